From an optimization exercise on the open Yosys and OpenROAD flow, aimed at small area; shortcuts taken in it are not production practice. RTL that was checked went through simulation tests only; none was proved equivalent to the original. The runs stand in the order in which they began. Some may have run side by side, so a run need not build on the results above it, and the first need not be the original design. Some runs may be left out. An edit can pass the tests and still lose a function that they never use. For runs 3 and 4, only the layout was checked, not whether the RTL still works. In runs 6 to 12 the design's own scripts or RTL, not TritonCTS, make the clock network. The clock input has no modelled driver; a real chip could not lean on it and would need a root buffer or a full tree.

<file path="flow/config.mk">
export PLATFORM = sky130hd
export DESIGN_NAME = main
export DESIGN_NICKNAME = main
export VERILOG_FILES = /design/flow/design.v
export SDC_FILE = /design/flow/constraint.sdc
export NUM_CORES = 4
export LEC_CHECK = 0
export CAP_MARGIN = 20
export CORE_MARGIN = 2
export CORE_UTILIZATION = 40
export SLEW_MARGIN = 20
</file>
<file path="flow/constraint.sdc">
create_clock -name core_clock -period 12.0 [get_ports {clk}]
set_input_delay 2.4000 -clock core_clock [delete_from_list [all_inputs] [get_ports {clk}]]
set_output_delay 2.4000 -clock core_clock [all_outputs]
set_load 0.01 [all_outputs]
</file>
<file path="flow/design.v">
module clk_div_1000(input wire fast_clk, input wire rst, output wire tick);
    reg [9:0] cntr;
    reg divided_clk;
    assign tick = (cntr >= 500) && !divided_clk;
    always @(posedge fast_clk) begin
        if (rst) begin
            cntr <= 0;
            divided_clk <= 0;
        end else begin
            cntr <= (cntr == 999) ? 0 : cntr + 1;
            divided_clk <= (cntr >= 500);
        end
    end
endmodule
module blink(input wire clk, input wire rst, output wire led);
    reg [16:0] cntr;
    assign led = cntr > 50000 ? 1 : 0;
    always @(posedge clk) begin
        if (rst)
            cntr <= 0;
        else
            cntr <= (cntr == 100000) ? 0 : cntr + 1;
    end
endmodule
module LowLevel3_7Seg(
	input wire clk,
	input wire rst,
	input wire seg_sw_en,
	input wire [7:0] Dig1,
	input wire [7:0] Dig2,
	input wire [7:0] Dig3,
	output wire[7:0] Seg,
	output wire[2:0] Dig
);
	reg [1:0] curr_dig;
	assign Seg = (curr_dig == 0) ?  ~Dig1 : (curr_dig == 1) ? ~Dig2 : (curr_dig == 2) ? ~Dig3 : 8'b00000000;
	assign Dig = (curr_dig == 0) ?  1 : (curr_dig == 1) ? 2 : (curr_dig == 2) ? 4 : 3'b000;
	always @(posedge clk) begin
		if (rst)
			curr_dig <= 0;
		else if (seg_sw_en)
			curr_dig <= (curr_dig == 2) ? 0 : curr_dig + 1;
	end
endmodule
module DigToSegs(input wire[3:0] DigVal, output wire [7:0] Seg);
	assign Seg = 
	(DigVal == 0) ? 8'b00111111 :
	(DigVal == 1) ? 8'b00000110 :
	(DigVal == 2) ? 8'b01011011 :
	(DigVal == 3) ? 8'b01001111 :
	(DigVal == 4) ? 8'b01100110 :
	(DigVal == 5) ? 8'b01101101 :
	(DigVal == 6) ? 8'b01111101 :
	(DigVal == 7) ? 8'b00000111 :
	(DigVal == 8) ? 8'b01111111 :
	(DigVal == 9) ? 8'b01101111 :
	(DigVal == 10) ? 8'b01110111 :
	(DigVal == 11) ? 8'b01111100 :
	(DigVal == 12) ? 8'b00111001 :
	(DigVal == 13) ? 8'b01011110 :
	(DigVal == 14) ? 8'b01111001 :
	(DigVal == 15) ? 8'b01110001 : 0;	
endmodule
module NumberOn3_7Seg(
	input wire clk,
	input wire rst,
	input wire seg_sw_en,
	input wire[9:0] Num,
	output wire[7:0] Seg,
	output wire[2:0] Dig
);
	wire[3:0] Dig1Val = Num / 100;
	wire[3:0] Dig2Val = (Num / 10) % 10;
	wire[3:0] Dig3Val = Num % 10;
	wire[7:0] Dig1;
	wire[7:0] Dig2;
	wire[7:0] Dig3;
	DigToSegs GetDig1(.DigVal(Dig1Val), .Seg(Dig1));
	DigToSegs GetDig2(.DigVal(Dig2Val), .Seg(Dig2));
	DigToSegs GetDig3(.DigVal(Dig3Val), .Seg(Dig3));
	LowLevel3_7Seg indicator(
		.clk(clk),
		.rst(rst),
		.seg_sw_en(seg_sw_en),
		.Dig1(Dig1),
		.Dig2(Dig2),
		.Dig3(Dig3),
		.Seg(Seg),
		.Dig(Dig)
	);	
endmodule
module count1000(input wire clk, input wire rst, output wire [9:0] value);
    reg [10:0] div_cntr;
    reg [9:0] out_cntr;
    reg divided_clk;
    wire tick = (div_cntr >= 1000) && !divided_clk;
    always @(posedge clk) begin
        if (rst) begin
            div_cntr <= 0;
            divided_clk <= 0;
            out_cntr <= 0;
        end else begin
            div_cntr <= (div_cntr == 1999) ? 0 : div_cntr + 1;
            divided_clk <= (div_cntr >= 1000);
            if (tick)
                out_cntr <= (out_cntr == 999) ? 0 : out_cntr + 1;
        end
    end
	 assign value = out_cntr;
endmodule
module main(
	input wire clk,
	input wire rst,
	output wire led5,
	output wire led6,
    output wire [7:0] disp_7seg_segments,
    output wire [2:0] disp_7seg_dig
);
    wire [9:0] displayed_val;
    wire disp7seg_tick;
    count1000 count1000_inst1(.clk(clk), .rst(rst), .value(displayed_val));
    clk_div_1000 clk_div_1000_inst1(.fast_clk(clk), .rst(rst), .tick(disp7seg_tick));
    NumberOn3_7Seg NumberOn3_7Seg_inst1(
        .clk(clk),
        .rst(rst),
        .seg_sw_en(disp7seg_tick),
        .Num(displayed_val),
        .Seg(disp_7seg_segments),
        .Dig(disp_7seg_dig)
    );
	blink blink_inst1(.clk(clk), .rst(rst), .led(led5));
	blink blink_inst2(.clk(clk), .rst(rst), .led(led6));
endmodule
</file>
<file path="flow/run.sh">
#!/bin/bash
# synth_recipe.tcl (not shown) runs the flow's synth.tcl, then flattens the netlist and writes it again
# the make line also repeats each setting of config.mk as NAME=value (left out here)
make -C /OpenROAD-flow-scripts/flow DESIGN_CONFIG=/design/flow/config.mk WORK_HOME=/design/flow/orfs CLKGATE_MAP_FILE= SYNTH_SCRIPT=/design/flow/synth_recipe.tcl finish
</file>
==> results of run 1 <==
==> sequential cells by signal (all words and copies together), names as in the netlist <==
register,count
count1000_inst1.divided_clk,1
blink_inst2.cntr,17
count1000_inst1.out_cntr,10
clk_div_1000_inst1.cntr,10
clk_div_1000_inst1.divided_clk,1
blink_inst1.cntr,17
count1000_inst1.div_cntr,11
NumberOn3_7Seg_inst1.indicator.curr_dig,2
==> placed cells by master (no fill, tap or decap), types with 4 or more instances in the layout <==
cell type	synthesis	routed
xnor2_1	41	39
nor4_1	5	5
a211oi_1	8	8
and3_1	13	13
and2_1	10	10
nand2_1	76	76
nand2b_1	7	7
o221ai_1	6	6
xor2_1	32	32
and4_1	4	4
clkdlybuf4s50_1	0	14
inv_1	43	43
clkbuf_16	0	9
a21o_1	15	15
ha_1	20	20
or3_1	10	10
or2_2	5	5
mux2i_1	9	9
dfxtp_1	69	69
o21ai_1	7	6
o211ai_1	15	15
nor3_1	25	24
nor2_1	140	140
o22ai_1	9	9
nor2b_1	4	4
a31oi_1	12	12
a21oi_1	52	52
nand4_1	15	15
o21ai_0	42	42
o21a_1	6	6
o31ai_1	8	8
buf_4	2	6
a41o_1	5	5
nand3_1	49	49
==> cells by family after synthesis <==
kind of cell               count (synthesis)  synth area share
adders and majority gates                 22            0.0404
AOI/OAI and AO/OA                        252             0.278
muxes                                     13            0.0224
and+or+nand+nor                          396             0.297
buffers and inverters                     94            0.0604
xor gates and xnor gates                  73            0.0955
DFF                                       69             0.206
==> cells in the mapped netlist (9+ instances only) <==
master,count,share of area
clkbuf_1,28,0.016
and2_1,10,0.0093
nor3_1,25,0.019
nand4_1,15,0.014
o211ai_1,15,0.017
nor2_1,140,0.079
dfxtp_1,69,0.21
xnor2_1,41,0.054
inv_1,43,0.024
mux2i_1,9,0.013
a31oi_1,12,0.011
or3_1,10,0.0093
o21ai_0,42,0.031
and3_1,13,0.012
a21oi_1,52,0.039
ha_1,20,0.037
o22ai_1,9,0.0084
a21o_1,15,0.017
nand2_1,76,0.043
xor2_1,32,0.042
nand3_1,49,0.037
==> metal layers <==
metal / share of wire / track usage
met2: 0.44 / 0.290
met5: 0 / 0
met4: 0.018 / 0.0556
met3: 0.038 / 0.0232
met1: 0.51 / 0.277
==> worst paths after layout <==
path	cells after the start	slack (ns)	end
min reg2reg	1	0.47	clk_div_1000_inst1.cntr[0]$_SDFF_PP0_
min	1	0.47	clk_div_1000_inst1.cntr[0]$_SDFF_PP0_
max reg2reg	7	9.47	count1000_inst1.out_cntr[9]$_SDFFE_PP0P_
max	30	0.76	disp_7seg_segments[3]
==> through the flow <==
step	util	cells	setup WS, ns	hold WS (ns)	instance area, sq um
floorplan	-	919	2.18	0.430	6690
global placement	0.421	1114	1.09	0.443	6940
detailed placement	0.422	1114	0.849	0.457	6940
CTS	0.440	1130	0.456	0.472	7250
global route	0.442	1130	0.0110	0.503	7270
finish	0.442	1130	0.758	0.471	7270
==> final cells by class <==
cell class,count,area [sq um]
repair buffers,20,185
well taps,220,275
fillers,1754,9200
multi-input cells,756,4940
inverters,49,189
flip-flops and latches,69,1380
clock inverters,5,60.1
clock buffers,11,243
==> repair_timing <==
action	4_1_cts	5_1_grt
endpoints found under the setup margin	0	7
resized for setup	0	4
setup buffers	0	0
endpoints found under the hold margin	0	0
==> qor.yml, run 1 <==
clock_network:
  cts_root_buf: "clkbuf_16"
  clock_latency_ns: 0.33
  cts_hold_buffers: 0
  cts_made_buffers: 9
  clk_pin_slew_ns: 0.06
  cts_sinks: 69
  htree_levels: 3
  cts_tree: "built"
  cts_buffer_depth: 2
floorplan:
  die_h_microns: 133
  fp.coreArea_sq_mm: 0.0165
  die_x_microns: 133
  num_rows: 47
  floorplan.die_area_sq_mm: 0.0178
  io_pins: 15
  start_util: 0.406
sta:
  tightestPinTransition_ns: 0.884
  fmax_ghz: 0.0890
  final_hold_viol_count: 0
  fin_crit_ns: 11.24
  post-route-period-util: 0.937
  clock_skew_ns: 0.00817
  tns_ns: 0
  rsz0062_at_grt: "false"
  setup_viol: 0
  drv_slew: 0
  max_slew_margin: 0.410
placed_design:
  io_buffer_count: 14
  dp_hpwl_microns: 12300
  place.gp.congestion: 0.888
cells_and_area:
  area_growth_pct: 8.66
  drive_gt1_frac: 0.0868
  n_antenna_cell: 0
  fin_nets: 927
drt:
  routedWlPerCell_microns: 15.1
  drt-pass1-iter-count: 5
  drc: 0
  routed_wl_microns: 17100
  drt_iter0_markers: 447
  drtAntennaViolNets: 0
  vias: 6593
  viasPerCell: 5.83
grt:
  antenna_found_initial: 0
  grt_max_degree: 27
  grt_usage: 0.189
  overflow: 0
  grt_pass1_wl_microns: 28600
  grt_pass1_vias: 5891
min_path:
  min_from: "clk_div_1000_inst1.cntr[0]$_SDFF_PP0_"
  holdCritPathClass: "reg2reg"
synth:
  yosys_most_used_dff: "dfxtp_1"
  syn_area_per_cell_sq_um: 7.28
  synth_cells: 919
  synth_nets: 941
  synth-seq-cells: 69
  synth_area_sq_mm: 0.00669
  synth_edf_count: 0
  yosysWarnings: 4
  ys_seq_area_frac: 0.206
  ys_async_sr_fraction: 0
  synth_cell_types: 106
setup_path:
  critical_path_required_ns: 9.60
  crit_family: "compound AO/OA/AOI/OAI gates"
  crit_path_start: "count1000_inst1.out_cntr[7]$_SDFFE_PP0P_"
  crit_type: "reg2out"
  rr_startpoint: "count1000_inst1.out_cntr[4]$_SDFFE_PP0P_"
  cp-start-kind: "flop"
  max_stage_delay_ns: 0.59
  slowest_stage: "or4b_4"
  critPathCaptureType: "primary output"
  path_max_fanout: 18
  crit_top_cell: "ha_1"
  cp.arrival_ns: 8.84
  critPathBufInv: 4
run_status:
  outcome: "timing/DRC/antenna clean"
job:
  drv_cap: 0
Power of run 1 is not shown: the default activity estimate is doubtful for this run.
==> run 2, diff against run 1 <==
==> flow/design.v (replaced) <==
module main(
	input wire clk,
	input wire rst,
	output wire led5,
	output wire led6,
    output wire [7:0] disp_7seg_segments,
    output wire [2:0] disp_7seg_dig
);
    localparam [8:0] PS_Z = 9'b010101010;
    localparam [8:0] PS_X = 9'b000101101;
    reg  [8:0] ps;
    wire ps_wrap = (ps == PS_X);
    wire ps_ld = rst | ps_wrap;
    reg  [1:0] q;
    always @(posedge clk) begin
        ps[8:1] <= ps_ld ? PS_Z[8:1] : ~ps[7:0];
        ps[0]   <= rst ? PS_Z[0] : ps_wrap ? ~PS_Z[0] : (ps[3] ^ ps[8]);
        q       <= rst ? 2'd0 : q + {1'b0, ps_wrap};
    end
    wire scan_tick = ps_wrap & ~q[0];
    wire num_tick  = ps_wrap & (q == 2'd1);
    reg [1:0] p;
    always @(posedge clk) begin
        if (rst)
            p <= 2'd0;
        else if (scan_tick)
            p <= {p[0], ~(p[0] | p[1])};
    end
    assign disp_7seg_dig = {p[1], p[0], ~(p[0] | p[1])};
    reg [3:0] d_u, d_t, d_h;
    wire u9 = (d_u == 4'd9);
    wire t9 = (d_t == 4'd9);
    wire h9 = (d_h == 4'd9);
    always @(posedge clk) begin
        if (rst) begin
            d_u <= 4'd0; d_t <= 4'd0; d_h <= 4'd0;
        end else if (num_tick) begin
            d_u <= u9 ? 4'd0 : d_u + 4'd1;
            if (u9) begin
                d_t <= t9 ? 4'd0 : d_t + 4'd1;
                if (t9)
                    d_h <= h9 ? 4'd0 : d_h + 4'd1;
            end
        end
    end
    wire [3:0] dv = p[0] ? d_t : p[1] ? d_u : d_h;
    reg  [6:0] pat;
    always @(*) begin
        case (dv)
            4'd0: pat = 7'h3f;
            4'd1: pat = 7'h06;
            4'd2: pat = 7'h5b;
            4'd3: pat = 7'h4f;
            4'd4: pat = 7'h66;
            4'd5: pat = 7'h6d;
            4'd6: pat = 7'h7d;
            4'd7: pat = 7'h07;
            4'd8: pat = 7'h7f;
            4'd9: pat = 7'h6f;
            default: pat = 7'bxxxxxxx;
        endcase
    end
    assign disp_7seg_segments = {1'b1, ~pat};
    localparam [15:0] BL_Z = 16'b1010101010101010;
    localparam [15:0] BL_X = 16'b0110110110111101;
    localparam [15:0] BL_M = 16'b1111001111111111;    
    reg [15:0] bl;
    reg led;
    wire bl_wrap = ((bl & BL_M) == (BL_X & BL_M));
    wire bl_ld = rst | bl_wrap;
    always @(posedge clk) begin
        bl[15:1] <= bl_ld ? BL_Z[15:1] : ~bl[14:0];
        bl[0]    <= rst ? BL_Z[0] : bl_wrap ? (led ? BL_Z[0] : ~BL_Z[0]) : (bl[12] ^ bl[15]);
        led      <= ~rst & (led ^ bl_wrap);
    end
    assign led5 = led;
    assign led6 = led;
endmodule
==> run 2 against run 1 <==
Critical path depth decreased by 23. Via count decreased by 79%. Maximum frequency increased by 120%. First-iteration DRC count decreased by 88%. Register-to-register slack improved by 0.33 ns. Clock-buffer cell count decreased by 6. Die area decreased by 71%. Still clean on timing, DRC and antenna. Setup slack improved by 6.1 ns. Cell count decreased by 76%.
==> qor.yml, run 2 <==
setup_path:
  path_max_fanout: 8  # -10
  critPathCaptureType: "primary output"
  cp-start-kind: "flop"
  crit_type: "reg2out"
  crit_chain: "mux2i_1, o21ai_0, inv_1, ha_1, or2_2, a21oi_1, clkdlybuf4s50_1"
  slowest_stage: "clkdlybuf4s50_1"
  crit_family: "buffers and inverters"
  max_stage_delay_ns: 0.55  # -0.04 ns
  critical_path_required_ns: 9.60  # about the same
  critPathBufInv: 2  # -2
  cp.arrival_ns: 2.73  # -6.11 ns
placed_design:
  io_buffer_count: 13  # -1
  dp_hpwl_microns: 2300  # -81%
  place.gp.congestion: 0.776  # -13%
synth:
  ys_seq_area_frac: 0.458  # +0.252
  synth_top_family_by_area: "simple AND/OR/NAND/NOR gates"
  synth_edf_count: 0  # unchanged
  synth_compound_area_frac: 0.118  # -0.160
  yosysWarnings: 1  # -3
  yosys.area.top_type: "dfxtp_1"
  synthXorXnorAreaFrac: 0.0191  # -0.0765
  synth_cell_types: 40  # -62%
  synth-seq-cells: 42  # -39%
  yosys_most_used_dff: "dfxtp_1"
  synth_cells: 204  # -78%
  synth_adder_area_share: 0.0477  # +0.00733
  synth-simple-area-share: 0.275  # -0.0217
  ys_async_sr_fraction: 0  # unchanged
  synth_nets: 213  # -77%
  synth_top_area_share: 0.458  # +0.252
  synthTopCellsByArea: "dfxtp_1 (46%), ha_1 (4.8%), a21oi_1 (4.4%)"
  yosysMostFrequentCell: "dfxtp_1"
  syn_area_per_cell_sq_um: 9.00  # +24%
  synth_area_sq_mm: 0.00184  # -73%
  muxShareOfSynthArea: 0.0389  # +0.0164
  synth.top_cells.by_count: "dfxtp_1 (42), nor2_1 (21), nand2_1 (17), a21oi_1 (16), nand2b_1 (10)"
cells_and_area:
  drive_gt1_frac: 0.0645  # -0.0223
  n_antenna_cell: 0  # unchanged
  reg.largest.list: "bl: 16 flops, ps: 9 flops"
  final_common_cell: "dfxtp_1"
  fin_nets: 225  # -76%
  area_growth_pct: 15.0
  largest-register: "bl"
  largest_register_ffs: 16
  mostFrequentLayoutCells: "dfxtp_1 (42), nor2_1 (21), nand2_1 (17)"
sta:
  clock_skew_ns: 0.00876  # +0.000587 ns
  drv_slew: 0  # unchanged
  fin_crit_ns: 5.13  # -6.11 ns
  setup_viol: 0  # unchanged
  tightestPinTransition_ns: 0.881  # -0.00314 ns
  rsz0062_at_grt: "false"
  max_slew_margin: 0.407  # -0.00251
  fmax_ghz: 0.195  # +120%
  post-route-period-util: 0.427  # -0.509
  final_hold_viol_count: 0  # unchanged
  tns_ns: 0  # unchanged
floorplan:
  fp.coreArea_sq_mm: 0.00438  # -73%
  num_rows: 24  # -49%
  die_x_microns: 71.7  # -46%
  floorplan.die_area_sq_mm: 0.00515  # -71%
  io_pins: 15  # unchanged
  start_util: 0.419  # +0.0123
  die_h_microns: 71.7  # -46%
grt:
  grt_max_degree: 35  # +30%
  grt_pass1_wl_microns: 5610  # -80%
  grt_pass1_vias: 1250  # -79%
  overflow: 0  # unchanged
  grt_usage: 0.135  # -0.0540
  antenna_found_initial: 0  # unchanged
clock_network:
  htree_levels: 2  # -1
  post_cts_buffers: 0  # unchanged
  cts_sinks: 42  # -39%
  cts_root_buf: "clkbuf_8"
  cts_tree: "built"
  cts_hold_buffers: 0  # unchanged
  cts_buffer_depth: 2  # unchanged
  clk_pin_slew_ns: 0.09  # +0.03 ns
  clock_latency_ns: 0.29  # -0.04 ns
  cts_resized: 0  # unchanged
  cts_made_buffers: 5  # -4
drt:
  drtAntennaViolNets: 0  # unchanged
  drt_iter0_markers: 55  # -88%
  routedWlPerCell_microns: 11.9  # -22%
  routed_wl_microns: 3190  # -81%
  viasPerCell: 5.12  # -12%
  drt-pass1-iter-count: 4  # -1
  vias: 1376  # -79%
  drc: 0  # unchanged
run_status:
  outcome: "timing/DRC/antenna clean"
min_path:
  holdCritPathClass: "reg2reg"
job:
  drv_cap: 0  # unchanged
## run 2: path summary, 6_finish.rpt
path / from / slack, ns / cells after the start / endpoint
max: p[1]$_SDFFE_PP0P_ / 6.87 / 7 / disp_7seg_segments[3]
min: bl[10]$_SDFF_PP0_ / 0.36 / 1 / bl[11]$_SDFF_PP1_
min reg2reg: bl[10]$_SDFF_PP0_ / 0.36 / 1 / bl[11]$_SDFF_PP1_
max reg2reg: ps[7]$_SDFF_PP1_ / 9.80 / 4 / d_t[3]$_SDFFE_PP0P_
## run 2: layout make-up
| class | count | area (sq um) |
|---|---|---|
| fillers | 428 | 2270 |
| clock inverters | 3 | 45.0 |
| repair buffers | 14 | 138 |
| flip-flops and latches | 42 | 841 |
| multi-input cells | 144 | 920 |
| well taps | 52 | 65.1 |
| inverters | 9 | 33.8 |
| clock buffers | 5 | 68.8 |
## run 2: cell families (layout without fill, tap and decap cells)
| group | Yosys count | count (layout) |
|---|---|---|
| compound gates | 36 | 36 |
| xor+xnor | 4 | 4 |
| fa+ha+maj | 7 | 7 |
| buf+inv | 18 | 31 |
| flops | 42 | 42 |
| mux | 7 | 7 |
| other cells | 1 | 1 |
| simple gates | 89 | 89 |
## run 2: per-layer routing
layer,share of wire,up-vias,track usage
met5,0,-,0
li1,-,738,-
met2,0.43,11,0.201
met4,0.012,0,0.0440
met1,0.53,623,0.192
met3,0.023,4,0.0338
## run 2: metrics by stage
stage          area (sq um)  std cells  setup slack [ns]  hold slack [ns]   util
6_report               2110        269              6.87            0.360  0.481
5_1_grt                2110        269              6.68            0.392  0.481
4_1_cts                2110        269              6.85            0.369  0.481
3_5_place_dp           2000        261              7.17            0.356  0.455
3_3_place_gp           2000        261              7.22            0.345  0.455
2_1_floorplan          1840        204              7.62            0.343      -
Power of run 2 is not shown: the default activity estimate is doubtful for this run.
==> run 3, diff against run 2 <==
--- a/flow/design.v
+++ b/flow/design.v
@@ -17,3 +17,4 @@
         ps[0]   <= rst ? PS_Z[0] : ps_wrap ? ~PS_Z[0] : (ps[3] ^ ps[8]);
-        q       <= rst ? 2'd0 : q + {1'b0, ps_wrap};
+        q[0]    <= ~rst & (q[0] ^ ps_wrap);
+        q[1]    <= ~rst & (q[1] ^ (q[0] & ps_wrap));
     end
@@ -30,16 +31,25 @@
     reg [3:0] d_u, d_t, d_h;
-    wire u9 = (d_u == 4'd9);
-    wire t9 = (d_t == 4'd9);
-    wire h9 = (d_h == 4'd9);
+    function [3:0] inc10(input [3:0] d);
+        case (d)
+            4'd0: inc10 = 4'd1;
+            4'd1: inc10 = 4'd2;
+            4'd2: inc10 = 4'd3;
+            4'd3: inc10 = 4'd4;
+            4'd4: inc10 = 4'd5;
+            4'd5: inc10 = 4'd6;
+            4'd6: inc10 = 4'd7;
+            4'd7: inc10 = 4'd8;
+            4'd8: inc10 = 4'd9;
+            4'd9: inc10 = 4'd0;
+            default: inc10 = 4'bxxxx;
+        endcase
+    endfunction
+    wire u9 = d_u[3] & d_u[0];
+    wire t9 = d_t[3] & d_t[0];
+    wire en_t = num_tick & u9;
+    wire en_h = en_t & t9;
     always @(posedge clk) begin
-        if (rst) begin
-            d_u <= 4'd0; d_t <= 4'd0; d_h <= 4'd0;
-        end else if (num_tick) begin
-            d_u <= u9 ? 4'd0 : d_u + 4'd1;
-            if (u9) begin
-                d_t <= t9 ? 4'd0 : d_t + 4'd1;
-                if (t9)
-                    d_h <= h9 ? 4'd0 : d_h + 4'd1;
-            end
-        end
+        d_u <= rst ? 4'd0 : num_tick ? inc10(d_u) : d_u;
+        d_t <= rst ? 4'd0 : en_t ? inc10(d_t) : d_t;
+        d_h <= rst ? 4'd0 : en_h ? inc10(d_h) : d_h;
     end
==> flow/flow/run.sh (new file) <==
#!/bin/bash
# Own layout flow: the standard synthesis, then an area re-mapping of its
# combinational logic (registers kept as they are, same instances and names),
# then the standard ORFS steps with smaller port buffers and a lighter clock tree.
set -euo pipefail
HERE=$(pwd)
R=$HERE/orfs/results/sky130hd/main/base
LIB=$FLOW_HOME/platforms/sky130hd/lib/sky130_fd_sc_hd__tt_025C_1v80.lib

bash standard.sh synth > log_synth.txt 2>&1
cp $R/1_2_yosys.v $HERE/synth_standard.v

cat > $HERE/reopt.ys <<EOT
read_liberty -ignore_miss_func $LIB
setattr -mod -set keep_hierarchy 1 sky130_fd_sc_hd__dfxtp_1
read_verilog $HERE/synth_standard.v
hierarchy -top $FLOW_TOP
flatten
delete t:\$scopeinfo
opt_clean -purge
abc -liberty $LIB -dont_use *lpflow* -dont_use *probe* -script $HERE/flow/area.abc
opt_clean -purge
hilomap -singleton -hicell sky130_fd_sc_hd__conb_1 HI -locell sky130_fd_sc_hd__conb_1 LO
rename -hide w:*.*
select -module $FLOW_TOP
tee -o $HERE/reopt_stat.txt stat -liberty $LIB
write_verilog -noattr -selected $HERE/synth_reopt.v
EOT
yosys -s $HERE/reopt.ys > log_reopt.txt 2>&1
cp $HERE/synth_reopt.v $R/1_2_yosys.v
rm -f $R/1_synth.odb

bash standard.sh \
  BUFFER_PORTS_ARGS="-buffer_cell sky130_fd_sc_hd__buf_1" \
  CTS_ARGS="-sink_clustering_enable -repair_clock_nets -buf_list sky130_fd_sc_hd__clkbuf_8 -sink_clustering_size 50 -sink_clustering_max_diameter 300 -dont_use_dummy_load" \
  finish > log_finish.txt 2>&1
==> flow/flow/area.abc (new file) <==
&get -n
&deepsyn -T 30
&put
dch -f
&get -n
&nf -R 1000
&put
==> flow/standard.sh (new file) <==
#!/bin/bash
# synth_recipe.tcl (not shown) runs the flow's synth.tcl, then flattens the netlist and writes it again
# the make line also repeats each setting of config.mk as NAME=value (left out here)
make -C /OpenROAD-flow-scripts/flow DESIGN_CONFIG=/design/flow/config.mk WORK_HOME=/design/flow/orfs CLKGATE_MAP_FILE= SYNTH_SCRIPT=/design/flow/synth_recipe.tcl "${@:-finish}"
removed: flow/run.sh
==> run 3 against run 2 <==
Maximum frequency increased by 4.3%. Clock skew increased by 0.013 ns. Critical path depth increased by 1. Non-clock buffer count unchanged. Die area decreased by 18%. Clock-buffer cell count unchanged. Area after synthesis decreased by 19%. Global-route usage increased by 1.1 points. Core utilization decreased by 1.9 points. Sequential share of layout area increased by 11 points. Highest routed layer unchanged.
==> qor.yml, run 3 <==
run_status:
  outcome: "timing/DRC/antenna clean"
sta:
  final_hold_viol_count: 0  # unchanged
  tns_ns: 0  # unchanged
  clock_skew_ns: 0.0217  # +0.0129 ns
  drv_slew: 0  # unchanged
  max_slew_margin: 0.572  # +0.165
  tightestPinTransition_ns: 0.636  # -0.245 ns
  fmax_ghz: 0.203  # +4.3%
  rsz0062_at_grt: "false"
  fin_crit_ns: 4.92  # -0.210 ns
  post-route-period-util: 0.410  # -0.0175
  setup_viol: 0  # unchanged
setup_path:
  crit_chain: "nor2b_1, a222oi_1, nand3_1, nand2_1, nor2_1, or3_1, nand3_1, buf_1"
  crit_top_cell: "nand3_1"
  path_max_fanout: 11  # +3
  cp-start-kind: "flop"
  crit_type: "reg2out"
  cp.arrival_ns: 2.52  # -0.21 ns
  critPathCaptureType: "primary output"
  max_stage_delay_ns: 0.56  # about the same
  critical_path_required_ns: 9.60  # about the same
  slowest_stage: "a222oi_1"
  crit_path_start: "p[0]$_SDFFE_PP0P_"
  rr_startpoint: "ps[4]$_SDFF_PP0_"
cells_and_area:
  mostFrequentLayoutCells: "dfxtp_1 (42), nor2_1 (21), nand2_1 (20)"
  fillers: 359  # -16%
  reg.largest.list: "bl: 16 flops, ps: 9 flops"
  drive_gt1_frac: 0.0331  # -0.0314
  n_antenna_cell: 0  # unchanged
  regArea_sq_um: 841  # unchanged
  final_common_cell: "dfxtp_1"
  fin_nets: 185  # -18%
  largest_register_ffs: 16  # unchanged
  largest-register: "bl"
  area_growth_pct: 12.5
  multi_input_area_sq_um: 634  # -31%
placed_design:
  dp_hpwl_microns: 1950  # -15%
  place.gp.congestion: 0.778  # +0.21%
  io_buffer_count: 13  # unchanged
synth:
  yosysWarnings: 1  # unchanged
  syn_area_per_cell_sq_um: 9.15  # +1.7%
  synth_area_sq_mm: 0.00148  # -19%
  synth_nets: 164  # -23%
  synth_cells: 162  # -21%
floorplan:
  num_rows: 22  # -8.3%
  start_util: 0.411  # -0.00749
  die_x_microns: 64.9  # -9.6%
  io_pins: 15  # unchanged
  die_h_microns: 64.9  # -9.6%
  fp.coreArea_sq_mm: 0.00361  # -18%
  floorplan.die_area_sq_mm: 0.00421  # -18%
clock_network:
  cts_root_buf: "clkbuf_8"
  clock_latency_ns: 0.29  # about the same
  cts_tree: "built"
  cts_sinks: 42  # unchanged
  cts_resized: 0  # unchanged
  clk_pin_slew_ns: 0.08  # about the same
  htree_levels: 2  # unchanged
  cts_made_buffers: 5  # unchanged
  cts_hold_buffers: 0  # unchanged
  post_cts_buffers: 0  # unchanged
  cts_buffer_depth: 2  # unchanged
drt:
  viasPerCell: 5.23  # +2.3%
  drtAntennaViolNets: 0  # unchanged
  drt_iter0_markers: 75  # +36%
  vias: 1198  # -13%
  drt-pass1-iter-count: 4  # unchanged
  routedWlPerCell_microns: 11.8  # -0.33%
  drc: 0  # unchanged
  routed_wl_microns: 2710  # -15%
grt:
  antenna_found_initial: 0  # unchanged
  grt_pass1_vias: 1098  # -12%
  grt_pass1_wl_microns: 4760  # -15%
  grt_usage: 0.146  # +0.0106
  grt_max_degree: 33  # -5.7%
  overflow: 0  # unchanged
job:
  drv_cap: 0  # unchanged
min_path:
  min_from: "bl[10]$_SDFF_PP0_"
  holdCritPathClass: "reg2reg"
run 3: routing by layer:
metal | up-vias | wire [microns] | track usage | part of all wire
met5 | - | 0 | 0 | 0
met2 | 25 | 1180 | 0.226 | 0.43
met3 | 6 | 140 | 0.0486 | 0.052
li1 | 618 | - | - | -
met1 | 549 | 1330 | 0.178 | 0.49
met4 | 0 | 58 | 0.0798 | 0.021
run 3: layout make-up:
cell class / count / share of cell area
clock buffers: 5 / 0.0413
inverters: 2 / 0.00450
multi-input cells: 118 / 0.380
flip-flops and latches: 42 / 0.504
well taps: 48 / 0.0360
repair buffers: 14 / 0.0338
run 3: metrics by stage:
step	utilization	instance area [sq um]	std cells	hold slack, ns	worst slack (ns)
2_1_floorplan	-	1480	162	0.343	7.66
3_3_place_gp	0.443	1600	224	0.347	7.55
3_5_place_dp	0.443	1600	224	0.347	7.40
4_1_cts	0.463	1670	229	0.368	7.09
5_1_grt	0.463	1670	229	0.383	6.82
6_report	0.463	1670	229	0.366	7.08
run 3: worst max-delay path, delay by kind of cell (launching register included):
family,cells,cell delay [ns]
AOI/OAI and AO/OA,1,0.56
buffers and inverters,1,0.15
DFF,1,0.52
and+or+nand+nor,6,1.03
run 3: path summary, 6_finish.rpt:
check | end | slack, ns | cells after the start
setup / recovery | disp_7seg_segments[4] | 7.08 | 8
setup reg to reg | d_h[3]$_SDFFE_PP0P_ | 8.97 | 9
hold / removal | bl[11]$_SDFF_PP1_ | 0.37 | 1
hold reg to reg | bl[11]$_SDFF_PP1_ | 0.37 | 1
Power of run 3 is not shown: the default activity estimate is doubtful for this run.
==> run 4, diff against run 3 <==
--- a/flow/flow/run.sh
+++ b/flow/flow/run.sh
@@ -1,9 +1,12 @@
 #!/bin/bash
-# Own layout flow: the standard synthesis, then an area re-mapping of its
-# combinational logic (registers kept as they are, same instances and names),
-# then the standard ORFS steps with smaller port buffers and a lighter clock tree.
+# Own layout flow:
+#  1. the standard synthesis, then an area re-mapping of its combinational
+#     logic (registers kept as they are: same instances, names and cells);
+#  2. the standard ORFS floorplan and placement, with buf_1 port buffers;
+#  4. the standard ORFS routing and finishing.
 set -euo pipefail
-HERE=$(pwd)
+export HERE=$(pwd)
 R=$HERE/orfs/results/sky130hd/main/base
 LIB=$FLOW_HOME/platforms/sky130hd/lib/sky130_fd_sc_hd__tt_025C_1v80.lib
+P=$FLOW_HOME/platforms/sky130hd
 
@@ -32,5 +35,27 @@
 
-bash standard.sh \
-  BUFFER_PORTS_ARGS="-buffer_cell sky130_fd_sc_hd__buf_1" \
-  CTS_ARGS="-sink_clustering_enable -repair_clock_nets -buf_list sky130_fd_sc_hd__clkbuf_8 -sink_clustering_size 50 -sink_clustering_max_diameter 300 -dont_use_dummy_load" \
-  finish > log_finish.txt 2>&1
+export BUFFER_PORTS_ARGS="-buffer_cell sky130_fd_sc_hd__buf_1"
+bash standard.sh place > log_place.txt 2>&1
+
+best=""
+for cfg in "2 clkbuf_4" "3 clkbuf_4" "2 clkbuf_8" "4 clkbuf_4" "3 clkbuf_8" "4 clkbuf_8" "2 clkbuf_16" "3 clkbuf_16" "4 clkbuf_16"; do
+  set -- $cfg
+  export CLK_K=$1 CLK_BUF=$2 OUT_DB=$HERE/cts_$1_$2.odb OUT_SDC=$HERE/cts_$1_$2.sdc
+  cat > $HERE/cts_$1_$2.tcl <<EOT
+read_lef $P/lef/sky130_fd_sc_hd.tlef
+read_lef $P/lef/sky130_fd_sc_hd_merged.lef
+read_liberty $LIB
+read_db $R/3_place.odb
+read_sdc $R/3_place.sdc
+source $HERE/flow/clk_try.tcl
+EOT
+  openroad -no_init -exit $HERE/cts_$1_$2.tcl > log_cts_$1_$2.txt 2>&1 || continue
+  s=$(awk '/^MAXSLEW/{print $2}' log_cts_$1_$2.txt)
+  echo "$cfg $s" >> log_cts_choice.txt
+  if awk -v s="$s" 'BEGIN{exit !(s != "" && s < 0.110)}'; then best="$1_$2"; break; fi
+done
+[ -n "$best" ] || { echo "no clock network candidate met the slew target" >> log_cts_choice.txt; exit 1; }
+echo "chosen $best" >> log_cts_choice.txt
+cp $HERE/cts_$best.sdc $R/4_cts.sdc
+cp $HERE/cts_$best.odb $R/4_1_cts.odb
+
+bash standard.sh finish > log_finish.txt 2>&1
==> flow/flow/clk_split.tcl (new file) <==
# split the flip-flops into K groups (by k-means on location) and drive
# each group's clock pins from its own buffer of type BUF placed at the group's centre
proc clk_split {K BUF} {
  set block [ord::get_db_block]
  set pts {}
  foreach inst [$block getInsts] {
    set m [$inst getMaster]
    if {![$m isSequential]} continue
    set bb [$inst getBBox]
    lappend pts [list [$inst getName] [expr {([$bb xMin]+[$bb xMax])/2.0}] [expr {([$bb yMin]+[$bb yMax])/2.0}]]
  }
  set pts [lsort -real -index 1 $pts]
  set n [llength $pts]
  set cs {}
  for {set k 0} {$k < $K} {incr k} {
    set p [lindex $pts [expr {int(($k+0.5)*$n/$K)}]]
    lappend cs [list [lindex $p 1] [lindex $p 2]]
  }
  for {set it 0} {$it < 50} {incr it} {
    set groups {}
    for {set k 0} {$k < $K} {incr k} { lappend groups {} }
    foreach p $pts {
      set best -1; set bd 1e30
      for {set k 0} {$k < $K} {incr k} {
        set c [lindex $cs $k]
        set d [expr {pow([lindex $p 1]-[lindex $c 0],2)+pow([lindex $p 2]-[lindex $c 1],2)}]
        if {$d < $bd} {set bd $d; set best $k}
      }
      lset groups $best [concat [lindex $groups $best] [list $p]]
    }
    set cs {}
    foreach g $groups {
      set sx 0; set sy 0
      foreach p $g { set sx [expr {$sx+[lindex $p 1]}]; set sy [expr {$sy+[lindex $p 2]}] }
      set m [llength $g]; if {$m == 0} {set m 1}
      lappend cs [list [expr {$sx/$m}] [expr {$sy/$m}]]
    }
  }
  set dbu [$block getDbUnitsPerMicron]
  set k 0
  foreach g $groups c $cs {
    if {[llength $g] == 0} continue
    set pins {}
    foreach p $g { lappend pins [get_pins "[lindex $p 0]/CLK"] }
    insert_buffer -buffer_cell $BUF -load_pins $pins -location [list [expr {[lindex $c 0]/$dbu}] [expr {[lindex $c 1]/$dbu}]] -buffer_name clkbuf_leaf_$k -net_name clk_leaf_$k
    incr k
  }
}
==> flow/flow/clk_try.tcl (new file) <==
source $::env(FLOW_HOME)/platforms/sky130hd/setRC.tcl
source $::env(HERE)/flow/clk_split.tcl
clk_split $::env(CLK_K) sky130_fd_sc_hd__$::env(CLK_BUF)
detailed_placement
set_propagated_clock [all_clocks]
estimate_parasitics -placement
set mx 0
foreach p [all_registers -edge_triggered -clock_pins] {
  foreach t {rise fall} { set s [get_property $p slew_max_$t] ; if {$s > $mx} {set mx $s} }
}
puts "MAXSLEW $mx"
report_clock_skew
report_checks -path_delay min
report_checks -path_delay max
write_db $::env(OUT_DB)
write_sdc $::env(OUT_SDC)
--- a/flow/config.mk
+++ b/flow/config.mk
@@ -9,3 +9,4 @@
 export CORE_MARGIN = 2
-export CORE_UTILIZATION = 40
+export CORE_UTILIZATION = 70
+export PLACE_DENSITY = 0.8
 export SLEW_MARGIN = 20
==> run 4 against run 3 <==
Global-route usage rose by 9.5 points. Synthesized cell count did not move. Critical endpoint unchanged. Core utilization rose by 35 points. Clock skew rose by 0.0069 ns. Still clean on timing, DRC and antenna. Die area fell by 41%. Non-clock buffer count did not move. Critical path depth did not move. Worst hold slack improved by 0.0048 ns. Cell count fell by 10%. Via count rose by 0.67%.
==> qor.yml, run 4 <==
placed_design:
  io_buffer_count: 13  # unchanged
  dp_hpwl_microns: 2000  # +2.8%
  dp.cells: 203  # -9.4%
  place_area_sq_mm: 0.00157  # -1.6%
  place.gp.congestion: 0.789  # +1.4%
  place_ws_ns: 7.41  # +0.0102 ns
setup_path:
  slowest_stage: "a222oi_1"
  critPathCaptureType: "primary output"
  cp.arrival_ns: 2.39  # -0.13 ns
  path_max_fanout: 11  # unchanged
  crit_top_cell: "nand3_1"
  cp-start-kind: "flop"
  reg2reg_depth: 9  # unchanged
  max_stage_delay_ns: 0.55  # about the same
  crit_type: "reg2out"
  critical_path_required_ns: 9.60  # about the same
  crit_chain: "nor2b_1, a222oi_1, nand3_1, nand2_1, nor2_1, or3_1, nand3_1, buf_1"
cells_and_area:
  final_cells: 206  # -10%
  mostFrequentLayoutCells: "dfxtp_1 (42), nor2_1 (21), nand2_1 (20)"
  largest-register: "bl"
  area_growth_pct: 8.86
  finalInstanceArea_sq_mm: 0.00161  # -3.2%
  n_antenna_cell: 0  # unchanged
  drive_gt1_frac: 0.0223  # -0.0108
  final_common_cell: "dfxtp_1"
  fin_nets: 183  # -1.1%
  reg.largest.list: "bl: 16 flops, ps: 9 flops"
  largest_register_ffs: 16  # unchanged
floorplan:
  start_util: 0.748  # +0.337
  floorplan.die_area_sq_mm: 0.00250  # -41%
  io_pins: 15  # unchanged
  die_h_microns: 50.0  # -23%
  die_x_microns: 50.0  # -23%
  num_rows: 16  # -27%
  fp.coreArea_sq_mm: 0.00198  # -45%
clock_network:
  clock_latency_ns: 0.16  # -0.13 ns
  clk_pin_slew_ns: 0.10  # +0.02 ns
sta:
  setup_viol: 0  # unchanged
  tns_ns: 0  # unchanged
  rsz0062_at_grt: "false"
  drv_slew: 0  # unchanged
  worst_slack_ns: 7.21  # +0.125 ns
  post-route-period-util: 0.400  # -0.0104
  tightestPinTransition_ns: 0.691  # +0.0554 ns
  fmax_ghz: 0.209  # +2.6%
  clock_skew_ns: 0.0286  # +0.00689 ns
  fin_crit_ns: 4.79  # -0.125 ns
  max_slew_margin: 0.535  # -0.0373
  final_hold_viol_count: 0  # unchanged
synth:
  syn_area_per_cell_sq_um: 9.15  # unchanged
  synth_nets: 164  # unchanged
  synth_cells: 162  # unchanged
  synth_area_sq_mm: 0.00148  # unchanged
  yosysWarnings: 1  # unchanged
grt:
  grt_pass1_wl_microns: 4850  # +1.9%
  grt_pass1_vias: 1147  # +4.5%
  grt_usage: 0.240  # +0.0946
  antenna_found_initial: 0  # unchanged
  overflow: 0  # unchanged
  grt_max_degree: 33  # unchanged
drt:
  drc: 0  # unchanged
  vias: 1206  # +0.67%
  drt_iter0_markers: 29  # -61%
  routedWlPerCell_microns: 13.4  # +14%
  drtAntennaViolNets: 0  # unchanged
  routed_wl_microns: 2760  # +2.1%
  viasPerCell: 5.85  # +12%
  drt-pass1-iter-count: 4  # unchanged
job:
  drv_cap: 0  # unchanged
min_path:
  hold_depth: 1  # unchanged
  holdCritPathClass: "reg2reg"
run_status:
  outcome: "timing/DRC/antenna clean"
==> run 4: per-stage QoR <==
stage	util	hold WS, ns
floorplan	-	0.343
global placement	0.794	0.347
detailed placement	0.794	0.353
global route	0.814	0.399
finish	0.814	0.371
==> run 4: critical path: cells and delay by family, from the launching register on <==
family / cells / cell delay [ns]
buf+inv: 1 / 0.15
compound gates: 1 / 0.55
simple gates: 6 / 1.03
flops: 1 / 0.53
==> run 4: final timing paths <==
check,slack [ns],startpoint,to
min reg2reg,0.37,bl[8]$_SDFF_PP0_,bl[9]$_SDFF_PP1_
min,0.37,bl[8]$_SDFF_PP0_,bl[9]$_SDFF_PP1_
max reg2reg,9.01,ps[4]$_SDFF_PP0_,d_h[3]$_SDFFE_PP0P_
max,7.21,p[0]$_SDFFE_PP0P_,disp_7seg_segments[4]
==> run 4: layer usage <==
metal	share of wire	track usage	up-vias
li1	-	-	609
met2	0.48	0.445	33
met4	0.020	0.0556	0
met1	0.46	0.299	557
met5	0	0	-
met3	0.038	0.0182	7
==> run 4: cell type report <==
cell class              count  area (sq um)
inverters                   2          7.51
multi-input cells         118           634
clock buffers               3          41.3
well taps                  27          33.8
repair buffers             14          56.3
fillers                   132           368
flip-flops and latches     42           841
Power of run 4 is not shown: the default activity estimate is doubtful for this run.
==> run 5, diff against run 4 <==
--- a/flow/design.v
+++ b/flow/design.v
@@ -29,18 +29,7 @@
     end
-    assign disp_7seg_dig = {p[1], p[0], ~(p[0] | p[1])};
+    wire s0 = ~(p[0] | p[1]);
+    assign disp_7seg_dig = {p[1], p[0], s0};
     reg [3:0] d_u, d_t, d_h;
-    function [3:0] inc10(input [3:0] d);
-        case (d)
-            4'd0: inc10 = 4'd1;
-            4'd1: inc10 = 4'd2;
-            4'd2: inc10 = 4'd3;
-            4'd3: inc10 = 4'd4;
-            4'd4: inc10 = 4'd5;
-            4'd5: inc10 = 4'd6;
-            4'd6: inc10 = 4'd7;
-            4'd7: inc10 = 4'd8;
-            4'd8: inc10 = 4'd9;
-            4'd9: inc10 = 4'd0;
-            default: inc10 = 4'bxxxx;
-        endcase
+    function [3:0] tog(input [3:0] d);
+        tog = {(d[2] & d[1] & d[0]) | (d[3] & d[0]), d[1] & d[0], d[0] & ~d[3], 1'b1};
     endfunction
@@ -51,7 +40,7 @@
     always @(posedge clk) begin
-        d_u <= rst ? 4'd0 : num_tick ? inc10(d_u) : d_u;
-        d_t <= rst ? 4'd0 : en_t ? inc10(d_t) : d_t;
-        d_h <= rst ? 4'd0 : en_h ? inc10(d_h) : d_h;
+        d_u <= {4{~rst}} & (d_u ^ ({4{num_tick}} & tog(d_u)));
+        d_t <= {4{~rst}} & (d_t ^ ({4{en_t}} & tog(d_t)));
+        d_h <= {4{~rst}} & (d_h ^ ({4{en_h}} & tog(d_h)));
     end
-    wire [3:0] dv = p[0] ? d_t : p[1] ? d_u : d_h;
+    wire [3:0] dv = ({4{s0}} & d_h) | ({4{p[0]}} & d_t) | ({4{p[1]}} & d_u);
     reg  [6:0] pat;
--- a/flow/flow/run.sh
+++ b/flow/flow/run.sh
@@ -3,3 +3,4 @@
 #  1. the standard synthesis, then an area re-mapping of its combinational
-#     logic (registers kept as they are: same instances, names and cells);
+#     logic (registers kept as they are: same instances, names and cells),
+#     the smallest of several ABC runs (flow/reopt.sh);
 #  2. the standard ORFS floorplan and placement, with buf_1 port buffers;
@@ -15,19 +16,4 @@
 
-cat > $HERE/reopt.ys <<EOT
-read_liberty -ignore_miss_func $LIB
-setattr -mod -set keep_hierarchy 1 sky130_fd_sc_hd__dfxtp_1
-read_verilog $HERE/synth_standard.v
-hierarchy -top $FLOW_TOP
-flatten
-delete t:\$scopeinfo
-opt_clean -purge
-abc -liberty $LIB -dont_use *lpflow* -dont_use *probe* -script $HERE/flow/area.abc
-opt_clean -purge
-hilomap -singleton -hicell sky130_fd_sc_hd__conb_1 HI -locell sky130_fd_sc_hd__conb_1 LO
-rename -hide w:*.*
-select -module $FLOW_TOP
-tee -o $HERE/reopt_stat.txt stat -liberty $LIB
-write_verilog -noattr -selected $HERE/synth_reopt.v
-EOT
-yosys -s $HERE/reopt.ys > log_reopt.txt 2>&1
+bash $HERE/flow/reopt.sh $HERE/synth_standard.v $HERE/synth_reopt.v $HERE/reopt $FLOW_TOP $LIB > log_reopt.txt 2>&1
+cp $HERE/reopt/summary.txt $HERE/reopt_summary.txt
 cp $HERE/synth_reopt.v $R/1_2_yosys.v
==> flow/flow/reopt.sh (new file) <==
#!/bin/bash
# reopt.sh IN.v OUT.v WORKDIR TOP LIB : re-map the combinational logic of a mapped
# netlist for area, flip-flops kept as they are (same instances, names, cells).
# Tries several ABC scripts and seeds, 4 at a time, and keeps the smallest result
# (the input netlist itself counts as a candidate).
set -uo pipefail
IN=$1; OUT=$2; W=$3; TOP=$4; LIB=$5
mkdir -p $W
cat > $W/in.ys <<EOT
read_liberty -lib $LIB
read_verilog $IN
hierarchy -top $TOP
tee -o $W/in.stat stat -liberty $LIB
EOT
yosys -s $W/in.ys > $W/in.log 2>&1
cp $IN $W/in.v
pids=()
for s in 1 2 3 4; do
  for v in a b; do
    n=${v}${s}
    if [ $v = a ]; then
      printf '&get -n\n&deepsyn -T 20 -S %d\n&put\n&get -n\n&dch -f\n&nf -R 1000\n&put\n' $s > $W/$n.abc
    else
      printf '&get -n\n&deepsyn -T 20 -S %d\n&put\ndch -f\n&get -n\n&nf -R 1000\n&put\nmfs2 -a\n&get -n\n&nf -R 1000\n&put\n' $((s+10)) > $W/$n.abc
    fi
    cat > $W/$n.ys <<EOT
read_liberty -ignore_miss_func $LIB
setattr -mod -set keep_hierarchy 1 sky130_fd_sc_hd__dfxtp_1
read_verilog $IN
hierarchy -top $TOP
flatten
delete t:\$scopeinfo
opt_clean -purge
abc -liberty $LIB -dont_use *lpflow* -dont_use *probe* -script $W/$n.abc
opt_clean -purge
hilomap -singleton -hicell sky130_fd_sc_hd__conb_1 HI -locell sky130_fd_sc_hd__conb_1 LO
rename -hide w:*.*
select -module $TOP
tee -o $W/$n.stat stat -liberty $LIB
write_verilog -noattr -selected $W/$n.v
EOT
    ( yosys -s $W/$n.ys > $W/$n.log 2>&1 ) &
    pids+=($!)
    if [ ${#pids[@]} -ge 4 ]; then wait ${pids[@]}; pids=(); fi
  done
done
wait
for f in $W/*.stat; do a=$(awk '/Chip area/{print $NF}' $f); [ -n "$a" ] && echo "$a ${f%.stat}"; done | sort -g > $W/summary.txt
best=$(head -1 $W/summary.txt)
cp ${best#* }.v $OUT
--- a/flow/config.mk
+++ b/flow/config.mk
@@ -9,4 +9,4 @@
 export CORE_MARGIN = 2
-export CORE_UTILIZATION = 70
-export PLACE_DENSITY = 0.8
+export CORE_UTILIZATION = 85
+export PLACE_DENSITY = 0.9
 export SLEW_MARGIN = 20
removed: flow/flow/area.abc
==> run 5 against run 4 <==
Area after synthesis decreased by 2.4%. The run now fails in global placement without I/O. Synthesized cell count is 1.9% lower.
==> qor.yml, run 5 <==
run_status:
  outcome: "did not finish"
  failing_step: "global placement without I/O"
  error_line: "[ERROR GPL-0301] Utilization 103.661 % exceeds 100%."
synth:
  syn_area_per_cell_sq_um: 9.10  # -0.52%
  synth_cells: 159  # -1.9%
  synth_nets: 161  # -1.8%
  yosysWarnings: 1  # unchanged
  synth_area_sq_mm: 0.00145  # -2.4%
floorplan:
  die_h_microns: 45.3  # -9.5%
  num_rows: 14  # -2
  die_x_microns: 45.3  # -9.5%
  start_util: 0.929  # +0.180
==> run 6, diff against run 5 <==
--- a/flow/flow/run.sh
+++ b/flow/flow/run.sh
@@ -24,7 +24,9 @@
 
+# clock network candidates (leaf count, root inverter, leaf inverter), smallest first
 best=""
-for cfg in "2 clkbuf_4" "3 clkbuf_4" "2 clkbuf_8" "4 clkbuf_4" "3 clkbuf_8" "4 clkbuf_8" "2 clkbuf_16" "3 clkbuf_16" "4 clkbuf_16"; do
+for cfg in "1 inv_2 inv_16" "2 inv_2 inv_8" "4 inv_2 inv_4" "3 inv_2 inv_8" "2 inv_2 inv_12" "2 inv_2 inv_16" "3 inv_2 inv_12" "4 inv_2 inv_12"; do
   set -- $cfg
-  export CLK_K=$1 CLK_BUF=$2 OUT_DB=$HERE/cts_$1_$2.odb OUT_SDC=$HERE/cts_$1_$2.sdc
-  cat > $HERE/cts_$1_$2.tcl <<EOT
+  tag=$1_$2_$3
+  export CLK_K=$1 CLK_ROOT=$2 CLK_LEAF=$3 OUT_DB=$HERE/cts_$tag.odb OUT_SDC=$HERE/cts_$tag.sdc
+  cat > $HERE/cts_$tag.tcl <<EOT
 read_lef $P/lef/sky130_fd_sc_hd.tlef
@@ -36,6 +38,6 @@
 EOT
-  openroad -no_init -exit $HERE/cts_$1_$2.tcl > log_cts_$1_$2.txt 2>&1 || continue
-  s=$(awk '/^MAXSLEW/{print $2}' log_cts_$1_$2.txt)
+  openroad -no_init -exit $HERE/cts_$tag.tcl > log_cts_$tag.txt 2>&1 || continue
+  s=$(awk '/^MAXSLEW/{print $2}' log_cts_$tag.txt)
   echo "$cfg $s" >> log_cts_choice.txt
-  if awk -v s="$s" 'BEGIN{exit !(s != "" && s < 0.110)}'; then best="$1_$2"; break; fi
+  if awk -v s="$s" 'BEGIN{exit !(s != "" && s < 0.108)}'; then best="$tag"; break; fi
 done
==> flow/flow/clk_inv.tcl (new file) <==
# Clock network: clk -> one inverter ROOT -> K inverters LEAF (one per group of
# flip-flops, groups by k-means on placement, each leaf at its group's centre) -> flops.
proc clk_inv {K ROOT LEAF} {
  set db [ord::get_db]
  set block [ord::get_db_block]
  set dbu [$block getDbUnitsPerMicron]
  set pts {}
  foreach inst [$block getInsts] {
    if {![[$inst getMaster] isSequential]} continue
    set bb [$inst getBBox]
    lappend pts [list $inst [expr {([$bb xMin]+[$bb xMax])/2.0}] [expr {([$bb yMin]+[$bb yMax])/2.0}]]
  }
  set pts [lsort -real -index 1 $pts]
  set n [llength $pts]
  set cs {}
  for {set k 0} {$k < $K} {incr k} {
    set p [lindex $pts [expr {int(($k+0.5)*$n/$K)}]]
    lappend cs [list [lindex $p 1] [lindex $p 2]]
  }
  for {set it 0} {$it < 50} {incr it} {
    set groups {}
    for {set k 0} {$k < $K} {incr k} { lappend groups {} }
    foreach p $pts {
      set best -1; set bd 1e30
      for {set k 0} {$k < $K} {incr k} {
        set c [lindex $cs $k]
        set d [expr {pow([lindex $p 1]-[lindex $c 0],2)+pow([lindex $p 2]-[lindex $c 1],2)}]
        if {$d < $bd} {set bd $d; set best $k}
      }
      lset groups $best [concat [lindex $groups $best] [list $p]]
    }
    set cs {}
    foreach g $groups {
      set sx 0; set sy 0
      foreach p $g { set sx [expr {$sx+[lindex $p 1]}]; set sy [expr {$sy+[lindex $p 2]}] }
      set m [llength $g]; if {$m == 0} {set m 1}
      lappend cs [list [expr {$sx/$m}] [expr {$sy/$m}]]
    }
  }
  set clknet [$block findNet clk]
  set rm [$db findMaster $ROOT]
  set lm [$db findMaster $LEAF]
  set root [odb::dbInst_create $block $rm clkinv_root]
  set nroot [odb::dbNet_create $block clk_root_n]
  $nroot setSigType CLOCK
  [$root findITerm A] connect $clknet
  [$root findITerm Y] connect $nroot
  set ax 0; set ay 0
  foreach c $cs { set ax [expr {$ax+[lindex $c 0]/$K}]; set ay [expr {$ay+[lindex $c 1]/$K}] }
  $root setLocation [expr {int($ax)}] [expr {int($ay)}]
  $root setPlacementStatus PLACED
  set k 0
  foreach g $groups c $cs {
    if {[llength $g] == 0} continue
    set leaf [odb::dbInst_create $block $lm clkinv_leaf_$k]
    set nl [odb::dbNet_create $block clk_leaf_$k]
    $nl setSigType CLOCK
    [$leaf findITerm A] connect $nroot
    [$leaf findITerm Y] connect $nl
    $leaf setLocation [expr {int([lindex $c 0])}] [expr {int([lindex $c 1])}]
    $leaf setPlacementStatus PLACED
    foreach p $g {
      set it [[lindex $p 0] findITerm CLK]
      $it disconnect
      $it connect $nl
    }
    incr k
  }
}
--- a/flow/flow/clk_try.tcl
+++ b/flow/flow/clk_try.tcl
@@ -1,5 +1,8 @@
+# Builds the clock network (flow/clk_inv.tcl) on the placed design, legalizes,
+# prints the worst flip-flop clock-pin slew and writes the CTS-stage database.
 source $::env(FLOW_HOME)/platforms/sky130hd/setRC.tcl
-source $::env(HERE)/flow/clk_split.tcl
-clk_split $::env(CLK_K) sky130_fd_sc_hd__$::env(CLK_BUF)
+source $::env(HERE)/flow/clk_inv.tcl
+clk_inv $::env(CLK_K) sky130_fd_sc_hd__$::env(CLK_ROOT) sky130_fd_sc_hd__$::env(CLK_LEAF)
 detailed_placement
+check_placement -verbose
 set_propagated_clock [all_clocks]
--- a/flow/flow/reopt.sh
+++ b/flow/flow/reopt.sh
@@ -17,3 +17,3 @@
 pids=()
-for s in 1 2 3 4; do
+for s in 1 2 3 4 5 6; do
   for v in a b; do
--- a/flow/config.mk
+++ b/flow/config.mk
@@ -9,4 +9,4 @@
 export CORE_MARGIN = 2
-export CORE_UTILIZATION = 85
-export PLACE_DENSITY = 0.9
+export CORE_UTILIZATION = 70
+export PLACE_DENSITY = 0.8
 export SLEW_MARGIN = 20
removed: flow/flow/clk_split.tcl
==> run 6 against run 5 <==
The run now finishes clean. Area after synthesis unchanged. Synthesized cell count is the same.
==> qor.yml, run 6 <==
sta:
  drv_slew: 0
  clock_skew_ns: 0.00563
  setup_viol: 0
  fin_crit_ns: 4.68
  rsz0062_at_grt: "false"
  tns_ns: 0
  final_hold_viol_count: 0
  max_slew_margin: 0.550
  post-route-period-util: 0.390
  tightestPinTransition_ns: 0.668
  fmax_ghz: 0.214
setup_path:
  crit_type: "reg2out"
  reg2reg_depth: 11
  cp-start-kind: "flop"
  crit_chain: "nor2_1, a22oi_1, nand2_1, o21ai_0, nor2_1, nor4_1, or2_0, buf_1"
  critPathCaptureType: "primary output"
  crit_top_cell: "nor2_1"
  cp.arrival_ns: 2.28
  worst-path-stages: 8
  critical_path_required_ns: 9.60
  max_stage_delay_ns: 0.47
  path_max_fanout: 8
  crit_family: "simple AND/OR/NAND/NOR gates"
  critPathBufInv: 1
  slowest_stage: "dfxtp_1"
floorplan:
  floorplan.die_area_sq_mm: 0.00245
  io_pins: 15
  num_rows: 16  # +2
  fp.coreArea_sq_mm: 0.00196
  die_x_microns: 49.5  # +9.3%
  start_util: 0.738  # -0.191
  die_h_microns: 49.5  # +9.3%
cells_and_area:
  fin_nets: 180
  n_antenna_cell: 0
  regArea_sq_um: 841
  final_cells: 203
  fillers: 155
  largest_register_ffs: 16
  largest-register: "bl"
  mostFrequentLayoutCells: "dfxtp_1 (42), nor2_1 (27), nand2_1 (17)"
  final_common_cell: "dfxtp_1"
  area_growth_pct: 8.04
  multi_input_area_sq_um: 596
  drive_gt1_frac: 0.0227
  reg.largest.list: "bl: 16 flops, ps: 9 flops"
grt:
  antenna_found_initial: 0
  grt_usage: 0.247
  grt_pass1_wl_microns: 4930
  grt_max_degree: 36
  overflow: 0
  grt_pass1_vias: 1139
synth:
  synth_area_sq_mm: 0.00145  # unchanged
  synth_nets: 161  # unchanged
  syn_area_per_cell_sq_um: 9.10  # unchanged
  synth_cells: 159  # unchanged
  yosysWarnings: 1  # unchanged
drt:
  viasPerCell: 5.85
  drtAntennaViolNets: 0
  drt-pass1-iter-count: 4
  drt_iter0_markers: 20
  routedWlPerCell_microns: 13.3
  drc: 0
  vias: 1187
  routed_wl_microns: 2710
placed_design:
  dp.cells: 200
  place.gp.congestion: 0.830
  io_buffer_count: 13
  dp_hpwl_microns: 1990
job:
  drv_cap: 0
run_status:
  outcome: "timing/DRC/antenna clean"
min_path:
  hold_depth: 1
  holdCritPathClass: "reg2reg"
clock_network:
  clock_latency_ns: 0.19
  clk_pin_slew_ns: 0.10
-- run 6: routing by layer --
| layer | vias to the layer above | wire length [microns] | GRT usage |
|---|---|---|---|
| li1 | 580 | - | - |
| met1 | 561 | 1150 | 0.327 |
| met2 | 40 | 1360 | 0.437 |
| met3 | 6 | 143 | 0.0273 |
| met4 | 0 | 53 | 0.0556 |
| met5 | - | 0 | 0 |
-- run 6: path summary, 6_finish.rpt --
check                    start                     to  slack, ns
max          p[0]$_SDFFE_PP0P_  disp_7seg_segments[4]       7.32
min          bl[10]$_SDFF_PP0_      bl[11]$_SDFF_PP1_       0.38
max reg2reg   ps[7]$_SDFF_PP1_         d_h[3]$_DFF_P_       9.32
min reg2reg  bl[10]$_SDFF_PP0_      bl[11]$_SDFF_PP1_       0.38
-- run 6: area by class of cell --
cell class,instances,area share
inverters,6,0.0240
multi-input cells,114,0.381
flip-flops and latches,42,0.538
well taps,27,0.0216
repair buffers,14,0.0360
-- run 6: metrics by stage --
stage	util	worst slack (ns)	cell area (sq um)	hold slack [ns]
3_3_place_gp	0.784	7.80	1540	0.348
3_5_place_dp	0.784	7.64	1540	0.365
2_1_floorplan	-	7.58	1450	0.343
6_report	0.797	7.32	1560	0.384
5_1_grt	0.797	6.87	1560	0.395
-- run 6: worst register-to-register path, cell delays in order (launching register included) --
cell and delay (ns):
dfxtp_1 0.33, nor2_1 0.12, nand2_1 0.08, nor3_1 0.37, nand2_1 0.17, nor2_1 0.17, and2_0 0.31, and3_1 0.32
and3_1 0.29, and3_1 0.21, nor2_1 0.05, a211oi_1 0.19
Power of run 6 is not shown: the default activity estimate is doubtful for this run.
==> run 7, diff against run 6 <==
--- a/flow/config.mk
+++ b/flow/config.mk
@@ -9,3 +9,3 @@
 export CORE_MARGIN = 2
-export CORE_UTILIZATION = 70
+export CORE_UTILIZATION = 40
 export PLACE_DENSITY = 0.8
==> run 7 against run 6 <==
Critical path type unchanged. Largest cell class unchanged. First-iteration DRC count stayed put. Wire length is 15% lower. Synthesized cell count stayed put. Via count is 8.1% lower. Clock skew hardly changed. Global-route usage is 13 points lower. Area after synthesis stayed put. Register-to-register slack better by 0.11 ns. Maximum frequency is 3.2% higher. Core utilization is 33 points lower. Worst hold slack worse by 0.0061 ns. Critical path depth is 1 higher.
==> qor.yml, run 7 <==
cells_and_area:
  reg.largest.list: "bl: 16 flops, ps: 9 flops"
  final_common_cell: "dfxtp_1"
  drive_gt1_frac: 0.0227  # unchanged
  fin_nets: 180  # unchanged
  largest_register_ffs: 16  # unchanged
  n_antenna_cell: 0  # unchanged
  largest-register: "bl"
  mostFrequentLayoutCells: "dfxtp_1 (42), nor2_1 (27), nand2_1 (17)"
  area_growth_pct: 9.68
  fillers: 340  # +120%
drt:
  vias: 1091  # -8.1%
  drt-pass1-iter-count: 4  # unchanged
  routedWlPerCell_microns: 10.4  # -22%
  viasPerCell: 4.91  # -16%
  drt_iter0_markers: 20  # unchanged
  routed_wl_microns: 2300  # -15%
  drtAntennaViolNets: 0  # unchanged
  drc: 0  # unchanged
setup_path:
  rrSetupSlack_ns: 9.43  # +0.11 ns
  cp-start-kind: "flop"
  rr_startpoint: "ps[8]$_SDFF_PP0_"
  r2r_end: "d_h[3]$_DFF_P_"
  path_max_fanout: 7  # -1
  critPathCapture: "disp_7seg_segments[4]"
  crit_path_start: "p[1]$_SDFFE_PP0P_"
  crit_type: "reg2out"
  reg2reg_depth: 10  # -1
  critPathCaptureType: "primary output"
  cp.arrival_ns: 2.13  # -0.15 ns
  critical_path_required_ns: 9.60  # about the same
sta:
  drv_slew: 0  # unchanged
  tns_ns: 0  # unchanged
  setup_viol: 0  # unchanged
  max_slew_margin: 0.603  # +0.0526
  fmax_ghz: 0.221  # +3.2%
  clock_skew_ns: 0.00539  # -0.000243 ns
  post-route-period-util: 0.378  # -0.0122
  rsz0062_at_grt: "false"
  final_hold_viol_count: 0  # unchanged
  tightestPinTransition_ns: 0.590  # -0.0781 ns
  fin_crit_ns: 4.53  # -0.146 ns
placed_design:
  place.gp.congestion: 0.798  # -3.8%
  io_buffer_count: 13  # unchanged
  dp_hpwl_microns: 1650  # -17%
floorplan:
  die_x_microns: 64.2  # +30%
  fp.coreArea_sq_mm: 0.00342  # +74%
  die_h_microns: 64.2  # +30%
  num_rows: 21  # +5
  start_util: 0.424  # -0.314
  floorplan.die_area_sq_mm: 0.00412  # +68%
  io_pins: 15  # unchanged
job:
  drv_cap: 0  # unchanged
synth:
  synth_nets: 161  # unchanged
  synth_cells: 159  # unchanged
  synth_area_sq_mm: 0.00145  # unchanged
  syn_area_per_cell_sq_um: 9.10  # unchanged
  yosysWarnings: 1  # unchanged
min_path:
  hold_depth: 1  # unchanged
  holdCritPathClass: "reg2reg"
grt:
  overflow: 0  # unchanged
  grt_max_degree: 36  # unchanged
  grt_pass1_vias: 991  # -13%
  grt_usage: 0.120  # -0.128
  grt_pass1_wl_microns: 4190  # -15%
  antenna_found_initial: 0  # unchanged
clock_network:
  clk_pin_slew_ns: 0.10  # about the same
  clock_latency_ns: 0.19  # about the same
run_status:
  outcome: "timing/DRC/antenna clean"
[run 7: how the worst min path moves through the flow]
stage                              endpoint  slack [ns]              start
after detailed placement  bl[11]$_SDFF_PP1_        0.36  bl[10]$_SDFF_PP0_
after floorplan           bl[11]$_SDFF_PP1_        0.34  bl[10]$_SDFF_PP0_
final                     bl[11]$_SDFF_PP1_        0.38  bl[10]$_SDFF_PP0_
after global placement    bl[11]$_SDFF_PP1_        0.35  bl[10]$_SDFF_PP0_
after global routing      bl[11]$_SDFF_PP1_        0.41  bl[10]$_SDFF_PP0_
[run 7: worst max-delay path, stage by stage (launching register included)]
cell and delay, ns:
dfxtp_1 0.38, nor2_1 0.29, a22oi_1 0.11, nand2_1 0.14, a21boi_0 0.32, clkinv_1 0.11, nor2_1 0.18, nor4_1 0.08
or2_0 0.20, buf_1 0.12
[run 7: stage by stage]
| stage | hold slack, ns | cells | setup WS (ns) | util | area [sq um] |
|---|---|---|---|---|---|
| 6_report | 0.378 | 222 | 7.47 | 0.465 | 1590 |
| 5_1_grt | 0.406 | 222 | 7.13 | 0.465 | 1590 |
| 3_5_place_dp | 0.358 | 219 | 7.68 | 0.457 | 1560 |
| 3_3_place_gp | 0.352 | 219 | 7.75 | 0.457 | 1560 |
| 2_1_floorplan | 0.343 | 159 | 7.58 | - | 1450 |
[run 7: metal layers]
metal | up-vias | share of wire | global-route usage | routed length (microns)
met3 | 4 | 0.018 | 0.0106 | 41
met1 | 498 | 0.52 | 0.160 | 1190
li1 | 583 | - | - | -
met5 | - | 0 | 0 | 0
met2 | 6 | 0.45 | 0.214 | 1040
met4 | 0 | 0.013 | 0.0186 | 31
[run 7: area by class of cell]
| cell class | count | area [sq um] | area share |
|---|---|---|---|
| tap | 46 | 57.6 | 0.0362 |
| inverter | 6 | 37.5 | 0.0236 |
| sequential | 42 | 841 | 0.530 |
| multi-input combinational | 114 | 596 | 0.375 |
| timing repair buffer | 14 | 56.3 | 0.0355 |
Power of run 7 is not shown: the default activity estimate is doubtful for this run.
==> run 8, diff against run 7 <==
--- a/flow/flow/run.sh
+++ b/flow/flow/run.sh
@@ -24,2 +24,18 @@
 
+# one buf_2 input port buffer in place of buf_1 plus the buffer placement adds
+PLACE_DB=$R/3_place.odb; PLACE_SDC=$R/3_place.sdc
+cat > $HERE/fix_inbuf_run.tcl <<EOT
+read_lef $P/lef/sky130_fd_sc_hd.tlef
+read_lef $P/lef/sky130_fd_sc_hd_merged.lef
+read_liberty $LIB
+read_db $R/3_place.odb
+read_sdc $R/3_place.sdc
+source $HERE/flow/fix_inbuf.tcl
+EOT
+if OUT_DB=$HERE/place_fix.odb OUT_SDC=$HERE/place_fix.sdc openroad -no_init -exit $HERE/fix_inbuf_run.tcl > log_fix_inbuf.txt 2>&1 \
+   && grep -q '^VIOLATIONS 0$' log_fix_inbuf.txt; then
+  PLACE_DB=$HERE/place_fix.odb; PLACE_SDC=$HERE/place_fix.sdc
+fi
+echo "placement used: $PLACE_DB" > log_cts_choice.txt
+
 # clock network candidates (leaf count, root inverter, leaf inverter), smallest first
@@ -34,4 +50,4 @@
 read_liberty $LIB
-read_db $R/3_place.odb
-read_sdc $R/3_place.sdc
+read_db $PLACE_DB
+read_sdc $PLACE_SDC
 source $HERE/flow/clk_try.tcl
==> flow/flow/fix_inbuf.tcl (new file) <==
# The input port buffer of the placed design (buf_1 from buffer_ports) drives the
# reset's high fanout, for which placement adds a second buffer. Replace the two
# by one buf_2 port buffer; report remaining max-slew/max-cap violations.
source $::env(FLOW_HOME)/platforms/sky130hd/setRC.tcl
set block [ord::get_db_block]
foreach inst [$block getInsts] {
  set nm [$inst getName]
  if {![string match "input*" $nm]} continue
  if {![string match "*buf*" [[$inst getMaster] getName]]} continue
  replace_cell $nm sky130_fd_sc_hd__buf_2
  set net [[$inst findITerm X] getNet]
  set extra {}
  foreach it [$net getITerms] {
    set li [$it getInst]
    set lnm [$li getName]
    if {$lnm eq $nm} continue
    if {[string match "input*" $lnm] || [string match "output*" $lnm]} continue
    if {[string match "sky130_fd_sc_hd__buf_*" [[$li getMaster] getName]]} { lappend extra [get_cells $lnm] }
  }
  if {[llength $extra]} { remove_buffers $extra }
}
detailed_placement
check_placement -verbose
estimate_parasitics -placement
set nv [expr {[sta::max_slew_violation_count] + [sta::max_capacitance_violation_count]}]
report_check_types -max_slew -max_capacitance -violators
puts "VIOLATIONS $nv"
write_db $::env(OUT_DB)
write_sdc $::env(OUT_SDC)
==> run 8 against run 7 <==
Still clean. Sequential share of layout area increased by 0.21 points. Setup slack lost 0.0010 ns. Cell area down 0.39%. Worst hold slack is essentially flat. First-iteration DRC count fell by 10%. Critical path type unchanged.
==> qor.yml, run 8 <==
cells_and_area:
  drive_gt1_frac: 0.0229  # +0.000130
  n_antenna_cell: 0  # unchanged
  final_common_cell: "dfxtp_1"
  largest_register_ffs: 16  # unchanged
  fin_nets: 179  # -0.56%
  regArea_sq_um: 841  # unchanged
  reg.largest.list: "bl: 16 flops, ps: 9 flops"
  largest-register: "bl"
  mostFrequentLayoutCells: "dfxtp_1 (42), nor2_1 (27), nand2_1 (17)"
  area_growth_pct: 9.25
  multi_input_area_sq_um: 596  # unchanged
  fillers: 341  # +0.29%
setup_path:
  crit_type: "reg2out"
  critPathCaptureType: "primary output"
  critical_path_required_ns: 9.60  # about the same
  crit_top_cell: "nor2_1"
  rr_startpoint: "ps[8]$_SDFF_PP0_"
  cp.arrival_ns: 2.14  # about the same
  crit_path_start: "p[1]$_SDFFE_PP0P_"
  crit_chain: "nor2_1, a22oi_1, nand2_1, a21boi_0, clkinv_1, nor2_1, nor4_1, or2_0, buf_1"
  slowest_stage: "dfxtp_1"
  path_max_fanout: 7  # unchanged
  cp-start-kind: "flop"
  max_stage_delay_ns: 0.38  # about the same
grt:
  grt_pass1_wl_microns: 4180  # -0.17%
  grt_max_degree: 36  # unchanged
  grt_usage: 0.119  # -0.000371
  grt_pass1_vias: 971  # -2.0%
  antenna_found_initial: 0  # unchanged
  overflow: 0  # unchanged
sta:
  rsz0062_at_grt: "false"
  setup_viol: 0  # unchanged
  tns_ns: 0  # unchanged
  fin_crit_ns: 4.54  # +0.00103 ns
  final_hold_viol_count: 0  # unchanged
  tightestPinTransition_ns: 0.591  # +0.000411 ns
  max_slew_margin: 0.603  # about the same
  post-route-period-util: 0.378  # about the same
  drv_slew: 0  # unchanged
  clock_skew_ns: 0.00544  # +0.0000499 ns
  fmax_ghz: 0.221  # about the same
synth:
  synth_area_sq_mm: 0.00145  # unchanged
  synth_nets: 161  # unchanged
  syn_area_per_cell_sq_um: 9.10  # unchanged
  yosysWarnings: 1  # unchanged
  synth_cells: 159  # unchanged
drt:
  drtAntennaViolNets: 0  # unchanged
  routedWlPerCell_microns: 10.4  # +0.32%
  drt_iter0_markers: 18  # -10%
  vias: 1082  # -0.82%
  drt-pass1-iter-count: 4  # unchanged
  routed_wl_microns: 2300  # -0.13%
  drc: 0  # unchanged
  viasPerCell: 4.90  # -0.38%
clock_network:
  clock_latency_ns: 0.19  # about the same
  clk_pin_slew_ns: 0.10  # about the same
floorplan:
  die_h_microns: 64.2  # unchanged
  floorplan.die_area_sq_mm: 0.00412  # unchanged
  fp.coreArea_sq_mm: 0.00342  # unchanged
  start_util: 0.424  # unchanged
  die_x_microns: 64.2  # unchanged
  num_rows: 21  # unchanged
  io_pins: 15  # unchanged
run_status:
  outcome: "timing/DRC/antenna clean"
placed_design:
  place.gp.congestion: 0.798  # unchanged
  io_buffer_count: 13  # unchanged
  dp_hpwl_microns: 1650  # unchanged
min_path:
  holdCritPathClass: "reg2reg"
  min_from: "bl[10]$_SDFF_PP0_"
job:
  drv_cap: 0  # unchanged
[run 8: changes by cell type in the layout (fill, tap and decap cells not counted), sizes merged]
cell	before	now
buf	14	13
[run 8: final cells by class]
type | instances | area share
flip-flops and latches | 42 | 0.532
multi-input cells | 114 | 0.377
well taps | 46 | 0.0364
repair buffers | 13 | 0.0316
inverters | 6 | 0.0237
[run 8: critical path, delay by kind of cell, from the launching register on]
| kind | cells | cell delay [ns] |
|---|---|---|
| buffers and inverters | 2 | 0.23 |
| flip-flops | 1 | 0.38 |
| AND/OR/NAND/NOR | 5 | 0.89 |
| AO/OA/AOI/OAI | 2 | 0.43 |
[run 8: through the flow]
step / area [sq um] / hold slack, ns / cells / utilization / setup WS [ns]
5_1_grt: 1580 / 0.406 / 221 / 0.463 / 7.13
3_5_place_dp: 1560 / 0.358 / 219 / 0.457 / 7.68
6_report: 1580 / 0.378 / 221 / 0.463 / 7.46
2_1_floorplan: 1450 / 0.343 / 159 / - / 7.58
3_3_place_gp: 1560 / 0.352 / 219 / 0.457 / 7.75
[run 8: worst paths after layout]
check                                        endpoint  slack, ns  cells after the start
worst max-delay path            disp_7seg_segments[4]       7.46                      9
worst min register to register      bl[11]$_SDFF_PP1_       0.38                      1
worst max register to register         d_h[3]$_DFF_P_       9.44                     10
worst min-delay path                bl[11]$_SDFF_PP1_       0.38                      1
[run 8: per-layer routing]
| metal | wire (microns) | track usage | vias up |
|---|---|---|---|
| met3 | 43 | 0.0106 | 4 |
| met1 | 1200 | 0.164 | 489 |
| met5 | 0 | 0 | - |
| met2 | 1020 | 0.207 | 8 |
| li1 | - | - | 581 |
| met4 | 31 | 0.0186 | 0 |
Power of run 8 is not shown: the default activity estimate is doubtful for this run.
==> run 9, diff against run 8 <==
==> flow/design.v (replaced) <==
module main(
	input wire clk,
	input wire rst,
	output wire led5,
	output wire led6,
    output wire [7:0] disp_7seg_segments,
    output wire [2:0] disp_7seg_dig
);
    localparam [9:0] PS_Z = 10'b1010101010;
    localparam [9:0] PS_X = 10'b1000101011;
    localparam [9:0] PS_Y = 10'b0011001001;
    reg  [9:0] ps;
    wire ps_wrap = (ps == PS_X);
    wire ps_ld = rst | ps_wrap;
    reg  h;
    always @(posedge clk) begin
        ps[9:1] <= ps_ld ? PS_Z[9:1] : ~ps[8:0];
        ps[0]   <= rst ? PS_Z[0] : ps_wrap ? ~PS_Z[0] : (ps[2] ^ ps[9]);
        h       <= ~rst & (h ^ ps_wrap);
    end
    wire scan_tick = (ps == PS_Y);
    wire num_tick  = ps_wrap & ~h;
    reg [1:0] p;
    always @(posedge clk) begin
        if (rst)
            p <= 2'd0;
        else if (scan_tick)
            p <= {p[0], ~(p[0] | p[1])};
    end
    assign disp_7seg_dig = {p[1], p[0], ~(p[0] | p[1])};
    reg [3:0] d_u, d_t, d_h;
    function [3:0] inc10(input [3:0] d);
        case (d)
            4'd0: inc10 = 4'd1;
            4'd1: inc10 = 4'd2;
            4'd2: inc10 = 4'd3;
            4'd3: inc10 = 4'd4;
            4'd4: inc10 = 4'd5;
            4'd5: inc10 = 4'd6;
            4'd6: inc10 = 4'd7;
            4'd7: inc10 = 4'd8;
            4'd8: inc10 = 4'd9;
            4'd9: inc10 = 4'd0;
            default: inc10 = 4'bxxxx;
        endcase
    endfunction
    wire u9 = d_u[3] & d_u[0];
    wire t9 = d_t[3] & d_t[0];
    wire en_t = num_tick & u9;
    wire en_h = en_t & t9;
    always @(posedge clk) begin
        d_u <= rst ? 4'd0 : num_tick ? inc10(d_u) : d_u;
        d_t <= rst ? 4'd0 : en_t ? inc10(d_t) : d_t;
        d_h <= rst ? 4'd0 : en_h ? inc10(d_h) : d_h;
    end
    wire [3:0] dv = p[0] ? d_t : p[1] ? d_u : d_h;
    reg  [6:0] pat;
    always @(*) begin
        case (dv)
            4'd0: pat = 7'h3f;
            4'd1: pat = 7'h06;
            4'd2: pat = 7'h5b;
            4'd3: pat = 7'h4f;
            4'd4: pat = 7'h66;
            4'd5: pat = 7'h6d;
            4'd6: pat = 7'h7d;
            4'd7: pat = 7'h07;
            4'd8: pat = 7'h7f;
            4'd9: pat = 7'h6f;
            default: pat = 7'bxxxxxxx;
        endcase
    end
    assign disp_7seg_segments = {1'b1, ~pat};
    localparam [15:0] BL_Z = 16'b0101010101010101;
    localparam [15:0] BL_X = 16'b1111011100111000;
    localparam [15:0] BL_M = 16'b1111110111111111;    
    reg [15:0] bl;
    reg led;
    wire bl_wrap = ((bl & BL_M) == (BL_X & BL_M));
    wire bl_ld = rst | bl_wrap;
    always @(posedge clk) begin
        bl[15:1] <= bl_ld ? BL_Z[15:1] : ~bl[14:0];
        bl[0]    <= rst ? BL_Z[0] : bl_wrap ? (led ? BL_Z[0] : ~BL_Z[0]) : ~(bl[8] ^ bl[15]);
        led      <= ~rst & (led ^ bl_wrap);
    end
    assign led5 = led;
    assign led6 = led;
endmodule
==> flow/flow/reopt.sh (replaced) <==
#!/bin/bash
# reopt.sh IN.v OUT.v WORKDIR TOP LIB : re-map the combinational logic of a mapped
# netlist for area, flip-flops kept as they are (same instances, names, cells).
# Tries several ABC scripts and seeds, 4 at a time, and keeps the smallest result.
set -uo pipefail
IN=$1; OUT=$2; W=$3; TOP=$4; LIB=$5
mkdir -p $W
variants=()
for s in 1 2 3 4 5 6 7 8 9 10 11 12; do
  T=$((10 + 5 * (s % 3)))
  variants+=("a$s|&get -n;&deepsyn -T $T -S $s;&put;&get -n;&dch -f;&nf -R 1000;&put")
  variants+=("b$s|&get -n;&deepsyn -T $T -S $((s+50));&put;dch -f;&get -n;&nf -R 1000;&put;mfs2 -a;&get -n;&nf -R 1000;&put")
done
pids=()
for v in "${variants[@]}"; do
  n=${v%%|*}; script=${v#*|}
  echo "$script" | tr ';' '\n' > $W/$n.abc
  cat > $W/$n.ys <<EOT
read_liberty -ignore_miss_func $LIB
setattr -mod -set keep_hierarchy 1 sky130_fd_sc_hd__dfxtp_1
read_verilog $IN
hierarchy -top $TOP
flatten
delete t:\$scopeinfo
opt_clean -purge
abc -liberty $LIB -dont_use *lpflow* -dont_use *probe* -script $W/$n.abc
opt_clean -purge
hilomap -singleton -hicell sky130_fd_sc_hd__conb_1 HI -locell sky130_fd_sc_hd__conb_1 LO
rename -hide w:*.*
select -module $TOP
tee -o $W/$n.stat stat -liberty $LIB
write_verilog -noattr -selected $W/$n.v
EOT
  ( yosys -s $W/$n.ys > $W/$n.log 2>&1 ) &
  pids+=($!)
  if [ ${#pids[@]} -ge 4 ]; then wait ${pids[@]}; pids=(); fi
done
wait
for f in $W/*.stat; do a=$(awk '/Chip area/{print $NF}' $f); [ -n "$a" ] && echo "$a ${f%.stat}"; done | sort -g > $W/summary.txt
best=$(head -1 $W/summary.txt)
cp ${best#* }.v $OUT
==> run 9 against run 8 <==
Critical path depth shrank 2. Flip-flop and latch count is the same. Area after synthesis shrank 0.26%. Maximum frequency shrank 6.0%. Sequential share of layout area shrank 0.25 points. Via count shrank 1.6%. Largest cell class unchanged. Cell area grew 0.47%. Still clean on timing, DRC and antenna. Critical endpoint is now disp_7seg_segments[1]. Cell count shrank 1.8%. Core utilization grew 0.58 points. First-iteration DRC count grew to 4.1 times the previous value. Synthesized cell count shrank 3.1%.
==> qor.yml, run 9 <==
run_status:
  outcome: "timing/DRC/antenna clean"
drt:
  drt-pass1-iter-count: 5  # +1
  drtAntennaViolNets: 0  # unchanged
  wl_met1_microns: 1260  # +4.6%
  wl_met3_microns: 102  # +140%
  drt_iter0_markers: 74  # +56
  routedWlPerCell_microns: 11.1  # +6.4%
  vias: 1065  # -1.6%
  viasPerCell: 4.91  # +0.24%
  routed.top_layer: "met4"
  wl_met2_microns: 1030  # +0.78%
  routed_wl_microns: 2400  # +4.4%
  drc: 0  # unchanged
sta:
  fmax_ghz: 0.207  # -6.0%
  tightestPinTransition_ns: 0.685  # +0.0943 ns
  setup_viol: 0  # unchanged
  tns_ns: 0  # unchanged
  max_slew_margin: 0.543  # -0.0592
  rsz0062_at_grt: "false"
  final_hold_viol_count: 0  # unchanged
  clock_skew_ns: 0.0276  # +0.0222 ns
  drv_slew: 0  # unchanged
  fin_crit_ns: 4.83  # +0.292 ns
  worst_slack_ns: 7.17  # -0.292 ns
  post-route-period-util: 0.402  # +0.0243
placed_design:
  io_buffer_count: 13  # unchanged
  place.gp.congestion: 0.743  # -7.0%
  place_ws_ns: 7.49  # -0.187 ns
  dp.cells: 214  # -2.3%
  dp_hpwl_microns: 1710  # +3.4%
synth:
  synth_nets: 156  # -3.1%
  yosysWarnings: 1  # unchanged
  syn_area_per_cell_sq_um: 9.38  # +3.0%
  synth_area_sq_mm: 0.00144  # -0.26%
  synth_cells: 154  # -3.1%
cells_and_area:
  mostFrequentLayoutCells: "dfxtp_1 (42), nor2_1 (28), nand2_1 (13)"
  n_antenna_cell: 0  # unchanged
  reg.largest.list: "bl: 16 flops, ps: 10 flops"
  area_growth_pct: 10.1
  largest_register_ffs: 16  # unchanged
  drive_gt1_frac: 0.0292  # +0.00638
  final_cells: 217  # -1.8%
  fillers: 323  # -5.3%
  final_common_cell: "dfxtp_1"
  largest-register: "bl"
  fin_nets: 175  # -2.2%
  final_util: 0.469  # +0.00580
setup_path:
  max_stage_delay_ns: 0.68  # +0.30 ns
  critPathBufInv: 1  # -1
  cp.arrival_ns: 2.43  # +0.29 ns
  rr_startpoint: "ps[4]$_SDFF_PP0_"
  crit_type: "reg2out"
  r2r_end: "d_h[2]$_SDFFE_PP0P_"
  critPathCapture: "disp_7seg_segments[1]"
  reg2reg_depth: 8  # -2
  slowest_stage: "a222oi_1"
  worst-path-stages: 7  # -2
  cp-start-kind: "flop"
  critPathCaptureType: "primary output"
  crit_family: "compound AO/OA/AOI/OAI gates"
  crit_path_start: "p[0]$_SDFFE_PP0N_"
  crit_chain: "nor2_1, a222oi_1, nand2b_1, a21oi_1, o21bai_1, nor3b_1, buf_1"
  rrSetupSlack_ns: 9.90  # +0.46 ns
  critical_path_required_ns: 9.60  # about the same
  path_max_fanout: 9  # +2
min_path:
  holdCritPathClass: "reg2reg"
floorplan:
  start_util: 0.426  # +0.00218
  fp.coreArea_sq_mm: 0.00339  # -0.77%
  io_pins: 15  # unchanged
  floorplan.die_area_sq_mm: 0.00411  # -0.25%
  num_rows: 21  # unchanged
  die_x_microns: 64.1  # -0.12%
  die_h_microns: 64.1  # -0.12%
clock_network:
  clock_latency_ns: 0.23  # +0.04 ns
  clk_pin_slew_ns: 0.09  # about the same
grt:
  antenna_found_initial: 0  # unchanged
  overflow: 0  # unchanged
  grt_pass1_vias: 978  # +0.72%
  grt_max_degree: 31  # -14%
  grt_usage: 0.116  # -0.00294
  grt_pass1_wl_microns: 4090  # -2.2%
job:
  drv_cap: 0  # unchanged
-- run 9: final cells by class --
cell class                 count  area, sq um  area share
sequential                    42          841       0.529
multi-input combinational    109          592       0.372
tap                           46         57.6      0.0362
timing repair buffer          13         50.0      0.0315
inverter                       7         48.8      0.0307
-- run 9: per-layer routing --
layer  GRT usage  vias up
li1            -      569
met1       0.158      472
met2       0.203       22
met3      0.0158        2
met4      0.0109        0
met5           0        -
-- run 9: worst register-to-register path, cell delays in order, from the launching register on --
cell	delay (ns)
dfxtp_1	0.32
nor2_1	0.10
nand4b_1	0.15
nor3_1	0.44
and3_1	0.30
and3_1	0.26
nor2b_1	0.22
or3_1	0.12
o21ai_0	0.07
-- run 9: worst min path at each step --
stage	start	endpoint	slack (ns)	cells past startpoint
detailed placement	bl[9]$_SDFF_PP0_	bl[10]$_SDFF_PP1_	0.36	1
finish	bl[11]$_SDFF_PP0_	bl[12]$_SDFF_PP1_	0.37	1
floorplan	bl[9]$_SDFF_PP0_	bl[10]$_SDFF_PP1_	0.34	1
global route	bl[13]$_SDFF_PP0_	bl[14]$_SDFF_PP1_	0.38	1
global placement	bl[9]$_SDFF_PP0_	bl[10]$_SDFF_PP1_	0.35	1
-- run 9: stage by stage --
step	hold WS [ns]	instance area (sq um)
after floorplan	0.343	1440
after global placement	0.347	1560
after detailed placement	0.361	1560
after global routing	0.384	1590
final	0.366	1590
Power of run 9 is not shown: the default activity estimate is doubtful for this run.
==> run 10, diff against run 9 <==
--- a/flow/flow/run.sh
+++ b/flow/flow/run.sh
@@ -42,3 +42,3 @@
 best=""
-for cfg in "1 inv_2 inv_16" "2 inv_2 inv_8" "4 inv_2 inv_4" "3 inv_2 inv_8" "2 inv_2 inv_12" "2 inv_2 inv_16" "3 inv_2 inv_12" "4 inv_2 inv_12"; do
+for cfg in "1 inv_2 inv_16" "2 inv_2 inv_8" "4 inv_2 inv_4" "3 inv_2 inv_6" "2 inv_2 inv_12" "3 inv_2 inv_8" "2 inv_2 inv_16" "3 inv_2 inv_12" "4 inv_2 inv_12"; do
   set -- $cfg
@@ -57,3 +57,3 @@
   echo "$cfg $s" >> log_cts_choice.txt
-  if awk -v s="$s" 'BEGIN{exit !(s != "" && s < 0.108)}'; then best="$tag"; break; fi
+  if awk -v s="$s" 'BEGIN{exit !(s != "" && s < 0.115)}'; then best="$tag"; break; fi
 done
==> flow/flow/reopt.sh (replaced) <==
#!/bin/bash
# reopt.sh IN.v OUT.v WORKDIR TOP LIB : re-map the combinational logic of a mapped
# netlist for area, flip-flops kept as they are (same instances, names, cells).
# Round 1 runs ABC (deepsyn with several seeds, then mapping) on IN, 4 runs at a
# time; round 2 does the same from round 1's smallest result. The smallest
# netlist of all (IN included) is written to OUT. deepsyn stops after a fixed
# number of steps without improvement, so the result does not depend on load.
set -uo pipefail
IN=$1; OUT=$2; W=$3; TOP=$4; LIB=$5
mkdir -p $W
cat > $W/in.ys <<EOT
read_liberty -lib $LIB
read_verilog $IN
hierarchy -top $TOP
tee -o $W/in.stat stat -liberty $LIB
EOT
yosys -s $W/in.ys > $W/in.log 2>&1
cp $IN $W/in.v

run_round () {   # run_round ROUND INPUT SEEDS...
  local r=$1 src=$2; shift 2
  local pids=()
  for s in "$@"; do
    for v in a b; do
      n=r${r}${v}$s
      if [ $v = a ]; then
        script="&get -n;&deepsyn -J 300 -T 150 -S $s;&put;&get -n;&dch -f;&nf -R 1000;&put"
      else
        script="&get -n;&deepsyn -J 300 -T 150 -S $((s+50));&put;dch -f;&get -n;&nf -R 1000;&put;mfs2 -a;&get -n;&nf -R 1000;&put"
      fi
      echo "$script" | tr ';' '\n' > $W/$n.abc
      cat > $W/$n.ys <<EOT
read_liberty -ignore_miss_func $LIB
setattr -mod -set keep_hierarchy 1 sky130_fd_sc_hd__dfxtp_1
read_verilog $src
hierarchy -top $TOP
flatten
delete t:\$scopeinfo
opt_clean -purge
abc -liberty $LIB -dont_use *lpflow* -dont_use *probe* -script $W/$n.abc
opt_clean -purge
hilomap -singleton -hicell sky130_fd_sc_hd__conb_1 HI -locell sky130_fd_sc_hd__conb_1 LO
rename -hide w:*.*
select -module $TOP
tee -o $W/$n.stat stat -liberty $LIB
write_verilog -noattr -selected $W/$n.v
EOT
      ( yosys -s $W/$n.ys > $W/$n.log 2>&1 ) &
      pids+=($!)
      if [ ${#pids[@]} -ge 4 ]; then wait ${pids[@]}; pids=(); fi
    done
  done
  wait
}
ranked () {
  for f in $W/*.stat; do a=$(awk '/Chip area/{print $NF}' $f); [ -n "$a" ] && echo "$a ${f%.stat}"; done | sort -g
}
run_round 1 $IN 1 2 3 4 5 6 7 8 9 10 11 12
best=$(ranked | head -1)
run_round 2 ${best#* }.v 21 22 23 24 25 26
ranked > $W/summary.txt
best=$(head -1 $W/summary.txt)
cp ${best#* }.v $OUT
==> run 10 against run 9 <==
Global-route usage barely moved. Die area is 0.25% lower. Synthesized cell count increased by 0.65%. Critical endpoint is now disp_7seg_segments[5]. Worst hold slack improved by 0.0020 ns. Cell count unchanged. First-iteration DRC count is 26% higher. Core utilization decreased by 0.44 points. Setup slack gained 0.10 ns. Flip-flop and latch count stayed put. Area after synthesis is 0.26% lower.
==> qor.yml, run 10 <==
sta:
  fin_crit_ns: 4.73  # -0.0997 ns
  post-route-period-util: 0.394  # -0.00831
  tightestPinTransition_ns: 0.563  # -0.122 ns
  rsz0062_at_grt: "false"
  final_hold_viol_count: 0  # unchanged
  drv_slew: 0  # unchanged
  max_slew_margin: 0.625  # +0.0814
  tns_ns: 0  # unchanged
  clock_skew_ns: 0.0119  # -0.0157 ns
  setup_viol: 0  # unchanged
  fmax_ghz: 0.212  # +2.1%
cells_and_area:
  largest-register: "bl"
  finalInstanceArea_sq_mm: 0.00157  # -0.94%
  largest_register_ffs: 16  # unchanged
  drive_gt1_frac: 0.0234  # -0.00585
  n_antenna_cell: 0  # unchanged
  final_common_cell: "dfxtp_1"
  area_growth_pct: 9.30
  fin_nets: 175  # unchanged
  reg.largest.list: "bl: 16 flops, ps: 10 flops"
  mostFrequentLayoutCells: "dfxtp_1 (42), nor2_1 (28), nand2_1 (17)"
placed_design:
  io_buffer_count: 13  # unchanged
  dp_hpwl_microns: 1690  # -1.2%
  place_area_sq_mm: 0.00155  # -0.24%
  place.gp.congestion: 0.745  # +0.32%
setup_path:
  rr_startpoint: "ps[2]$_SDFF_PP0_"
  cp-start-kind: "flop"
  cp.arrival_ns: 2.33  # -0.10 ns
  reg2reg_depth: 9  # +1
  critPathCaptureType: "primary output"
  crit_type: "reg2out"
  rrSetupSlack_ns: 9.40  # -0.50 ns
  path_max_fanout: 10  # +1
  r2r_end: "d_h[2]$_SDFFE_PP0P_"
  critical_path_required_ns: 9.60  # about the same
job:
  drv_cap: 0  # unchanged
synth:
  synth_area_sq_mm: 0.00144  # -0.26%
  synth_cells: 155  # +0.65%
  synth_nets: 157  # +0.64%
  syn_area_per_cell_sq_um: 9.29  # -0.90%
  yosysWarnings: 1  # unchanged
run_status:
  outcome: "timing/DRC/antenna clean"
drt:
  drt_iter0_markers: 93  # +26%
  viasPerCell: 5.07  # +3.4%
  routed_wl_microns: 2350  # -2.2%
  vias: 1101  # +3.4%
  drc: 0  # unchanged
  routedWlPerCell_microns: 10.8  # -2.2%
  drt-pass1-iter-count: 4  # -1
  drtAntennaViolNets: 0  # unchanged
grt:
  grt_pass1_vias: 1001  # +2.4%
  grt_max_degree: 30  # -3.2%
  overflow: 0  # unchanged
  grt_use_met3: 0.0176  # +0.00176
  use_met1: 0.151  # -0.00674
  grt_pass1_wl_microns: 4130  # +1.0%
  gr-usage-met2: 0.203  # unchanged
  grt_usage: 0.117  # +0.000442
  antenna_found_initial: 0  # unchanged
  busiest_layer: "met2"
clock_network:
  clock_latency_ns: 0.20  # -0.03 ns
  clk_pin_slew_ns: 0.10  # about the same
floorplan:
  die_x_microns: 64  # -0.12%
  die_h_microns: 64  # -0.12%
  floorplan.die_area_sq_mm: 0.00410  # -0.25%
  io_pins: 15  # unchanged
  start_util: 0.425  # -0.00111
  fp.coreArea_sq_mm: 0.00339  # unchanged
  num_rows: 21  # unchanged
min_path:
  hold_depth: 1  # unchanged
  min_from: "bl[9]$_SDFF_PP0_"
  holdPathEnd: "bl[10]$_SDFF_PP1_"
  holdCritPathClass: "reg2reg"
==> run 10: stage by stage <==
stage | setup WS [ns] | instances | hold slack [ns] | utilization
2_1_floorplan | 7.49 | 155 | 0.343 | -
3_3_place_gp | 7.70 | 215 | 0.347 | 0.458
3_5_place_dp | 7.57 | 215 | 0.351 | 0.458
5_1_grt | 6.98 | 217 | 0.390 | 0.464
6_report | 7.27 | 217 | 0.368 | 0.464
==> run 10: metal layers <==
metal / vias up / routed length (microns)
li1: 576 / -
met1: 498 / 1150
met2: 23 / 1030
met3: 4 / 129
met4: 0 / 38
met5: - / 0
==> run 10: worst max path at each step <==
stage	startpoint	cells after the start	to	slack [ns]
5_1_grt	p[0]$_SDFFE_PP0N_	8	disp_7seg_segments[5]	6.98
3_5_place_dp	p[0]$_SDFFE_PP0N_	8	disp_7seg_segments[5]	7.57
6_report	p[0]$_SDFFE_PP0N_	8	disp_7seg_segments[5]	7.27
2_1_floorplan	p[0]$_SDFFE_PP0N_	7	disp_7seg_segments[5]	7.49
3_3_place_gp	p[0]$_SDFFE_PP0N_	8	disp_7seg_segments[5]	7.70
==> run 10: worst max-delay path: stages, from the launching register on <==
cell	delay [ns]
dfxtp_1	0.50
nor2_1	0.15
a222oi_1	0.55
nand2_1	0.14
nand3_1	0.16
o21ai_0	0.13
nor3_1	0.22
o22ai_1	0.12
buf_1	0.15
==> run 10: final cells by class <==
cell class,count,area (sq um)
fill,338,1820
inverter,4,30.0
multi-input combinational,112,596
sequential,42,841
tap,46,57.6
timing repair buffer,13,50.0
Power of run 10 is not shown: the default activity estimate is doubtful for this run.
==> run 11, diff against run 10 <==
--- a/flow/flow/run.sh
+++ b/flow/flow/run.sh
@@ -4,3 +4,4 @@
 #     logic (registers kept as they are: same instances, names and cells),
-#     the smallest of several ABC runs (flow/reopt.sh);
+#     the smallest of several ABC runs (flow/reopt.sh), then gates that take
+#     the reset through an inverted pin share one inverter (flow/peep.py);
 #  2. the standard ORFS floorplan and placement, with buf_1 port buffers;
@@ -18,3 +19,27 @@
 cp $HERE/reopt/summary.txt $HERE/reopt_summary.txt
-cp $HERE/synth_reopt.v $R/1_2_yosys.v
+
+# gates taking the same net through an inverted pin share one inverter instead
+# (flow/peep.py); kept only if a SAT check proves the logic between the
+# flip-flops unchanged
+python3 $HERE/flow/peep.py $HERE/synth_reopt.v $HERE/synth_peep.v > log_peep.txt 2>&1
+python3 $HERE/flow/cutff.py $HERE/synth_reopt.v $HERE/eq_gold.v
+python3 $HERE/flow/cutff.py $HERE/synth_peep.v $HERE/eq_gate.v
+cat > $HERE/eq.ys <<EOT
+read_liberty -ignore_miss_func $LIB
+read_verilog $HERE/eq_gold.v
+rename $FLOW_TOP gold
+read_verilog $HERE/eq_gate.v
+rename $FLOW_TOP gate
+flatten gold gate
+miter -equiv -flatten -make_assert gold gate miter
+hierarchy -top miter
+sat -verify -prove-asserts miter
+EOT
+if yosys -s $HERE/eq.ys > log_peep_equiv.txt 2>&1; then
+  echo "peephole kept" >> log_peep.txt
+  cp $HERE/synth_peep.v $R/1_2_yosys.v
+else
+  echo "peephole dropped" >> log_peep.txt
+  cp $HERE/synth_reopt.v $R/1_2_yosys.v
+fi
 rm -f $R/1_synth.odb
==> flow/flow/cutff.py (new file) <==
#!/usr/bin/env python3
"""cutff.py IN.v OUT.v : turn each sky130 flip-flop instance into a cut: its Q net
becomes an input port and its D net an output port named after the instance,
leaving a purely combinational module (for equivalence checks)."""
import re, sys
src = open(sys.argv[1]).read()
inst_re = re.compile(r'\s*(sky130_fd_sc_hd__df\w+)\s+(\S+)\s*\((.*?)\);', re.S)
ins = []; outs = []
def repl(m):
    name = m.group(2).lstrip('\\')
    pins = dict(re.findall(r'\.(\w+)\(([^()]*)\)', m.group(3)))
    k = len(outs)
    ins.append((k, pins['Q'].strip())); outs.append((k, pins['D'].strip(), name))
    return ''
body = inst_re.sub(repl, src)
decl = []; assigns = []
for k, q in ins:
    decl.append('  input ffq_%d;' % k); assigns.append('  assign %s = ffq_%d;' % (q, k))
for k, d, name in outs:
    decl.append('  output ffd_%d;' % k); assigns.append('  assign ffd_%d = %s;' % (k, d))
m = re.search(r'module\s+(\w+)\s*\((.*?)\);', body, re.S)
ports = m.group(2) + ', ' + ', '.join(['ffq_%d' % k for k, _ in ins] + ['ffd_%d' % k for k, _, _ in outs])
body = body[:m.start()] + 'module %s(%s);\n' % (m.group(1), ports) + '\n'.join(decl) + '\n' + body[m.end():]
i = body.rindex('endmodule')
body = body[:i] + '\n'.join(assigns) + '\n' + body[i:]
open(sys.argv[2], 'w').write(body)
==> flow/flow/peep.py (new file) <==
#!/usr/bin/env python3
"""peep.py IN.v OUT.v : in a yosys-written netlist (sky130hd cells), gates with one
inverted input pin (nand2b, nor3b, a21boi, ...) whose net feeds such pins of
several gates are replaced by the plain gate fed from one shared inverter of
that net (or an existing inverter of it), when that is smaller in total.
Prints the area change. The caller checks equivalence."""
import re, sys
from collections import defaultdict
src = open(sys.argv[1]).read()
P = 'sky130_fd_sc_hd__'
# b-cell: (plain cell, inverted pin, plain pin, area b-cell, area plain)
MAP = {
    'nand2b_1': ('nand2_1', 'A_N', 'A', 6.2560, 3.7536),
    'nor2b_1':  ('nor2_1',  'B_N', 'B', 6.2560, 3.7536),
    'and2b_1':  ('and2_0',  'A_N', 'A', 7.5072, 6.2560),
    'or2b_1':   ('or2_0',   'B_N', 'B', 7.5072, 6.2560),
    'nand3b_1': ('nand3_1', 'A_N', 'A', 7.5072, 5.0048),
    'nor3b_1':  ('nor3_1',  'C_N', 'C', 7.5072, 5.0048),
    'and3b_1':  ('and3_1',  'A_N', 'A', 8.7584, 6.2560),
    'or3b_1':   ('or3_1',   'C_N', 'C', 8.7584, 6.2560),
    'nand4b_1': ('nand4_1', 'A_N', 'A', 8.7584, 6.2560),
    'nor4b_1':  ('nor4_1',  'D_N', 'D', 8.7584, 6.2560),
    'and4b_1':  ('and4_1',  'A_N', 'A', 10.0096, 8.7584),
    'or4b_1':   ('or4_1',   'D_N', 'D', 10.0096, 7.5072),
    'a21boi_0': ('a21oi_1', 'B1_N', 'B1', 7.5072, 5.0048),
    'o21bai_1': ('o21ai_0', 'B1_N', 'B1', 7.5072, 5.0048),
}
INV_AREA = 3.7536
inst_re = re.compile(r'(\s*)(sky130_fd_sc_hd__\w+)\s+(\S+)\s*\((.*?)\);', re.S)
pin_re = re.compile(r'\.(\w+)\(([^()]*)\)')
insts = list(inst_re.finditer(src))
existing_inv = {}
for m in insts:
    c = m.group(2)[len(P):]
    if re.match(r'(clk)?inv_\d+$', c):
        pins = dict(pin_re.findall(m.group(4)))
        existing_inv.setdefault(pins['A'].strip(), pins['Y'].strip())
bynet = defaultdict(list)
for m in insts:
    c = m.group(2)[len(P):]
    if c in MAP:
        pins = dict(pin_re.findall(m.group(4)))
        net = pins[MAP[c][1]].strip()
        bynet[net].append(m)
edits = {}; newinv = []; total = 0.0; k = 0
for net, ms in bynet.items():
    save = sum(MAP[m.group(2)[len(P):]][3] - MAP[m.group(2)[len(P):]][4] for m in ms)
    extra = 0.0 if net in existing_inv else INV_AREA
    if save - extra <= 1e-9:
        continue
    if net in existing_inv:
        nn = existing_inv[net]
    else:
        nn = 'pp_n%d' % k; k += 1; newinv.append((net, nn))
    for m in ms:
        plain, npin, pin, _, _ = MAP[m.group(2)[len(P):]]
        body = re.sub(r'\.%s\([^()]*\)' % npin, '.%s(%s)' % (pin, nn), m.group(4))
        edits[m.start()] = (m.end(), '%s%s%s %s (%s);' % (m.group(1), P, plain, m.group(3), body))
    total += save - extra
out = []; last = 0
for st in sorted(edits):
    en, txt = edits[st]
    out.append(src[last:st]); out.append(txt); last = en
out.append(src[last:])
src = ''.join(out)
if newinv:
    src = re.sub(r'(module\s+\w+\s*\(.*?\);)', lambda mm: mm.group(1) + ''.join('\n  wire %s;' % nn for _, nn in newinv), src, count=1, flags=re.S)
    i = src.rindex('endmodule')
    src = src[:i] + ''.join('  %sinv_1 %s_inv (\n    .A(%s),\n    .Y(%s)\n  );\n' % (P, nn, net, nn) for net, nn in newinv) + src[i:]
open(sys.argv[2], 'w').write(src)
print("%.4f" % -total)
--- a/flow/flow/reopt.sh
+++ b/flow/flow/reopt.sh
@@ -26,5 +26,5 @@
       if [ $v = a ]; then
-        script="&get -n;&deepsyn -J 300 -T 150 -S $s;&put;&get -n;&dch -f;&nf -R 1000;&put"
+        script="&get -n;&deepsyn -J 300 -T 300 -S $s;&put;&get -n;&dch -f;&nf -R 1000;&put"
       else
-        script="&get -n;&deepsyn -J 300 -T 150 -S $((s+50));&put;dch -f;&get -n;&nf -R 1000;&put;mfs2 -a;&get -n;&nf -R 1000;&put"
+        script="&get -n;&deepsyn -J 300 -T 300 -S $((s+50));&put;dch -f;&get -n;&nf -R 1000;&put;mfs2 -a;&get -n;&nf -R 1000;&put"
       fi
==> run 11 against run 10 <==
Still clean. Sequential share of layout area is 0.34 points higher. Flip-flop and latch count stayed put. Register-to-register slack hardly changed. Core utilization is 0.30 points lower. Area after synthesis is 0.70% lower. Highest routed layer unchanged.
==> qor.yml, run 11 <==
drt:
  drc: 0  # unchanged
  wl_met1_microns: 1280  # +11%
  drtAntennaViolNets: 0  # unchanged
  routed_wl_microns: 2460  # +4.8%
  viasPerCell: 5.09  # +0.26%
  wl_met2_microns: 1040  # +1.7%
  drt-pass1-iter-count: 6  # +2
  wl_met3_microns: 104  # -19%
  routed.top_layer: "met4"
  drt_iter0_markers: 87  # -6.5%
  vias: 1114  # +1.2%
  routedWlPerCell_microns: 11.2  # +3.9%
floorplan:
  die_h_microns: 63.8  # -0.32%
  io_pins: 15  # unchanged
  num_rows: 21  # unchanged
  floorplan.die_area_sq_mm: 0.00407  # -0.64%
  start_util: 0.422  # -0.00295
  die_x_microns: 63.8  # -0.32%
  fp.coreArea_sq_mm: 0.00339  # unchanged
synth:
  synth_nets: 159  # +1.3%
  syn_area_per_cell_sq_um: 9.11  # -2.0%
  yosysWarnings: 1  # unchanged
  synth_cells: 157  # +1.3%
  synth_area_sq_mm: 0.00143  # -0.70%
setup_path:
  path_max_fanout: 10  # unchanged
  cp.arrival_ns: 2.36  # +0.03 ns
  cp-start-kind: "flop"
  crit_type: "reg2out"
  rr_startpoint: "ps[2]$_SDFF_PP0_"
  critPathCaptureType: "primary output"
  critical_path_required_ns: 9.60  # about the same
  crit_path_start: "p[0]$_SDFFE_PP0N_"
cells_and_area:
  largest-register: "bl"
  n_antenna_cell: 0  # unchanged
  reg.largest.list: "bl: 16 flops, ps: 10 flops"
  largest_register_ffs: 16  # unchanged
  drive_gt1_frac: 0.0231  # -0.000270
  fillers: 326  # -3.6%
  mostFrequentLayoutCells: "dfxtp_1 (42), nor2_1 (28), nand2_1 (22)"
  fin_nets: 177  # +1.1%
  area_growth_pct: 9.36  # about the same
  final_common_cell: "dfxtp_1"
min_path:
  min_from: "bl[9]$_SDFF_PP0_"
  holdCritPathClass: "reg2reg"
placed_design:
  io_buffer_count: 13  # unchanged
  place_ws_ns: 7.54  # -0.0283 ns
  dp_hpwl_microns: 1780  # +5.3%
  place.gp.congestion: 0.755  # +1.4%
clock_network:
  clock_latency_ns: 0.19  # about the same
  clk_pin_slew_ns: 0.10  # about the same
sta:
  setup_viol: 0  # unchanged
  fmax_ghz: 0.210  # -0.69%
  max_slew_margin: 0.611  # -0.0142
  fin_crit_ns: 4.76  # +0.0329 ns
  post-route-period-util: 0.397  # +0.00274
  tns_ns: 0  # unchanged
  drv_slew: 0  # unchanged
  clock_skew_ns: 0.00168  # -0.0102 ns
  tightestPinTransition_ns: 0.584  # +0.0213 ns
  rsz0062_at_grt: "false"
  final_hold_viol_count: 0  # unchanged
  worst_slack_ns: 7.24  # -0.0329 ns
grt:
  grt_max_degree: 26  # -13%
  grt_usage: 0.124  # +0.00764
  overflow: 0  # unchanged
  grt_pass1_vias: 958  # -4.3%
  antenna_found_initial: 0  # unchanged
  grt_pass1_wl_microns: 4340  # +5.0%
job:
  drv_cap: 0  # unchanged
run_status:
  outcome: "timing/DRC/antenna clean"
==> run 11: cell types whose count changed in the layout (fill, tap and decap cells not counted), sizes merged <==
cell / change
nor3b: -1
nand3b: -1
inv: +2
nand3: +1
nand2b: -5
nor3: +1
nand2: +5
==> run 11: layout make-up <==
type	instances	area, sq um	share of cell area
Timing Repair Buffer	13	50.0	0.0320
Sequential cell	42	841	0.538
Inverter	6	37.5	0.0240
Multi-Input combinational cell	112	578	0.370
Tap cell	46	57.6	0.0368
==> run 11: path summary, 6_finish.rpt <==
| path | to | slack (ns) | cells past startpoint |
|---|---|---|---|
| max | disp_7seg_segments[5] | 7.24 | 8 |
| min | bl[10]$_SDFF_PP1_ | 0.37 | 1 |
| max reg2reg | d_h[2]$_SDFFE_PP0P_ | 9.40 | 9 |
| min reg2reg | bl[10]$_SDFF_PP1_ | 0.37 | 1 |
==> run 11: per-layer routing <==
| layer | track usage | up-vias |
|---|---|---|
| li1 | - | 582 |
| met1 | 0.178 | 500 |
| met4 | 0.0245 | 0 |
| met5 | 0 | - |
| met2 | 0.208 | 28 |
| met3 | 0.00704 | 4 |
==> run 11: stage by stage <==
stage / utilization / cell area, sq um / hold WS (ns) / std cells
6_report: 0.461 / 1560 / 0.373 / 219
5_1_grt: 0.461 / 1560 / 0.391 / 219
3_5_place_dp: 0.456 / 1540 / 0.353 / 217
3_3_place_gp: 0.456 / 1540 / 0.347 / 217
2_1_floorplan: - / 1430 / 0.343 / 157
==> run 11: worst max-delay path, cell delays in order (launching register included) <==
cell	delay [ns]
dfxtp_1	0.50
nor2_1	0.17
a222oi_1	0.57
or2_0	0.24
nand3_1	0.14
o21ai_0	0.14
nor3_1	0.10
o22ai_1	0.14
buf_1	0.16
Power of run 11 is not shown: the default activity estimate is doubtful for this run.
==> run 12, diff against run 11 <==
--- a/flow/flow/reopt.sh
+++ b/flow/flow/reopt.sh
@@ -57,5 +57,5 @@
 }
-run_round 1 $IN 1 2 3 4 5 6 7 8 9 10 11 12
+run_round 1 $IN 1 2 3 4 5 6 7 8 9 10 11 12 13 14 15 16
 best=$(ranked | head -1)
-run_round 2 ${best#* }.v 21 22 23 24 25 26
+run_round 2 ${best#* }.v 21 22 23 24 25 26 27 28
 ranked > $W/summary.txt
==> run 12 against run 11 <==
Synthesized cell count unchanged. Wire length unchanged. Cell area unchanged. Clock skew unchanged. Setup slack unchanged. Largest cell class unchanged.
==> qor.yml, run 12 <==
run_status:
  outcome: "timing/DRC/antenna clean"
cells_and_area:
  reg.largest.list: "bl: 16 flops, ps: 10 flops"
  final_common_cell: "dfxtp_1"
  n_antenna_cell: 0  # unchanged
  mostFrequentLayoutCells: "dfxtp_1 (42), nor2_1 (28), nand2_1 (22)"
  largest-register: "bl"
  fin_nets: 177  # unchanged
  largest_register_ffs: 16  # unchanged
  drive_gt1_frac: 0.0231  # unchanged
  finalInstanceArea_sq_mm: 0.00156  # unchanged
  area_growth_pct: 9.36  # unchanged
setup_path:
  cp.arrival_ns: 2.36  # about the same
  crit_type: "reg2out"
  crit_chain: "nor2_1, a222oi_1, or2_0, nand3_1, o21ai_0, nor3_1, o22ai_1, buf_1"
  path_max_fanout: 10  # unchanged
  critical_path_required_ns: 9.60  # about the same
  max_stage_delay_ns: 0.57  # about the same
  slowest_stage: "a222oi_1"
  cp-start-kind: "flop"
  critPathCaptureType: "primary output"
placed_design:
  io_buffer_count: 13  # unchanged
  place_area_sq_mm: 0.00154  # unchanged
  place.gp.congestion: 0.755  # unchanged
  dp_hpwl_microns: 1780  # unchanged
drt:
  routed_wl_microns: 2460  # unchanged
  drt_iter0_markers: 87  # unchanged
  drc: 0  # unchanged
  viasPerCell: 5.09  # unchanged
  vias: 1114  # unchanged
  drt-pass1-iter-count: 6  # unchanged
  routedWlPerCell_microns: 11.2  # unchanged
  drtAntennaViolNets: 0  # unchanged
sta:
  clock_skew_ns: 0.00168  # unchanged
  setup_viol: 0  # unchanged
  tightestPinTransition_ns: 0.584  # unchanged
  max_slew_margin: 0.611  # unchanged
  rsz0062_at_grt: "false"
  final_hold_viol_count: 0  # unchanged
  post-route-period-util: 0.397  # unchanged
  hold_ws_ns: 0.373  # unchanged
  drv_slew: 0  # unchanged
  fmax_ghz: 0.210  # unchanged
  fin_crit_ns: 4.76  # unchanged
  tns_ns: 0  # unchanged
floorplan:
  io_pins: 15  # unchanged
  num_rows: 21  # unchanged
  die_h_microns: 63.8  # unchanged
  fp.coreArea_sq_mm: 0.00339  # unchanged
  die_x_microns: 63.8  # unchanged
  start_util: 0.422  # unchanged
  floorplan.die_area_sq_mm: 0.00407  # unchanged
grt:
  grt_usage: 0.124  # unchanged
  antenna_found_initial: 0  # unchanged
  grt_pass1_wl_microns: 4340  # unchanged
  grt_max_degree: 26  # unchanged
  overflow: 0  # unchanged
  grt_pass1_vias: 958  # unchanged
synth:
  yosysWarnings: 1  # unchanged
  syn_area_per_cell_sq_um: 9.11  # unchanged
  synth_nets: 159  # unchanged
  synth_area_sq_mm: 0.00143  # unchanged
  synth_cells: 157  # unchanged
min_path:
  holdCritPathClass: "reg2reg"
clock_network:
  clk_pin_slew_ns: 0.10  # about the same
  clock_latency_ns: 0.19  # about the same
job:
  drv_cap: 0  # unchanged
-- run 12: cell type report --
cell class | count | area, sq um
Inverter | 6 | 37.5
Fill cell | 326 | 1830
Sequential cell | 42 | 841
Multi-Input combinational cell | 112 | 578
Tap cell | 46 | 57.6
Timing Repair Buffer | 13 | 50.0
-- run 12: critical path, delay by kind of cell, from the launching register on --
kind	cells	cell delay, ns
AOI/OAI and AO/OA	3	0.85
and+or+nand+nor	4	0.65
DFF	1	0.50
buffers and inverters	1	0.16
-- run 12: path summary, 6_finish.rpt --
check / startpoint / end / slack (ns) / cells after the start
setup reg to reg: ps[2]$_SDFF_PP0_ / d_h[2]$_SDFFE_PP0P_ / 9.40 / 9
setup / recovery: p[0]$_SDFFE_PP0N_ / disp_7seg_segments[5] / 7.24 / 8
hold reg to reg: bl[9]$_SDFF_PP0_ / bl[10]$_SDFF_PP1_ / 0.37 / 1
hold / removal: bl[9]$_SDFF_PP0_ / bl[10]$_SDFF_PP1_ / 0.37 / 1
-- run 12: layer usage --
layer / vias up / global-route usage / part of all wire
li1: 582 / - / -
met1: 500 / 0.178 / 0.52
met2: 28 / 0.208 / 0.42
met3: 4 / 0.00704 / 0.042
met4: 0 / 0.0245 / 0.015
met5: - / 0 / 0
-- run 12: metrics by stage --
step	setup WS [ns]	util	instances
floorplan	7.49	-	157
global placement	7.69	0.456	217
detailed placement	7.54	0.456	217
global route	7.06	0.461	219
finish	7.24	0.461	219
Power of run 12 is not shown: the default activity estimate is doubtful for this run.

[re-timing with driven ports]
The results above use ideal ports. As a check the final layouts listed here were re-extracted and re-timed, cells and wires unchanged.
Step 1 (the two cells are an assumption about what drives the block):
set clk [get_ports {clk}]
set_driving_cell -lib_cell sky130_fd_sc_hd__clkbuf_16 $clk
set_driving_cell -lib_cell sky130_fd_sc_hd__buf_2 [delete_from_list [all_inputs] $clk]
Step 2 moves the port delays by t, midway between the first and last clock arrival at a register: inputs arrive t later, outputs are due t later. That takes back most of the time a late clock gives input paths.
a / b / c = ideal ports / drivers / drivers and shift; a / b = the first two.
run	t (ns)	setup slack, ns	clock arrival spread, ns	pins driven straight from the clock port
run 1	0.365	0.758 / 0.718 / 1.083	0.009 / 0.008	1
run 2	0.309	6.871 / 6.846 / 7.156	0.010 / 0.009	1
run 3	0.307	7.081 / 7.056 / 7.363	0.022 / 0.021	1
run 4	0.185	7.206 / 7.163 / 7.348	0.029 / 0.029	3
run 6	0.217	7.320 / 7.292 / 7.509	0.006 / 0.006	1
run 7	0.219	7.466 / 7.439 / 7.658	0.006 / 0.006	1
run 8	0.220	7.465 / 7.438 / 7.658	0.007 / 0.007	1
run 9	0.242	7.173 / 7.148 / 7.390	0.028 / 0.028	1
run 10	0.221	7.273 / 7.245 / 7.466	0.012 / 0.012	1
run 11	0.216	7.240 / 7.214 / 7.430	0.002 / 0.002	1
run 12	0.216	7.240 / 7.214 / 7.430	0.002 / 0.002	1
After both steps setup and hold are still met in every run listed.
